From an optimization exercise on the open Yosys and OpenROAD flow, aimed at small area; shortcuts taken in it are not production practice.
The RTL was checked by simulation tests, not by an equivalence proof against the original design.
The runs stand in the order in which they began. Some may have run side by side, so a run need not build on the results above it, and the first need not be the original design.
Some runs may be left out. An edit can pass the tests and still lose a function that they never use.

`flow/design.v`:
```
`timescale 1ns / 1ps
module barrelShifter(    
    input [31:0] Shift_Data,  
    input [7:0] Shift_Num,  
    input [2:0] SHIFT_OP,  
    input Carry_flag,
    output reg [31:0] Shift_Out,
    output reg Shift_Carry_Out
);
    always@(*) begin
    case(SHIFT_OP[2:1])
        2'b00: begin
            if (Shift_Num == 0) begin
                Shift_Out = Shift_Data;
                Shift_Carry_Out = Carry_flag;
            end
            else if (Shift_Num >= 1 && Shift_Num <= 32) begin
                Shift_Out = (Shift_Data << Shift_Num);
                Shift_Carry_Out = Shift_Data[32-Shift_Num];
            end
            else begin
                Shift_Out = 0;
                Shift_Carry_Out = 0;
            end
        end
        2'b01: begin
            if (Shift_Num == 0 && SHIFT_OP[0] == 1) begin
                    Shift_Out = Shift_Data;
                    Shift_Carry_Out = Carry_flag;
            end
            else if (Shift_Num == 0 && SHIFT_OP[0] == 0) begin
                Shift_Out = 0;
                Shift_Carry_Out = Shift_Data[31];
            end
            else if (Shift_Num >= 1 && Shift_Num <= 32) begin
                Shift_Out = (Shift_Data >> Shift_Num);
                Shift_Carry_Out = Shift_Data[Shift_Num-1];
            end
            else begin
                Shift_Out = 0;
                Shift_Carry_Out = 0;
            end
        end
        2'b10: begin
            if (Shift_Num == 0 && SHIFT_OP[0] == 1) begin
                Shift_Out = Shift_Data;
                Shift_Carry_Out = Carry_flag;
            end
            if (Shift_Num == 0 && SHIFT_OP[0] == 0) begin
                Shift_Out ={32{Shift_Data[31]}};
                Shift_Carry_Out = Shift_Data[31];
            end
            else if (Shift_Num >= 1 && Shift_Num <= 31) begin
                Shift_Out = ({{32{Shift_Data[31]}},Shift_Data}>>Shift_Num);
                Shift_Carry_Out = Shift_Data[Shift_Num-1];
            end
            else begin
                Shift_Out = {32{Shift_Data[31]}};
                Shift_Carry_Out = Shift_Data[31];
            end
        end
        2'b11: begin
            if (Shift_Num == 0 && SHIFT_OP[0] == 1) begin
                    Shift_Out = Shift_Data;
                    Shift_Carry_Out = Carry_flag;
            end
            else if (Shift_Num == 0 && SHIFT_OP[0] == 0) begin
                    Shift_Out = {Carry_flag, Shift_Data[31:1]};
                    Shift_Carry_Out = Shift_Data[0];
            end
            else if (Shift_Num >= 1 && Shift_Num <= 32) begin
                Shift_Out = ({Shift_Data,Shift_Data}>>Shift_Num);
                Shift_Carry_Out = Shift_Data[Shift_Num-1];
            end
            else begin
                Shift_Out = ({{32{Shift_Data}},Shift_Data}>>Shift_Num[4:0]);
                Shift_Carry_Out = (Shift_Num[4:0] == 5'd0) ? Shift_Data[31] : Shift_Data[Shift_Num[4:0]-1];
            end
        end
    endcase
    end
endmodule
`timescale 1ns / 1ps
module ALU(ALU_OP, A, B, Shift_Carry_Out, CF, VF, NZCV, F);
    input [31:0] A;
    input [3:0] ALU_OP;
    input CF;  
    input VF;  
    input  [31:0] B;
    input  Shift_Carry_Out;
    output reg [31:0] F;  
    output reg [3:0] NZCV;  
    reg C32;
    always@(*) begin
    C32 = 1'b0;
    F = A;
    NZCV = {2'b00, Shift_Carry_Out, VF};
    case(ALU_OP)
         4'b0000:begin
            F = A & B;
            NZCV[1] = Shift_Carry_Out;
            NZCV[0] = VF;end
         4'b0001:begin
            F = A ^ B;
            NZCV[1] = Shift_Carry_Out;
            NZCV[0] = VF;end
         4'b0010:begin 
            {C32, F} = A - B;
            NZCV[1] = ~C32;
            NZCV[0] = C32 ^ F[31];end
         4'b0011:begin 
            {C32, F} = B - A;
            NZCV[1] = ~C32;
            NZCV[0] = C32 ^ F[31];end
         4'b0100:begin 
            {C32, F} = A + B;
            NZCV[1] = C32;
            NZCV[0] = C32 ^ F[31];end
         4'b0101:begin 
            {C32, F} = A + B + CF;
            NZCV[1] = C32;
            NZCV[0] = C32 ^ F[31];end
         4'b0110:begin
            {C32, F} = A - B + CF - 1;
            NZCV[1] = ~C32;
            NZCV[0] = C32 ^ F[31];end
         4'b0111:begin 
            {C32, F} = B - A + CF - 1;
            NZCV[1] = ~C32;
            NZCV[0] = C32 ^ F[31];end
         4'b1000:begin
            F = A;
            NZCV[1] = Shift_Carry_Out;
            NZCV[0] = VF;end
         4'b1010:begin 
            {C32, F} = A - B + 4;
            NZCV[1] = ~C32;
            NZCV[0] = C32 ^ F[31];end
         4'b1100:begin 
            F = A|B;
            NZCV[1] = Shift_Carry_Out;
            NZCV[0] = VF;end
         4'b1101:begin
            F = B;
            NZCV[1] = Shift_Carry_Out;
            NZCV[0] = VF;end
         4'b1110:begin 
            F = A & (~B);
            NZCV[1] = Shift_Carry_Out;
            NZCV[0] = VF;end
         4'b1111:begin 
            F = ~B;
            NZCV[1] = Shift_Carry_Out;
            NZCV[0] = VF;end
         default:begin
            F = A;
            NZCV[1] = Shift_Carry_Out;
            NZCV[0] = VF;end
     endcase
     NZCV[3] = F[31];
     NZCV[2] = (F == 0) ? 1 : 0;
     end
endmodule
`timescale 1ns / 1ps
module ALU_barrelShifter(
    input clk,Rst,LF,S,ALU_A_s,
    input [1:0] ALU_B_s,
    input [31:0] Shift_Data,
    input [7:0] Shift_Num,
    input [2:0] SHIFT_OP,
    input [3:0] ALU_OP,
    input [31:0] A_New,PC,
    input CF,VF,
    input [23:0] imm24,
    input [11:0] imm12,
    output reg [3:0] NZCV,
    output reg [31:0] F,
    output [31:0] Shift_Out
);
    wire Shift_Carry_Out;
    wire [3:0] NZCV_New;
    wire [31:0] F_New,A,B;
    barrelShifter barrelShifter_Instance(.SHIFT_OP(SHIFT_OP),.Shift_Data(Shift_Data),.Shift_Num(Shift_Num),.Carry_flag(CF),.Shift_Out(Shift_Out),.Shift_Carry_Out(Shift_Carry_Out));
    ALU ALU_Instance(.ALU_OP(ALU_OP),.A(A),.B(B),.Shift_Carry_Out(Shift_Carry_Out),.CF(CF),.VF(VF),.NZCV(NZCV_New),.F(F_New));
    assign A = ALU_A_s ? PC:A_New;
    assign B = ALU_B_s[1]?{{20{1'b0}},imm12}:(ALU_B_s[0]?{{6{imm24[23]}},imm24,2'b00}:Shift_Out);
    always@(negedge clk or posedge Rst)
        if (Rst)
            NZCV <= 0;
        else if (S)
            NZCV <= NZCV_New;
    always@(negedge clk or posedge Rst)
        if (Rst)
            F <= 0;
        else if (LF)
            F <= F_New;
endmodule
`timescale 1ns / 1ps
module RegFile(
    input clk,
    input Rst,
    input Write_Reg,
    input LA,LB,LC,
    input [3:0] R_Addr_A, R_Addr_B, R_Addr_C,
    input [3:0] W_Addr,
    input [31:0] W_Data,
    output reg [31:0] R_Data_A, R_Data_B, R_Data_C
);
    reg [31:0] REG_Files[0:15];
    integer i;
    always@(negedge clk or posedge Rst)
        if (Rst)
            for(i = 0; i<16; i=i+1) REG_Files[i] <= 0;
        else if (Write_Reg)
            REG_Files[W_Addr] <= W_Data;
    always@(negedge clk or posedge Rst)
        if (Rst)
            R_Data_A <= 0;
        else if (LA)
            R_Data_A <= REG_Files[R_Addr_A];
    always@(negedge clk or posedge Rst)
        if (Rst)
            R_Data_B <= 0;
        else if (LB)
            R_Data_B <= REG_Files[R_Addr_B];
    always@(negedge clk or posedge Rst)
        if (Rst)
            R_Data_C <= 0;
        else if (LC)
            R_Data_C <= REG_Files[R_Addr_C];
endmodule
`timescale 1ns / 1ps
module PC(
    input clk,
    input Rst,
    input Write_PC,
    input [1:0] PC_s,
    input [31:0] B, F,
    output reg [31:0] PC
);
    wire [31:0] PC_New;
    assign PC_New = PC + 4;
    always@(negedge clk or posedge Rst) begin 
        if(Rst) begin
            PC <= 0;
        end
        else if(Write_PC) begin
            case(PC_s)
                2'b00:PC <= PC_New;
                2'b01:PC <= B;
                2'b10:PC <= F;
            endcase
        end
    end
endmodule
`timescale 1ns / 1ps
module Inst_Reg(
    input clk,
    input Rst,
    input [3:0] NZCV,  
    input [31:0] Inst,  
    input Write_IR,
    output reg flag,
    output reg [31:0] IR_complete
    );
    always@(*)
    begin
        case(Inst[31:28])
            4'b0000: begin flag = NZCV[2];   end
            4'b0001: begin flag = !NZCV[2];  end
            4'b0010: begin flag = NZCV[1];   end
            4'b0011: begin flag = !NZCV[1];  end
            4'b0100: begin flag = NZCV[3];   end
            4'b0101: begin flag = !NZCV[3];  end
            4'b0110: begin flag = NZCV[0];   end
            4'b0111: begin flag = !NZCV[0];  end
            4'b1000: begin flag = NZCV[1] & !NZCV[2]; end
            4'b1001: begin flag = !NZCV[1] | NZCV[2]; end
            4'b1010: begin flag = NZCV[3] ^~ NZCV[0]; end
            4'b1011: begin flag = NZCV[3] ^ NZCV[0];  end
            4'b1100: begin flag = !NZCV[2] & (NZCV[3] ^~ NZCV[0]);  end
            4'b1101: begin flag = NZCV[2] | (NZCV[3] ^ NZCV[0]);    end
            4'b1110: begin flag = 1; end
            4'b1111: begin flag = 0; end
        endcase
    end
    always@(negedge clk)
        if (flag & Write_IR)
            IR_complete <= Inst;
endmodule
`timescale 1ns / 1ps
module Inst_Mod(
    input clk,
    input Rst,
    input Write_PC,
    input Write_IR,
    input [3:0] NZCV,  
    input [31:0] B, F,
    input [1:0] PC_s,
    input [31:0] Inst,  
    output flag,
    output [7:2] Inst_Addr,
    output  [31:28] cond, 
    output [27:0] IR,
    output [31:0] PC
);
wire [31:0] IR_complete;
assign Inst_Addr = PC[7:2];
assign cond = IR_complete[31:28];  
assign IR = IR_complete[27:0]; 
PC PC_Instance(
    .clk(clk),
    .Rst(Rst),
    .Write_PC(Write_PC),
    .PC_s(PC_s),
    .B(B), 
    .F(F),
    .PC(PC)
);
Inst_Reg Inst_Reg_Instance(
    .clk(clk),
    .Rst(Rst),
    .NZCV(NZCV),
    .Write_IR(Write_IR),
    .Inst(Inst),
    .flag(flag),
    .IR_complete(IR_complete)
);
endmodule
`timescale 1ns / 1ps
module top_CPU(
    input clk, Rst,
    output [5:0] Inst_Addr,
    input [31:0] Inst_Data,
    output [6:0] Mem_Addr,
    output [31:0] M_W_Data,
    output reg Mem_Write,
    input [31:0] M_R_Data
);
    wire [31:0] Inst;
    wire [31:0] A, B, C, F, Shift_Out;
    wire [3:0] NZCV;
    wire [31:0] PC;
    reg Write_PC, Write_IR, Write_Reg, S;
    reg rm_imm_s;
    reg [1:0] rs_imm_s, PC_s;
    reg [3:0] ALU_OP;
    reg [2:0] SHIFT_OP;
    reg LA, LB, LC, LF, ALU_A_s, W_Rdata_s, Mem_W_s, Reg_C_s;
    reg [1:0] rd_s, ALU_B_s;
    reg [3:0] DP;
    wire [31:0] W_Data;
    wire flag; 
    wire[31:28] cond; 
    wire [27:0] IR;
    Inst_Mod Inst_Mod_Instance(
    .clk(clk),
    .Rst(Rst),
    .Write_IR(Write_IR),
    .Write_PC(Write_PC),
    .NZCV(NZCV),
    .flag(flag),
    .PC(PC),
    .cond(cond),
    .IR(IR),
    .B(B),
    .F(W_Data),
    .PC_s(PC_s),
    .Inst(Inst_Data));
    assign Inst_Addr = PC[7:2];
    assign Inst = {cond,IR};
    parameter DP0  = 4'd1;
    parameter DP1  = 4'd2;
    parameter DP2  = 4'd3;
    parameter B1   = 4'd4;
    parameter BL   = 4'd5;
    parameter BX   = 4'd6;
    parameter SWP  = 4'd7;
    parameter LDR0 = 4'd8; 
    parameter LDR1 = 4'd9; 
    parameter STR0 = 4'd10; 
    parameter STR1 = 4'd11; 
    parameter Und  = 4'd0; 
    wire [3:0] OP,rn,rd,rs,rm;
    wire [4:0] imm5;
    wire [1:0] sh_type;
    wire [11:0] imm12;
    wire [23:0] imm24;
    wire P,U,W;
    assign OP    = IR[24:21];
    assign rn    = IR[19:16];
    assign rd    = IR[15:12];
    assign imm5  = IR[11:7];
    assign rs    = IR[11:8];
    assign sh_type  = IR[6:5];
    assign rm    = IR[3:0];
    assign imm12 = IR[11:0];
    assign imm24 = IR[23:0];
    assign P     = IR[24];
    assign U     = IR[23];
    assign W     = IR[21];
    wire swp_flag;
    assign swp_flag = (~&rd & ~&rn & ~&rm) && rn != rd && rn != rm;
    always@(*)
    begin
        case(IR[27:25])
            3'b000:
            begin
                if (IR[24:4] == 21'b1_0010_1111_1111_1111_0001)
                    DP = BX;
                else if (IR[24:20] == 5'b1_0000 && IR[11:4] == 8'b0000_1001)
                    DP = SWP;
                else if (!IR[4])
                    DP = DP0;
                else if (!IR[7])
                    DP = DP1;
                else
                    DP = Und;
            end
            3'b001:
            begin
                DP = DP2;
            end
            3'b010:
            begin
                if (IR[22])
                    DP = Und;
                else if (IR[20])
                    DP = LDR0;
                else
                    DP = STR0;
            end
            3'b011:
            begin
                if (IR[22])
                    DP = Und;
                else if (IR[20])
                    DP = LDR1;
                else
                    DP = STR1;
            end
            3'b101:
            begin
                DP = IR[24]?BL:B1;
            end
            default: DP = Und;
        endcase
    end
    wire str_flag;
    assign str_flag = &rm || (W && (&rn || rn == rd));
    reg Und_Ins;
    always@(*)
    begin
        if (DP == Und)
            Und_Ins = 1;
        else if (DP == SWP && !swp_flag)
            Und_Ins = 1;
        else if (DP == LDR0 && W && rn == rd)
            Und_Ins = 1;
        else if (DP >= LDR1 && str_flag)
            Und_Ins = 1;
        else
            Und_Ins = 0;
    end
    wire [3:0] W_Addr,R_Addr_C;
    assign W_Addr = rd_s[1] ? rn : (rd_s[0]?4'b1110:rd);
    assign W_Data = W_Rdata_s ? M_R_Data : F;
    assign R_Addr_C = Reg_C_s ? rd : rs;
    RegFile RegFile_Instance(
    .clk(clk),
    .Rst(Rst),
    .Write_Reg(Write_Reg),
    .LA(LA),
    .LB(LB),
    .LC(LC),
    .R_Addr_A(rn),
    .R_Addr_B(rm),
    .R_Addr_C(R_Addr_C),
    .W_Addr(W_Addr),
    .W_Data(W_Data),
    .R_Data_A(A),
    .R_Data_B(B),
    .R_Data_C(C));
    wire [7:0] Shift_Num;
    wire [31:0] Shift_Data;
    assign Shift_Data = rm_imm_s?{{24{1'b0}},imm12[7:0]}:B;
    assign Shift_Num  = rs_imm_s[1]?{{3{1'b0}},imm12[11:8],1'b0}:(rs_imm_s[0]?C[7:0]:{{3{1'b0}},imm5});
    ALU_barrelShifter ALU_barrelShifter_Instance(
    .clk(clk),
    .Rst(Rst),
    .SHIFT_OP(SHIFT_OP),
    .Shift_Data(Shift_Data),
    .Shift_Num(Shift_Num),
    .ALU_OP(ALU_OP),
    .A_New(A),
    .CF(NZCV[1]),
    .VF(NZCV[0]),
    .NZCV(NZCV),
    .F(F),
    .S(S),
    .LF(LF)
    ,.Shift_Out(Shift_Out),
    .ALU_A_s(ALU_A_s),
    .ALU_B_s(ALU_B_s),
    .PC(PC),
    .imm24(imm24),
    .imm12(imm12));
    assign Mem_Addr = F[6:0];
    assign M_W_Data = Mem_W_s?C:B;
    localparam Idle = 5'd0;
    localparam S0   = 5'd1;
    localparam S1   = 5'd2;
    localparam S2   = 5'd3;
    localparam S3   = 5'd4;
    localparam S7   = 5'd8;
    localparam S8   = 5'd9;
    localparam S9   = 5'd10;
    localparam S10  = 5'd11;
    localparam S11  = 5'd12;
    localparam S12  = 5'd13;
    localparam S13  = 5'd14;
    localparam S14  = 5'd15;
    localparam S15  = 5'd16;
    localparam S16  = 5'd17;
    localparam S17  = 5'd18;
    localparam S18  = 5'd19;
    reg [4:0] ST,Next_ST;
    always@(posedge clk or posedge Rst) 
    begin
        if (Rst)
            ST <= Idle;
        else
            ST <= Next_ST;
    end
    always@(*) 
    begin
        Next_ST = Idle;
        case(ST)
            Idle:    Next_ST = S0;
            S0:
            begin
                if (flag & !Und_Ins)
                    case(DP)
                        B1:Next_ST      = S8;
                        BL:Next_ST      = S10;
                        default:Next_ST = S1;
                    endcase
                else
                    Next_ST = S0;
            end
            S1:
            begin
                if (DP == BX)
                    Next_ST = S7;
                else if (DP[3])
                    Next_ST = S12;
                else if (DP == SWP)
                    Next_ST = S16;
                else
                    Next_ST = S2;
            end
            S2:      Next_ST = S3;
            S8:      Next_ST = S9;
            S10:     Next_ST = S11;
            S11:     Next_ST = S9;
            S12:     Next_ST = DP[1]?S15:S13;
            S13:     Next_ST = S14;
            S15:     Next_ST = S14;
            S16:     Next_ST = S17;
            S17:     Next_ST = S18;
            default: Next_ST = S0;
        endcase
    end
    always@(posedge clk or posedge Rst) 
    begin
        if (Rst)
        begin
            Write_PC  <= 1'b0;
            Write_IR  <= 1'b0;
            Write_Reg <= 1'b0;
            LA        <= 1'b0;
            LB        <= 1'b0;
            LC        <= 1'b0;
            LF        <= 1'b0;
            S         <= 1'b0;
            rm_imm_s  <= 1'b0;
            rs_imm_s  <= 2'b00;
            PC_s      <= 2'b00;
            rd_s      <= 2'b00;
            ALU_A_s   <= 1'b0;
            ALU_B_s   <= 2'b00;
            W_Rdata_s <= 0;
            Reg_C_s   <= 1'b0;
            Mem_Write <= 1'b0;
            Mem_W_s   <= 1'b0;
        end
        else
        begin
            case(Next_ST)
                S0:begin
                    Write_PC    <= 1'b1;
                    Write_IR    <= 1'b1;
                    Write_Reg   <= 1'b0;
                    LA          <= 1'b0;
                    LB          <= 1'b0;
                    LC          <= 1'b0;
                    LF          <= 1'b0;
                    S           <= 1'b0;
                    rm_imm_s    <= 1'b0;
                    rs_imm_s    <= 2'b00;
                    PC_s        <= 2'b00;
                    rd_s        <= 2'b00;
                    ALU_A_s     <= 1'b0;
                    ALU_B_s     <= 2'b00;
                    W_Rdata_s   <= 0;
                    Reg_C_s     <= 1'b0;
                    Mem_Write   <= 1'b0;
                    Mem_W_s     <= 1'b0;
                end
                S1:begin
                    Write_PC    <= 1'b0;
                    Write_IR    <= 1'b0;
                    Write_Reg   <= 1'b0;
                    LA          <= 1'b1;
                    LB          <= 1'b1;
                    LC          <= 1'b1;
                    LF          <= 1'b0;
                    S           <= 1'b0;
                    PC_s        <= 2'b00;
                     rd_s       <= 2'b00;
                    ALU_A_s     <= 1'b0;
                    ALU_B_s     <= 2'b00;
                end
                S2:begin
                    Write_PC    <= 1'b0;
                    Write_IR    <= 1'b0;
                    Write_Reg   <= 1'b0;
                    LA          <= 1'b0;
                    LB          <= 1'b0;
                    LC          <= 1'b0;
                    LF          <= 1'b1;
                    rm_imm_s    <= DP == DP2;
                    rs_imm_s    <= DP[1:0]-2'b01;
                    S           <= IR[20];
                    PC_s        <= 2'b00;
                    rd_s        <= 2'b00;
                    ALU_A_s     <= 1'b0;
                    ALU_B_s     <= 2'b00;
                    if (OP[3] & !OP[2])
                        ALU_OP <= 4'b1000>>(4-OP[1:0]);
                    else
                        ALU_OP <= OP;
                    if (DP == DP2)
                        SHIFT_OP <= 3'b111;
                    else
                        SHIFT_OP <= {sh_type,!DP[0]};
                end
                S3:begin
                    Write_PC    <= 1'b0;
                    Write_IR    <= 1'b0;
                    Write_Reg   <= !OP[3] | OP[2]; 
                    LA          <= 1'b0;
                    LB          <= 1'b0;
                    LC          <= 1'b0;
                    LF          <= 1'b0;
                    S           <= 1'b0;
                    PC_s        <= 2'b00;
                    rd_s        <= 2'b00;
                    ALU_A_s     <= 1'b0;
                    ALU_B_s     <= 2'b00;
                end
                S7:begin
                    Write_PC    <= 1'b1;
                    Write_IR    <= 1'b0;
                    Write_Reg   <= 1'b0;
                    LA          <= 1'b0;
                    LB          <= 1'b0;
                    LC          <= 1'b0;
                    LF          <= 1'b0;
                    S           <= 1'b0;
                    PC_s        <= 2'b01;
                    rd_s        <= 2'b00;
                    ALU_A_s     <= 1'b0;
                    ALU_B_s     <= 2'b00;
                end
                S8:begin
                    Write_PC    <= 1'b0;
                    Write_IR    <= 1'b0;
                    Write_Reg   <= 1'b0;
                    LA          <= 1'b0;
                    LB          <= 1'b0;
                    LC          <= 1'b0;
                    LF          <= 1'b1;
                    S           <= 1'b0;
                    PC_s        <= 2'b00;
                    rd_s        <= 2'b00;
                    ALU_A_s     <= 1'b1;
                    ALU_B_s     <= 2'b01;
                    ALU_OP      <= 4'b0100;
                end
                S9:begin
                    Write_PC    <= 1'b1;
                    Write_IR    <= 1'b0;
                    Write_Reg   <= 1'b0;
                    LA          <= 1'b0;
                    LB          <= 1'b0;
                    LC          <= 1'b0;
                    LF          <= 1'b0;
                    S           <= 1'b0;
                    PC_s        <= 2'b10;
                    rd_s        <= 2'b00;
                    ALU_A_s     <= 1'b0;
                    ALU_B_s     <= 2'b00;
                end
                S10:begin
                    Write_PC    <= 1'b0;
                    Write_IR    <= 1'b0;
                    Write_Reg   <= 1'b0;
                    LA          <= 1'b0;
                    LB          <= 1'b0;
                    LC          <= 1'b0;
                    LF          <= 1'b1;
                    S           <= 1'b0;
                    PC_s        <= 2'b00;
                    rd_s        <= 2'b00;
                    ALU_A_s     <= 1'b1;
                    ALU_B_s     <= 2'b00;
                    ALU_OP      <= 4'b1000;
                end
                S11:begin
                    Write_PC    <= 1'b0;
                    Write_IR    <= 1'b0;
                    Write_Reg   <= 1'b1;
                    LA          <= 1'b0;
                    LB          <= 1'b0;
                    LC          <= 1'b0;
                    LF          <= 1'b1;
                    S           <= 1'b0;
                    PC_s        <= 2'b10;
                    rd_s        <= 2'b01;
                    ALU_A_s     <= 1'b1;
                    ALU_B_s     <= 2'b01;
                    ALU_OP      <= 4'b0100;
                end
                S12:begin
                    Write_PC    <= 1'b0;
                    Write_IR    <= 1'b0;
                    Write_Reg   <= 1'b0;
                    LA          <= 1'b0;
                    LB          <= 1'b0;
                    LC          <= 1'b0;
                    LF          <= 1'b1;
                    S           <= 1'b0;
                    PC_s        <= 2'b00;
                    rd_s        <= 2'b00;
                    ALU_A_s     <= 1'b0;
                    ALU_B_s     <= {!DP[0],1'b0};
                    ALU_OP      <= P?(U?4'b0100:4'b0010):4'b1000;
                    SHIFT_OP    <= {sh_type,1'b0};
                    rm_imm_s    <= 1'b0;
                    rs_imm_s    <= 2'b00;
                end
                S13:begin
                    Write_PC    <= 1'b0;
                    Write_IR    <= 1'b0;
                    Write_Reg   <= 1'b1;
                    LA          <= 1'b0;
                    LB          <= 1'b0;
                    LC          <= 1'b0;
                    LF          <= !P;
                    S           <= 1'b0;
                    PC_s        <= 2'b00;
                    rd_s        <= 2'b00;
                    ALU_A_s     <= 1'b0;
                    ALU_B_s     <= {!DP[0],1'b0};
                    ALU_OP      <= U?4'b0100:4'b0010;
                    SHIFT_OP    <= {sh_type,1'b0};
                    W_Rdata_s   <= 1'b1;
                end
                S14:begin
                    Write_PC    <= 1'b0;
                    Write_IR    <= 1'b0;
                    Write_Reg   <= W | !P;
                    LA          <= 1'b0;
                    LB          <= 1'b0;
                    LC          <= 1'b0;
                    LF          <= 0;
                    S           <= 1'b0;
                    PC_s        <= 2'b00;
                    rd_s        <= 2'b10;
                    ALU_A_s     <= 1'b0;
                    ALU_B_s     <= {!DP[0],1'b0};
                    ALU_OP      <= U?4'b0100:4'b0010;
                    SHIFT_OP    <= {sh_type,1'b0};
                    W_Rdata_s   <= 1'b0;
                    Reg_C_s     <= 1'b0;
                    Mem_Write   <= 1'b0;
                    Mem_W_s     <= 1'b0;
                end
                S15:begin
                    Write_PC    <= 1'b0;
                    Write_IR    <= 1'b0;
                    Write_Reg   <= 1'b0;
                    LA          <= 1'b0;
                    LB          <= 1'b0;
                    LC          <= 1'b1;
                    LF          <= !P;
                    S           <= 1'b0;
                    PC_s        <= 2'b00;
                    rd_s        <= 2'b00;
                    ALU_A_s     <= 1'b0;
                    ALU_B_s     <= {!DP[0],1'b0};
                    ALU_OP      <= U?4'b0100:4'b0010;
                    SHIFT_OP    <= {sh_type,1'b0};
                    W_Rdata_s   <= 1'b1;
                    Reg_C_s     <= 1'b1;
                    Mem_Write   <= 1'b1;
                    Mem_W_s     <= 1'b1;
                end
                S16:begin
                    Write_PC    <= 1'b0;
                    Write_IR    <= 1'b0;
                    Write_Reg   <= 1'b0;
                    LA          <= 1'b0;
                    LB          <= 1'b0;
                    LC          <= 1'b0;
                    LF          <= 1'b1;
                    S           <= 1'b0;
                    PC_s        <= 2'b00;
                    rd_s        <= 2'b00;
                    ALU_A_s     <= 1'b0;
                    ALU_B_s     <= 2'b00;
                    ALU_OP      <= 4'b1000;
                end
                S17:begin
                    Write_PC    <= 1'b0;
                    Write_IR    <= 1'b0;
                    Write_Reg   <= 1'b1;
                    LA          <= 1'b0;
                    LB          <= 1'b0;
                    LC          <= 1'b0;
                    LF          <= 1'b0;
                    S           <= 1'b0;
                    PC_s        <= 2'b00;
                    rd_s        <= 2'b00;
                    ALU_A_s     <= 1'b0;
                    ALU_B_s     <= 2'b00;
                    ALU_OP      <= 4'b1000;
                    W_Rdata_s   <= 1'b1;
                end
                S18:begin
                    Write_PC    <= 1'b0;
                    Write_IR    <= 1'b0;
                    Write_Reg   <= 1'b0;
                    LA          <= 1'b0;
                    LB          <= 1'b0;
                    LC          <= 1'b0;
                    LF          <= 1'b0;
                    S           <= 1'b0;
                    PC_s        <= 2'b00;
                    rd_s        <= 2'b00;
                    ALU_A_s     <= 1'b0;
                    ALU_B_s     <= 2'b00;
                    ALU_OP      <= 4'b1000;
                    W_Rdata_s   <= 1'b1;
                    Mem_Write   <= 1'b1;
                    Mem_W_s     <= 1'b0;
                end
            endcase
        end
    end
endmodule
```
`flow/run.sh`:
```
#!/bin/bash
# synth_recipe.tcl (not shown) runs the flow's synth.tcl, then flattens the netlist and writes it again
# the make line also repeats each setting of config.mk as NAME=value (left out here)
make -C /OpenROAD-flow-scripts/flow DESIGN_CONFIG=/design/flow/config.mk WORK_HOME=/design/flow/orfs CLKGATE_MAP_FILE= SYNTH_SCRIPT=/design/flow/synth_recipe.tcl finish
```
`flow/config.mk`:
```
export PLATFORM = sky130hd
export DESIGN_NAME = top_CPU
export DESIGN_NICKNAME = top_CPU
export VERILOG_FILES = /design/flow/design.v
export SDC_FILE = /design/flow/constraint.sdc
export NUM_CORES = 4
export LEC_CHECK = 0
export CAP_MARGIN = 20
export CORE_MARGIN = 2
export CORE_UTILIZATION = 30
export PLACE_DENSITY = 0.5
export SETUP_SLACK_MARGIN = 1.0
export SLEW_MARGIN = 20
```
`flow/constraint.sdc`:
```
create_clock -name core_clock -period 22.0 [get_ports {clk}]
set_input_delay 4.4000 -clock core_clock [delete_from_list [all_inputs] [get_ports {clk}]]
set_output_delay 4.4000 -clock core_clock [all_outputs]
set_load 0.01 [all_outputs]
```
==> impl_metrics.csv, run 1 <==
group,metric,value,unit
status,status,"finished clean",
setup_path,cp_max_fo,51,
timing,rsz0062_at_grt,"true",
setup_path,required,11.57,ns
yosys,synth_fp_nets,8333,
timing,finalMaxSlewViolations,0,
final_layout,area_delta_synth_final,19.9,%
routing,dr_total_vias,79500,
min_path,hp-start,"Inst_Mod_Instance.PC_Instance.PC[1]",
timing,hold_viol,0,
routing,drtPass1Iterations,8,
setup_path,slowest_delay,0.87,ns
routing,wl,487000,um
yosys,synth_top_area_cell,"dfrtn_1",
floorplan,ios,112,
clock_network,clock_path_buffers,3,
setup_path,crit_family,"compound AO/OA/AOI/OAI gates",
yosys,synthCells,8111,
placed_design,dp_slack,1.02,ns
global_route,grt_pass1_vias,73700,
timing,setup_tns,0,ns
yosys,synthAdderAreaFrac,0.0314,
floorplan,die_x,463,um
timing,tightest_slew,1.30,ns
yosys,synth_common_cells,"nor2_1, a21oi_1, dfrtn_1, a22oi_1, clkbuf_1",
timing,slew_headroom,0.127,
yosys,synth_xor_xnor_area_share,0.0255,
placed_design,io_buffers,111,
global_route,antenna_found_initial,63,
global_route,grt_usage,0.435,
placed_design,gp_congestion,1.15,
job,cap_viol_max_count,0,
final_layout,utilization,0.362,
setup_path,crit_arrival,10.44,ns
yosys,synth-simple-area-share,0.186,
yosys,async_reset_ff_frac,0.953,
floorplan,rows,168,
final_layout,drive_gt1_frac,0.161,
min_path,hold_class,"flip-flop to flip-flop",
yosys,synthMuxAreaShare,0.0486,
final_layout,nets,8675,
yosys,netlist_area,63200,um2
timing,skew,0.118,ns
timing,finalHoldWorstSlack,0.461,ns
setup_path,worst-setup-path-type,"flip-flop to flip-flop",
setup_path,critPathLaunchType,"flip-flop",
setup_path,crit_buf_inv,6,
clock_network,cts_tree,"done",
timing,setup_viol,0,
yosys,yosysSeqAreaShare,0.294,
yosys,synth_ff_type,"dfrtn_1",
setup_path,critPathCaptureType,"flip-flop",
routing,first_iter_violations,14400,
global_route,grt_overflow_total,0,
global_route,grt_max_degree,164,
yosys,synth-compound-area-share,0.351,
setup_path,reg2reg_from,"rs_imm_s[1]",
yosys,synth_top_family_by_area,"compound AO/OA/AOI/OAI gates",
placed_design,dp_hpwl,349000,um
setup_path,cp-startpoint,"rs_imm_s[1]",
clock_network,cts_buffers,89,
floorplan,start_util,0.302,
yosys,synth_cell_types,123,
global_route,grt_pass1_wl,651000,um
floorplan,die_area,214000,um2
routing,routedWlPerCell,42.9,um
routing,route.detailed.drc,0,
yosys,synth.avg_cell_area,7.80,um2
timing,finalWorstSetupSlack,1.13,ns
yosys,yosysTopAreaCellShare,0.268,
routing,drtAntennaViolNets,0,
clock_network,clk_latency,0.77,ns
clock_network,path_clk_slew,0.05,ns
clock_network,cts_root_buffer,"clkbuf_16",
yosys,yosys_warnings,8,
routing,viasPerCell,7.00,
floorplan,coreArea,210000,um2
floorplan,die_h,463,um
yosys,ys_top_cells_by_area,"dfrtn_1, a21oi_1, a22oi_1",
clock_network,cts_sinks,737,
clock_network,cts-hold-fix-buffers,0,
clock_network,htreeDepth,3,
setup_path,critical_path.most_common_cell,"buf_4",
yosys,synth_most_common_cell,"nor2_1",
setup_path,slowest_stage,"mux2i_1",
yosys,ys_seq_elements,737,
yosys,synth-edff-count,35,
==> layer usage <==
metal	wire length [um]	GRT usage	part of all wire
met2	189000	0.596	0.39
met1	186000	0.551	0.38
met3	67400	0.168	0.14
met4	44000	0.312	0.090
met5	309	0.00290	0.00063
==> what timing repair did <==
action	CTS	global route
setup endpoints to repair	3	20
resized for setup	1	28
pin swaps	1	3
buffers inserted	7	1
==> through the flow <==
stage / std cells / instance area (um2)
2_1_floorplan: 8111 / 63200
3_3_place_gp: 11100 / 72100
3_5_place_dp: 11100 / 72100
4_1_cts: 11300 / 75500
5_1_grt: 11300 / 75800
6_report: 11400 / 75800
==> placed cells by master (no fill, tap or decap), types with 35 or more instances in the layout <==
cell,n
nor2_1,962
o221ai_1,159
edfxtp_1,35
and3_1,45
a21oi_1,999
mux2_2,50
o21ai_0,457
nor2b_1,46
nand2b_1,81
clkdlybuf4s50_1,111
a31oi_1,56
nor4_1,47
o211ai_1,75
a22o_1,79
nor2_4,54
a221oi_1,109
mux2i_1,136
xor2_1,49
dfrtn_1,676
nand4_1,187
a22oi_1,587
o21a_1,55
a211oi_1,143
clkbuf_16,89
buf_4,820
ha_1,148
nor3_1,137
a21o_1,62
xnor2_1,132
nand3_1,215
nand2_1,460
inv_1,260
o22ai_1,92
==> sequential cells by signal (all words and copies together) (netlist names), 5 cells and up <==
signal	cells
RegFile_Instance.REG_Files	512
ALU_barrelShifter_Instance.F	32
Inst_Mod_Instance.PC_Instance.PC	32
RegFile_Instance.R_Data_A	32
RegFile_Instance.R_Data_B	32
RegFile_Instance.R_Data_C	32
Inst_Mod_Instance.Inst_Reg_Instance.IR_complete	28
ST	5
==> logic make-up after synthesis <==
kind of cell	count (synthesis)
compound gates	3309
simple gates	2495
buf+inv	971
mux	259
flops	737
xor+xnor	183
fa+ha+maj	157
==> area by class of cell <==
type,count,area (um2)
Fill cell,22000,134000
Multi-Input combinational cell,6403,41800
Sequential cell,737,18600
Timing Repair Buffer,948,7560
Tap cell,2805,3510
Clock buffer,116,2480
Inverter,246,928
Clock inverter,76,860
Antenna cell,20,50.0
==> worst reg2reg max path: cells and delay by family, from the launching register on <==
kind,cells,cell delay (ns)
AND/OR/NAND/NOR,7,2.12
multiplexers,2,1.18
adder cells (fa/ha/maj),1,0.59
buffers and inverters,6,1.63
AO/OA/AOI/OAI,12,3.43
flip-flops,1,0.57
XOR/XNOR,1,0.16
==> worst paths after layout <==
path | end | slack [ns] | cells past startpoint
setup / recovery | ALU_barrelShifter_Instance.F[26] | 1.13 | 29
setup reg to reg | ALU_barrelShifter_Instance.F[26] | 1.13 | 29
max in group asynchronous | RegFile_Instance.REG_Files[13][24] | 5.00 | 4
hold reg to reg | Inst_Mod_Instance.PC_Instance.PC[1] | 0.46 | 1
hold / removal | Inst_Mod_Instance.PC_Instance.PC[1] | 0.46 | 1
min in group asynchronous | PC_s[0] | 4.87 | 3
Power of run 1 is not shown: the default activity estimate is doubtful for this run.
==> run 2: changes to the inputs <==
==> flow/design.v (replaced) <==
`timescale 1ns / 1ps
module barrelShifter(
    input [31:0] d,
    input [7:0] n,
    input [1:0] t,
    input r,
    input z,
    input cf,
    output [31:0] q,
    output reg co
);
    wire nz  = (n == 8'd0);
    wire big = |n[7:5];
    wire lsl = (t == 2'b00);
    wire lsr = (t == 2'b01);
    wire asr = (t == 2'b10);
    wire ror = (t == 2'b11);
    wire rrx = ror & nz & ~r;
    wire n32 = (n == 8'd32);
    wire [4:0] k = lsl ? (5'd0 - n[4:0]) : {n[4:1], n[0] | rrx};
    wire [31:0] r0 = k[0] ? {d[0], d[31:1]} : d;
    wire [31:0] r1 = k[1] ? {r0[1:0], r0[31:2]} : r0;
    wire [31:0] r2 = k[2] ? {r1[3:0], r1[31:4]} : r1;
    wire [31:0] r3 = k[3] ? {r2[7:0], r2[31:8]} : r2;
    wire [31:0] rot = k[4] ? {r3[15:0], r3[31:16]} : r3;
    wire fill = asr & d[31];
    genvar i;
    generate
        for (i = 0; i < 32; i = i + 1) begin : m
            wire keep_l = ~big & ~z & (i >= n[4:0]);
            wire keep_r = ~big & ~nz & ((i + n[4:0]) <= 31);
            wire keep = lsl ? keep_l :
                        ror ? 1'b1 :
                        (keep_r | (nz & r & lsr));
            if (i == 31) begin : top
                assign q[i] = rrx ? cf : (keep ? rot[i] : fill);
            end else begin : low
                assign q[i] = keep ? rot[i] : fill;
            end
        end
    endgenerate
    always @(*) begin
        case (t)
            2'b00:   co = nz ? cf : ((big & ~n32) ? 1'b0 : rot[0]);
            2'b01:   co = (nz & r) ? cf : ((big & ~n32) ? 1'b0 : rot[31]);
            2'b10:   co = (nz | big) ? d[31] : rot[31];
            default: co = (nz & r) ? cf : rot[31];
        endcase
    end
endmodule
`timescale 1ns / 1ps
module ALU(
    input [31:0] x, y,
    input xinv, yinv, cin,
    input [3:0] rsel,
    input [31:0] mrd,
    output [31:0] f,
    output [31:0] sum,
    output cout
);
    wire [31:0] xp = x ^ {32{xinv}};
    wire [31:0] yp = y ^ {32{yinv}};
    wire [31:0] p = xp ^ yp;
    wire [31:0] g = xp & yp;
    wire [32:0] c;
    assign c[0] = cin;
    genvar i;
    generate
        for (i = 0; i < 32; i = i + 1) begin : bit_
            assign c[i+1] = g[i] | (p[i] & c[i]);
        end
    endgenerate
    assign sum = p ^ c[31:0];
    assign cout = c[32];
    assign f = (sum & {32{rsel[0]}}) | (p & {32{rsel[1]}}) |
               (g & {32{rsel[2]}}) | (mrd & {32{rsel[3]}});
endmodule
`timescale 1ns / 1ps
`timescale 1ns / 1ps
module RegFile(
    input clk,
    input Rst,
    input we,
    input [3:0] wa,
    input [31:0] wd,
    input [3:0] ra,
    input re,                   
    output [31:0] rq
);
    reg [15:0] valid;
    wire [31:0] q [0:15];
    wire [31:0] part [0:16];
    assign part[0] = 32'd0;
    genvar i;
    generate
        for (i = 0; i < 16; i = i + 1) begin : r
            reg [31:0] data;
            always @(posedge clk)
                if (we && wa == i) data <= wd;
            always @(posedge clk or posedge Rst)
                if (Rst) valid[i] <= 1'b0;
                else if (we && wa == i) valid[i] <= 1'b1;
            wire sel = re && valid[i] && ra == i;
            assign part[i+1] = part[i] | (data & {32{sel}});
        end
    endgenerate
    assign rq = part[16];
endmodule
`timescale 1ns / 1ps
`timescale 1ns / 1ps
`timescale 1ns / 1ps
`timescale 1ns / 1ps
module top_CPU(
    input clk, Rst,
    output [5:0] Inst_Addr,
    input [31:0] Inst_Data,
    output [6:0] Mem_Addr,
    output [31:0] M_W_Data,
    output Mem_Write,
    input [31:0] M_R_Data
);
    localparam [4:0] IDLE = 5'd0,
                     FE   = 5'd1,    
                     D1   = 5'd2,    
                     D2   = 5'd3,
                     D3   = 5'd4,
                     X1   = 5'd5,    
                     X7   = 5'd6,
                     B8   = 5'd7,    
                     J9   = 5'd8,    
                     L10  = 5'd9,    
                     L11  = 5'd10,
                     M1   = 5'd11,   
                     M12  = 5'd12,
                     L13  = 5'd13,   
                     L14  = 5'd14,
                     T15  = 5'd15,   
                     T14  = 5'd16,
                     W1   = 5'd17,   
                     W16  = 5'd18,
                     W17  = 5'd19,
                     W18  = 5'd20;
    reg [4:0] ST;
    reg [4:0] Next_ST;
    reg [27:0] IR;
    reg [3:0]  NZCV;
    reg [31:0] PC;
    reg        pcv;           
    reg [31:0] B;
    reg [7:0]  C8;
    reg [6:0]  F7;
    wire [3:0] rn = IR[19:16];
    wire [3:0] rd = IR[15:12];
    wire [3:0] rs = IR[11:8];
    wire [3:0] rm = IR[3:0];
    wire [3:0] OP = IR[24:21];
    wire P = IR[24];
    wire U = IR[23];
    wire W = IR[21];
    wire Ibit = IR[25];
    wire wb = W | ~P;
    wire sFE  = (ST == FE);
    wire sD1  = (ST == D1);
    wire sD2  = (ST == D2);
    wire sD3  = (ST == D3);
    wire sX1  = (ST == X1);
    wire sX7  = (ST == X7);
    wire sB8  = (ST == B8);
    wire sJ9  = (ST == J9);
    wire sL10 = (ST == L10);
    wire sL11 = (ST == L11);
    wire sM1  = (ST == M1);
    wire sM12 = (ST == M12);
    wire sL13 = (ST == L13);
    wire sL14 = (ST == L14);
    wire sT15 = (ST == T15);
    wire sT14 = (ST == T14);
    wire sW16 = (ST == W16);
    wire sW18 = (ST == W18);
    wire [31:0] I = Inst_Data;
    reg flag;
    always @(*) begin
        case (I[31:28])
            4'b0000: flag = NZCV[2];
            4'b0001: flag = !NZCV[2];
            4'b0010: flag = NZCV[1];
            4'b0011: flag = !NZCV[1];
            4'b0100: flag = NZCV[3];
            4'b0101: flag = !NZCV[3];
            4'b0110: flag = NZCV[0];
            4'b0111: flag = !NZCV[0];
            4'b1000: flag = NZCV[1] & !NZCV[2];
            4'b1001: flag = !NZCV[1] | NZCV[2];
            4'b1010: flag = NZCV[3] ^~ NZCV[0];
            4'b1011: flag = NZCV[3] ^ NZCV[0];
            4'b1100: flag = !NZCV[2] & (NZCV[3] ^~ NZCV[0]);
            4'b1101: flag = NZCV[2] | (NZCV[3] ^ NZCV[0]);
            4'b1110: flag = 1'b1;
            default: flag = 1'b0;
        endcase
    end
    wire [3:0] i_rn = I[19:16];
    wire [3:0] i_rd = I[15:12];
    wire [3:0] i_rm = I[3:0];
    wire i_W = I[21];
    wire i_isBX  = (I[27:25] == 3'b000) && (I[24:4] == 21'b1_0010_1111_1111_1111_0001);
    wire i_isSWP = (I[27:25] == 3'b000) && !i_isBX && (I[24:20] == 5'b1_0000) && (I[11:4] == 8'b0000_1001);
    wire i_isDP01 = (I[27:25] == 3'b000) && !i_isBX && !i_isSWP && (!I[4] || !I[7]);
    wire i_isDP2 = (I[27:25] == 3'b001);
    wire i_isMEM = (I[27:26] == 2'b01) && !I[22];
    wire i_isB   = (I[27:25] == 3'b101);
    wire swp_ok  = (~&i_rd & ~&i_rn & ~&i_rm) && i_rn != i_rd && i_rn != i_rm;
    wire str_bad = &i_rm || (i_W && (&i_rn || i_rn == i_rd));
    wire i_mem_bad = (I[25] | !I[20]) ? str_bad : (i_W && i_rn == i_rd);
    wire go = flag & (i_isDP01 | i_isDP2 | i_isB | (i_isBX) |
                      (i_isSWP & swp_ok) | (i_isMEM & !i_mem_bad));
    always @(*) begin
        Next_ST = FE;
        case (ST)
            IDLE: Next_ST = FE;
            FE: begin
                if (!go)            Next_ST = FE;
                else if (i_isB)     Next_ST = I[24] ? L10 : B8;
                else if (i_isBX)    Next_ST = X1;
                else if (i_isSWP)   Next_ST = W1;
                else if (i_isMEM)   Next_ST = M1;
                else                Next_ST = D1;
            end
            D1:  Next_ST = D2;
            D2:  Next_ST = D3;
            X1:  Next_ST = X7;
            B8:  Next_ST = J9;
            L10: Next_ST = L11;
            L11: Next_ST = J9;
            M1:  Next_ST = M12;
            M12: Next_ST = IR[20] ? L13 : T15;
            L13: Next_ST = L14;
            T15: Next_ST = T14;
            W1:  Next_ST = W16;
            W16: Next_ST = W17;
            W17: Next_ST = W18;
            default: Next_ST = FE;
        endcase
    end
    always @(posedge clk or posedge Rst)
        if (Rst) ST <= IDLE;
        else     ST <= Next_ST;
    always @(posedge clk)
        if (sFE) IR <= Inst_Data[27:0];
    reg [3:0] ra;
    always @(*) begin
        if (sD2)                                     ra = rs;
        else if (sT15)                               ra = rd;
        else if (sD3 | sM12 | sL13 | sT14 | sW16)    ra = rn;
        else                                         ra = rm;
    end
    wire dp_mov = (OP == 4'b1101) | (OP == 4'b1111);
    wire sel_pc  = sFE | sJ9 | sL11;
    wire sel_i24 = sB8 | sL10;
    wire sel_i8  = sD1 & Ibit;
    wire sel_i12 = sM1 & ~Ibit;
    wire sel_rf  = (sD1 & ~Ibit) | sX1 | (sM1 & Ibit) | sW18 | sD2 |
                   (sD3 & ~dp_mov) | sM12 | sL13 | sT14 | sW16 | sT15;
    wire [31:0] rf_q;
    wire        we;
    reg  [3:0]  wa;
    wire [31:0] wdata;
    RegFile RegFile_Instance(
        .clk(clk), .Rst(Rst),
        .we(we), .wa(wa), .wd(wdata),
        .ra(ra), .re(sel_rf), .rq(rf_q));
    wire [31:0] imm = { {8{IR[23] & sel_i24}},
                        IR[23:12] & {12{sel_i24}},
                        IR[11:8] & {4{sel_i24 | sel_i12}},
                        IR[7:0] & {8{sel_i24 | sel_i12 | sel_i8}} };
    wire [31:0] PC_eff = PC & {32{pcv}};
    wire [31:0] bus = rf_q | imm | (PC_eff & {32{sel_pc}});
    assign M_W_Data = bus;
    always @(posedge clk)
        if (sD1 | sX1 | sM1 | sB8 | sL10) B <= bus;
    always @(posedge clk)
        C8 <= bus[7:0];
    reg [1:0] sh_t;
    reg       sh_r;
    reg [7:0] sh_n;
    reg       sh_z;    
    always @(*) begin
        sh_t = 2'b00; sh_r = 1'b1; sh_n = 8'd0; sh_z = 1'b0;
        if (sD3) begin
            if (Ibit) begin
                sh_t = 2'b11; sh_r = 1'b1; sh_n = {3'b000, IR[11:8], 1'b0};
            end else if (IR[4]) begin
                sh_t = IR[6:5]; sh_r = 1'b1; sh_n = C8;
            end else begin
                sh_t = IR[6:5]; sh_r = 1'b0; sh_n = {3'b000, IR[11:7]};
            end
        end else if (sFE | sL11 | sW16 | (sM12 & IR[20] & ~P)) begin
            sh_z = 1'b1;
        end else if ((sM12 | sL13 | sT14) & Ibit) begin
            sh_t = IR[6:5]; sh_r = 1'b0; sh_n = {3'b000, IR[11:7]};
        end else if (sJ9) begin
            sh_n = 8'd2;
        end
    end
    wire [31:0] sh_out;
    wire        sh_c;
    barrelShifter barrelShifter_Instance(
        .d(B), .n(sh_n), .t(sh_t), .r(sh_r), .z(sh_z), .cf(NZCV[1]),
        .q(sh_out), .co(sh_c));
    reg xinv, yinv;
    reg [1:0] cs;         
    reg [3:0] rsel;       
    reg arith;
    always @(*) begin
        xinv = 1'b0; yinv = 1'b0; cs = 2'd0; rsel = 4'b0001; arith = 1'b1;
        if (sD3) begin
            case (OP)
                4'b0000, 4'b1000: begin rsel = 4'b0100; arith = 1'b0; end             
                4'b0001, 4'b1001: begin rsel = 4'b0010; arith = 1'b0; end             
                4'b0010, 4'b1010: begin yinv = 1'b1; cs = 2'd1; end                   
                4'b0011:          begin xinv = 1'b1; cs = 2'd1; end                   
                4'b0100, 4'b1011: begin end                                           
                4'b0101:          begin cs = 2'd2; end                                
                4'b0110:          begin yinv = 1'b1; cs = 2'd2; end                   
                4'b0111:          begin xinv = 1'b1; cs = 2'd2; end                   
                4'b1100:          begin rsel = 4'b0110; arith = 1'b0; end             
                4'b1101:          begin rsel = 4'b0010; arith = 1'b0; end             
                4'b1110:          begin yinv = 1'b1; rsel = 4'b0100; arith = 1'b0; end  
                default:          begin yinv = 1'b1; rsel = 4'b0010; arith = 1'b0; end  
            endcase
        end else if ((sM12 & ~(IR[20] & ~P)) | sL13 | sT14) begin
            if (!U) begin yinv = 1'b1; cs = 2'd1; end
        end else if (sL14 | sW18) begin
            rsel = 4'b1000;
        end
    end
    wire [31:0] alu_f;
    wire [31:0] alu_sum;
    wire        alu_c, alu_v;
    ALU ALU_Instance(
        .x(bus), .y({sh_out[31:3], sh_out[2] | sFE, sh_out[1:0]}),
        .xinv(xinv), .yinv(yinv),
        .cin(cs[1] ? NZCV[1] : cs[0]),
        .rsel(rsel), .mrd(M_R_Data),
        .f(alu_f), .sum(alu_sum), .cout(alu_c));
    assign alu_v = (alu_c ^ (xinv | yinv)) ^ alu_f[31];
    always @(posedge clk or posedge Rst)
        if (Rst) NZCV <= 4'b0000;
        else if (sD3 & IR[20])
            NZCV <= {alu_f[31], alu_f == 32'd0,
                     arith ? alu_c : sh_c,
                     arith ? alu_v : NZCV[0]};
    assign wdata = alu_f;
    assign we = (sD3 & (~OP[3] | OP[2])) | sL11 | (sL13 & wb) |
                (sL14 & ~(wb & (rd == rn))) | (sT14 & wb) | sW18;
    always @(*) begin
        if (sL11)              wa = 4'd14;
        else if (sL13 | sT14)  wa = rn;
        else                   wa = rd;
    end
    always @(posedge clk)
        if (sM12 | sW16) F7 <= alu_f[6:0];
    assign Mem_Addr = F7;
    assign Mem_Write = sT15 | sW18;
    wire pc_we = sFE | sX7 | sJ9;
    always @(posedge clk)
        if (pc_we) PC <= alu_sum;
    always @(posedge clk or posedge Rst)
        if (Rst) pcv <= 1'b0;
        else     pcv <= (ST != IDLE);
    assign Inst_Addr = pc_we ? alu_sum[7:2] : PC_eff[7:2];
endmodule
==> run 2 against run 1 <==
Net effect: flip-flop and latch count fell by 87; clock skew fell by 0.081 ns; still clean; core utilization fell by 0.46 points; sequential share of layout area rose by 28 points; first-iteration DRC count fell by 79%; design area fell by 51%; wire length fell by 75%; critical endpoint is now NZCV[2]; largest cell class is now sequential cells; global-route usage fell by 21 points; setup slack improved by 2.5 ns; register-to-register slack improved by 2.5 ns; hold slack improved by 0.013 ns.
==> impl_metrics.csv, run 2 <==
group,metric,value,unit
timing,finalMaxSlewViolations,0,
clock_network,clock_path_buffers,3,
yosys,synth_ff_type,"edfxtp_1",
final_layout,multi_input_area,11400,um2
global_route,grt_pass1_vias,22000,
floorplan,die_area,107000,um2
final_layout,num_antenna_cells,0,
setup_path,critical_path.most_common_cell,"fa_1",
global_route,grt.met2_usage,0.380,
yosys,ys_seq_elements,650,
global_route,busiest_layer,"met2",
floorplan,start_util,0.302,
timing,rsz0062_at_grt,"false",
yosys,synth_common_cells,"edfxtp_1, mux2i_1, a22oi_1, nand2_1",
min_path,hp-start,"RegFile_Instance.valid[9]",
floorplan,ios,112,
timing,hold_viol,0,
clock_network,cts-hold-fix-buffers,0,
timing,fin_crit_sh,0.836,
setup_path,reg2reg_slack,3.61,ns
yosys,synth-edff-count,609,
setup_path,slowest_stage,"dfrtp_1",
timing,setup_tns,0,ns
min_path,whs_path_depth,1,
setup_path,reg2reg_to,"NZCV[2]",
timing,slew_headroom,0.202,
final_layout,largest_reg_flops,512,
final_layout,nets,2600,
yosys,async_reset_ff_frac,0.0400,
routing,wl,123000,um
routing,drtPass1Iterations,10,
yosys,yosys_warnings,3,
placed_design,io_buffers,111,
status,status,"finished clean",
final_layout,final_cell_mix,"edfxtp_1, mux2i_1, a22oi_1, clkdlybuf4s50_1, buf_4",
global_route,use_met1,0.301,
routing,drtAntennaViolNets,0,
clock_network,cts-resized-gates,0,
final_layout,regArea,19200,um2
yosys,synth-compound-area-share,0.137,
min_path,hold_class,"flip-flop to flip-flop",
placed_design,gp_congestion,0.902,
setup_path,reg2reg_from,"ST[1]",
floorplan,coreArea,103000,um2
routing,first_iter_violations,3037,
final_layout,largest_register,"RegFile_Instance.r.data",
yosys,netlist_area,31200,um2
setup_path,worst-setup-path-type,"flip-flop to flip-flop",
yosys,synth.avg_cell_area,13.5,um2
routing,dr_total_vias,22500,
global_route,grt_util_met3,0.0301,
yosys,synth_most_common_cell,"edfxtp_1",
yosys,synth_cell_types,91,
yosys,synth_xor_xnor_area_share,0.0344,
job,cap_viol_max_count,0,
global_route,grt_max_degree,49,
yosys,synth_fp_nets,2454,
timing,max_freq,54.4,MHz
final_layout,nFillCells,10000,
global_route,grt_usage,0.226,
global_route,antenna_found_initial,2,
yosys,synthCells,2313,
clock_network,cts_buffers,71,
final_layout,reg.largest.list,"RegFile_Instance.r.data (512), B (32), PC (32)",
global_route,grt_pass1_wl,172000,um
routing,route.detailed.drc,0,
placed_design,dp_hpwl,81800,um
timing,fin_crit,18.39,ns
floorplan,die_x,327,um
final_layout,area_delta_synth_final,18.2,%
final_layout,drive_gt1_frac,0.126,
timing,tightest_slew,1.19,ns
global_route,grt_overflow_total,0,
yosys,synthMuxAreaShare,0.0641,
clock_network,path_clk_slew,0.06,ns
setup_path,crit_arrival,18.94,ns
yosys,yosysTopAreaCellShare,0.585,
clock_network,cts_root_buffer,"clkbuf_16",
routing,viasPerCell,5.78,
yosys,yosysSeqAreaShare,0.616,
clock_network,htreeDepth,3,
clock_network,clk_latency,0.65,ns
setup_path,slowest_delay,0.86,ns
floorplan,die_h,327,um
setup_path,cp_max_fo,32,
setup_path,required,22.55,ns
yosys,synth_top_area_cell,"edfxtp_1",
setup_path,r2r_cells,58,
min_path,hold-path-endpoint,"RegFile_Instance.valid[9]",
yosys,synth_top_family_by_area,"compound AO/OA/AOI/OAI gates",
setup_path,critPathLaunchType,"flip-flop",
timing,setup_viol,0,
setup_path,critPathCaptureType,"flip-flop",
yosys,synthAdderAreaFrac,0.0377,
timing,skew,0.0370,ns
floorplan,rows,118,
final_layout,final_common_cell,"edfxtp_1",
clock_network,post-cts-setup-buffers,0,
yosys,synth-simple-area-share,0.0808,
yosys,ys_top_cells_by_area,"edfxtp_1, mux2i_1, a22oi_1",
routing,routedWlPerCell,31.6,um
clock_network,cts_tree,"done",
clock_network,cts_sinks,650,
run 2: worst max-delay path by stage:
stage                from      end  cells past startpoint
floorplan           ST[2]  NZCV[2]                     59
finish              ST[1]  NZCV[2]                     58
detailed placement  ST[1]  NZCV[2]                     58
CTS                 ST[1]  NZCV[2]                     58
global placement    ST[1]  NZCV[2]                     58
global route        ST[4]  NZCV[2]                     58
run 2: metrics by stage:
step / cell area [um2] / hold WS (ns) / setup WS, ns / utilization / cells
finish: 36900 / 0.474 / 3.61 / 0.357 / 3896
global route: 36900 / 0.491 / 2.77 / 0.357 / 3896
CTS: 36900 / 0.474 / 3.73 / 0.357 / 3896
detailed placement: 34500 / 0.459 / 3.74 / 0.334 / 3766
global placement: 34500 / 0.452 / 4.11 / 0.334 / 3766
floorplan: 31200 / 0.430 / 5.96 / - / 2313
run 2: kinds of logic after synthesis:
| kind of cell | Yosys count |
|---|---|
| flops | 650 |
| compound gates | 581 |
| simple gates | 472 |
| buf+inv | 222 |
| mux | 191 |
| xor+xnor | 122 |
| fa+ha+maj | 75 |
run 2: final cells by class:
| class | instances | area share |
|---|---|---|
| clock buffer | 94 | 0.0511 |
| clock inverter | 36 | 0.0133 |
| inverter | 78 | 0.00793 |
| multi-input combinational | 1441 | 0.308 |
| sequential | 650 | 0.521 |
| tap | 1380 | 0.0468 |
| timing repair buffer | 217 | 0.0517 |
run 2: layer usage:
metal / up-vias / routed length (um)
met3: 176 / 8840
met4: 0 / 4040
met1: 11800 / 50300
li1: 9485 / -
met5: - / 0
met2: 1123 / 59800
run 2: critical path: cells and delay by family, from the launching register on:
| family | cells | cell delay, ns |
|---|---|---|
| fa+ha+maj | 33 | 11.59 |
| compound gates | 8 | 2.01 |
| simple gates | 8 | 1.83 |
| buf+inv | 5 | 0.96 |
| mux | 3 | 0.88 |
| flops | 1 | 0.86 |
| xor+xnor | 1 | 0.11 |
Power of run 2 is not shown: default switching activity piles up to over one toggle a cycle in this logic, so the estimate is an artifact.
==> run 3: changes to the inputs <==
--- a/flow/design.v
+++ b/flow/design.v
@@ -7,61 +7,49 @@
     input z,
     input cf,
     output [31:0] q,
-    output reg co
+    output co
 );
+    wire [4:0] s = n[4:0];
     wire nz  = (n == 8'd0);
     wire big = |n[7:5];
+    wire n32 = big & (n[7:6] == 2'b00) & (s == 5'd0);
     wire lsl = (t == 2'b00);
     wire lsr = (t == 2'b01);
     wire asr = (t == 2'b10);
     wire ror = (t == 2'b11);
     wire rrx = ror & nz & ~r;
-    wire n32 = (n == 8'd32);
-    wire [4:0] k = lsl ? (5'd0 - n[4:0]) : {n[4:1], n[0] | rrx};
-    wire [31:0] r0 = k[0] ? {d[0], d[31:1]} : d;
-    wire [31:0] r1 = k[1] ? {r0[1:0], r0[31:2]} : r0;
-    wire [31:0] r2 = k[2] ? {r1[3:0], r1[31:4]} : r1;
-    wire [31:0] r3 = k[3] ? {r2[7:0], r2[31:8]} : r2;
-    wire [31:0] rot = k[4] ? {r3[15:0], r3[31:16]} : r3;
-    wire fill = asr & d[31];
-    genvar i;
-    generate
-        for (i = 0; i < 32; i = i + 1) begin : m
-            wire keep_l = ~big & ~z & (i >= n[4:0]);
-            wire keep_r = ~big & ~nz & ((i + n[4:0]) <= 31);
-            wire keep = lsl ? keep_l :
-                        ror ? 1'b1 :
-                        (keep_r | (nz & r & lsr));
-            if (i == 31) begin : top
-                assign q[i] = rrx ? cf : (keep ? rot[i] : fill);
-            end else begin : low
-                assign q[i] = keep ? rot[i] : fill;
-            end
-        end
-    endgenerate
-    always @(*) begin
-        case (t)
-            2'b00:   co = nz ? cf : ((big & ~n32) ? 1'b0 : rot[0]);
-            2'b01:   co = (nz & r) ? cf : ((big & ~n32) ? 1'b0 : rot[31]);
-            2'b10:   co = (nz | big) ? d[31] : rot[31];
-            default: co = (nz & r) ? cf : rot[31];
-        endcase
-    end
+    wire sign = d[31];
+    wire zero_all = z | (lsr & ((nz & ~r) | big)) | (lsl & big & ~n32);
+    wire sign_all = asr & (nz | big);
+    wire [31:0] hi_d = (lsl | ror) ? d : {32{asr & sign}};
+    wire [31:0] hi = zero_all ? 32'd0 : sign_all ? {32{sign}} :
+                     {hi_d[31:1], rrx ? cf : hi_d[0]};
+    wire [31:0] lo = zero_all ? 32'd0 : sign_all ? {32{sign}} :
+                     (lsl & ~nz) ? 32'd0 : d;
+    wire dn = sign & ~(lsr & big & ~n32);
+    wire [4:0] k = lsl ? (5'd0 - s) : {s[4:1], s[0] | rrx};
+    wire [64:0] v = {hi, lo, dn};
+    wire [48:0] v4 = k[4] ? v[64:16] : v[48:0];
+    wire [40:0] v3 = k[3] ? v4[48:8] : v4[40:0];
+    wire [36:0] v2 = k[2] ? v3[40:4] : v3[36:0];
+    wire [34:0] v1 = k[1] ? v2[36:2] : v2[34:0];
+    wire [33:0] w  = k[0] ? v1[34:1] : v1[33:0];
+    assign q = w[32:1];
+    assign co = (nz & (lsl | (r & ~asr))) ? cf : (lsl ? w[33] : w[0]);
 endmodule
 `timescale 1ns / 1ps
 module ALU(
     input [31:0] x, y,
-    input xinv, yinv, cin,
-    input [3:0] rsel,
+    input yinv, cin,
+    input [4:0] rs,
     input [31:0] mrd,
     output [31:0] f,
     output [31:0] sum,
     output cout
 );
-    wire [31:0] xp = x ^ {32{xinv}};
     wire [31:0] yp = y ^ {32{yinv}};
-    wire [31:0] p = xp ^ yp;
-    wire [31:0] g = xp & yp;
+    wire [31:0] p = x ^ yp;
+    wire [31:0] g = x & yp;
     wire [32:0] c;
     assign c[0] = cin;
     genvar i;
@@ -72,8 +60,8 @@
     endgenerate
     assign sum = p ^ c[31:0];
     assign cout = c[32];
-    assign f = (sum & {32{rsel[0]}}) | (p & {32{rsel[1]}}) |
-               (g & {32{rsel[2]}}) | (mrd & {32{rsel[3]}});
+    assign f = (sum & {32{rs[0]}}) | (~sum & {32{rs[1]}}) | (p & {32{rs[2]}}) |
+               (g & {32{rs[3]}}) | (mrd & {32{rs[4]}});
 endmodule
 `timescale 1ns / 1ps
 `timescale 1ns / 1ps
@@ -147,8 +135,7 @@
     reg [31:0] PC;
     reg        pcv;           
     reg [31:0] B;
-    reg [7:0]  C8;
-    reg [6:0]  F7;
+    reg [7:0]  C8;            
     wire [3:0] rn = IR[19:16];
     wire [3:0] rd = IR[15:12];
     wire [3:0] rs = IR[11:8];
@@ -278,8 +265,6 @@
     assign M_W_Data = bus;
     always @(posedge clk)
         if (sD1 | sX1 | sM1 | sB8 | sL10) B <= bus;
-    always @(posedge clk)
-        C8 <= bus[7:0];
     reg [1:0] sh_t;
     reg       sh_r;
     reg [7:0] sh_n;
@@ -294,7 +279,7 @@
             end else begin
                 sh_t = IR[6:5]; sh_r = 1'b0; sh_n = {3'b000, IR[11:7]};
             end
-        end else if (sFE | sL11 | sW16 | (sM12 & IR[20] & ~P)) begin
+        end else if (sFE | sD2 | sL11 | sW16 | (sM12 & IR[20] & ~P)) begin
             sh_z = 1'b1;
         end else if ((sM12 | sL13 | sT14) & Ibit) begin
             sh_t = IR[6:5]; sh_r = 1'b0; sh_n = {3'b000, IR[11:7]};
@@ -307,48 +292,38 @@
     barrelShifter barrelShifter_Instance(
         .d(B), .n(sh_n), .t(sh_t), .r(sh_r), .z(sh_z), .cf(NZCV[1]),
         .q(sh_out), .co(sh_c));
-    reg xinv, yinv;
-    reg [1:0] cs;         
-    reg [3:0] rsel;       
-    reg arith;
-    always @(*) begin
-        xinv = 1'b0; yinv = 1'b0; cs = 2'd0; rsel = 4'b0001; arith = 1'b1;
-        if (sD3) begin
-            case (OP)
-                4'b0000, 4'b1000: begin rsel = 4'b0100; arith = 1'b0; end             
-                4'b0001, 4'b1001: begin rsel = 4'b0010; arith = 1'b0; end             
-                4'b0010, 4'b1010: begin yinv = 1'b1; cs = 2'd1; end                   
-                4'b0011:          begin xinv = 1'b1; cs = 2'd1; end                   
-                4'b0100, 4'b1011: begin end                                           
-                4'b0101:          begin cs = 2'd2; end                                
-                4'b0110:          begin yinv = 1'b1; cs = 2'd2; end                   
-                4'b0111:          begin xinv = 1'b1; cs = 2'd2; end                   
-                4'b1100:          begin rsel = 4'b0110; arith = 1'b0; end             
-                4'b1101:          begin rsel = 4'b0010; arith = 1'b0; end             
-                4'b1110:          begin yinv = 1'b1; rsel = 4'b0100; arith = 1'b0; end  
-                default:          begin yinv = 1'b1; rsel = 4'b0010; arith = 1'b0; end  
-            endcase
-        end else if ((sM12 & ~(IR[20] & ~P)) | sL13 | sT14) begin
-            if (!U) begin yinv = 1'b1; cs = 2'd1; end
-        end else if (sL14 | sW18) begin
-            rsel = 4'b1000;
-        end
-    end
+    wire [15:0] opd = 16'd1 << OP;
+    wire d_and   = opd[0] | opd[8] | opd[14];               
+    wire d_xor   = opd[1] | opd[9] | opd[13] | opd[15];     
+    wire d_orr   = opd[12];
+    wire d_nsum  = opd[3] | opd[7];                         
+    wire d_arith = ~(d_and | d_xor | d_orr);
+    wire d_yinv  = opd[2] | opd[10] | opd[3] | opd[6] | opd[7] | opd[14] | opd[15];
+    wire d_cin   = opd[2] | opd[10] | ((opd[5] | opd[6] | opd[7]) & (NZCV[1] ^ opd[7]));
+    wire mem_u   = (sM12 & ~(IR[20] & ~P)) | sL13 | sT14;   
+    wire use_mrd = sL14 | sW18;
+    wire yinv = sD3 ? d_yinv : (mem_u & ~U);
+    wire cin  = sD3 ? d_cin  : (mem_u & ~U);
+    wire [4:0] rsl = sD3 ? {1'b0, d_and | d_orr, d_xor | d_orr, d_nsum, d_arith & ~d_nsum}
+                         : {use_mrd, 3'b000, ~use_mrd};
+    wire arith = d_arith;
     wire [31:0] alu_f;
     wire [31:0] alu_sum;
     wire        alu_c, alu_v;
     ALU ALU_Instance(
         .x(bus), .y({sh_out[31:3], sh_out[2] | sFE, sh_out[1:0]}),
-        .xinv(xinv), .yinv(yinv),
-        .cin(cs[1] ? NZCV[1] : cs[0]),
-        .rsel(rsel), .mrd(M_R_Data),
+        .yinv(yinv),
+        .cin(cin),
+        .rs(rsl), .mrd(M_R_Data),
         .f(alu_f), .sum(alu_sum), .cout(alu_c));
-    assign alu_v = (alu_c ^ (xinv | yinv)) ^ alu_f[31];
+    wire c32 = alu_c ^ (yinv & ~rsl[1]);
+    assign alu_v = c32 ^ alu_f[31];
+    wire alu_cflag = alu_c ^ rsl[1];
     always @(posedge clk or posedge Rst)
         if (Rst) NZCV <= 4'b0000;
         else if (sD3 & IR[20])
             NZCV <= {alu_f[31], alu_f == 32'd0,
-                     arith ? alu_c : sh_c,
+                     arith ? alu_cflag : sh_c,
                      arith ? alu_v : NZCV[0]};
     assign wdata = alu_f;
     assign we = (sD3 & (~OP[3] | OP[2])) | sL11 | (sL13 & wb) |
@@ -359,8 +334,8 @@
         else                   wa = rd;
     end
     always @(posedge clk)
-        if (sM12 | sW16) F7 <= alu_f[6:0];
-    assign Mem_Addr = F7;
+        if (sD2 | sM12 | sW16) C8 <= alu_f[7:0];
+    assign Mem_Addr = C8[6:0];
     assign Mem_Write = sT15 | sW18;
     wire pc_we = sFE | sX7 | sJ9;
     always @(posedge clk)
==> flow/flow/run.sh (new file) <==
#!/bin/bash
# The standard layout (standard.sh), with two changes:
#  - the input and output ports are buffered with the smallest buffer (buf_1);
#  - clock tree synthesis clusters up to 25 sinks within 100 um per leaf
#    buffer and inserts no dummy loads.
# Each tool's full output is in orfs/logs/ (one log per step); make's own
# output is in standard.log.
set -euo pipefail
export BUFFER_PORTS_ARGS="-buffer_cell sky130_fd_sc_hd__buf_1"
export CTS_ARGS="-sink_clustering_enable -repair_clock_nets -sink_clustering_size 25 -sink_clustering_max_diameter 100 -dont_use_dummy_load"
bash standard.sh > standard.log 2>&1
==> flow/standard.sh (new file) <==
#!/bin/bash
# synth_recipe.tcl (not shown) runs the flow's synth.tcl, then flattens the netlist and writes it again
# the make line also repeats each setting of config.mk as NAME=value (left out here)
make -C /OpenROAD-flow-scripts/flow DESIGN_CONFIG=/design/flow/config.mk WORK_HOME=/design/flow/orfs CLKGATE_MAP_FILE= SYNTH_SCRIPT=/design/flow/synth_recipe.tcl "${@:-finish}"
--- a/flow/config.mk
+++ b/flow/config.mk
@@ -7,7 +7,8 @@
 export LEC_CHECK = 0
 export CAP_MARGIN = 20
 export CORE_MARGIN = 2
-export CORE_UTILIZATION = 30
-export PLACE_DENSITY = 0.5
+export CORE_UTILIZATION = 45
+export PLACE_DENSITY = 0.7
 export SETUP_SLACK_MARGIN = 1.0
 export SLEW_MARGIN = 20
+export SYNTH_HIERARCHICAL = 1
removed: flow/run.sh
==> run 3 against run 2 <==
Net effect: still clean on timing, DRC and antenna; cell count decreased by 21%; via count decreased by 6.1%; critical path depth decreased by 2; highest routed layer is now met5.
==> impl_metrics.csv, run 3 <==
group,metric,value,unit
routing,dr_total_vias,21200,
timing,max_freq,49.9,MHz
yosys,yosys_warnings,8,
floorplan,die_h,264,um
job,cap_viol_max_count,0,
yosys,synth_common_cells,"edfxtp_1, a22o_1, nand2_1, mux2i_1, a221oi_1",
yosys,ys_seq_elements,636,
min_path,hold_class,"flip-flop to flip-flop",
floorplan,start_util,0.454,
yosys,netlist_area,30400,um2
status,status,"finished clean",
yosys,synth_most_common_cell,"edfxtp_1",
placed_design,gp_congestion,1.00,
clock_network,path_clk_slew,0.10,ns
clock_network,cts_root_buffer,"clkbuf_16",
yosys,yosysSeqAreaShare,0.623,
clock_network,clk_latency,0.66,ns
timing,setup_tns,0,ns
timing,fin_crit_sh,0.911,
clock_network,cts_tree,"done",
yosys,ys_top_cells_by_area,"edfxtp_1, a22o_1, mux2i_1",
floorplan,ios,112,
timing,hold_viol,0,
placed_design,io_buffers,111,
setup_path,critPathCaptureType,"flip-flop",
final_layout,reg.largest.list,"RegFile_Instance.r.data (512), B (32), PC (32)",
setup_path,required,22.53,ns
routing,wl,99400,um
global_route,grt_max_degree,36,
timing,slew_headroom,0.263,
clock_network,htreeDepth,1,
global_route,grt_usage,0.282,
yosys,synth_ff_type,"edfxtp_1",
clock_network,cts-hold-fix-buffers,0,
yosys,synth_cell_types,102,
final_layout,nets,2325,
yosys,synth-edff-count,610,
yosys,synth_fp_nets,2283,
final_layout,final_cell_mix,"edfxtp_1, a22o_1, buf_1, nand2_1, mux2i_1",
yosys,synthCells,2147,
routing,drtAntennaViolNets,0,
clock_network,cts_buffers,31,
floorplan,die_area,69700,um2
global_route,grt_pass1_wl,144000,um
floorplan,rows,95,
global_route,grt_overflow_total,0,
setup_path,critPathLaunchType,"flip-flop",
timing,rsz0062_at_grt,"false",
clock_network,cts_sinks,636,
setup_path,slowest_delay,0.93,ns
final_layout,largest_reg_flops,512,
yosys,async_reset_ff_frac,0.0409,
global_route,antenna_found_initial,1,
global_route,grt_pass1_vias,20700,
floorplan,die_x,264,um
yosys,synth_top_area_cell,"edfxtp_1",
routing,viasPerCell,6.91,
routing,routedWlPerCell,32.5,um
setup_path,critical_path.most_common_cell,"fa_1",
final_layout,area_delta_synth_final,6.88,%
clock_network,clock_path_buffers,3,
routing,first_iter_violations,2790,
floorplan,coreArea,67000,um2
setup_path,crit_arrival,20.57,ns
routing,route.detailed.drc,0,
yosys,synth.avg_cell_area,14.2,um2
final_layout,largest_register,"RegFile_Instance.r.data",
timing,finalMaxSlewViolations,0,
final_layout,final_common_cell,"edfxtp_1",
final_layout,drive_gt1_frac,0.0974,
setup_path,reg2reg_slack,1.96,ns
setup_path,cp_max_fo,33,
timing,skew,0.0898,ns
timing,fin_crit,20.04,ns
timing,tightest_slew,1.08,ns
setup_path,slowest_stage,"dfrtp_1",
yosys,yosysTopAreaCellShare,0.602,
placed_design,dp_hpwl,63600,um
routing,drtPass1Iterations,8,
setup_path,worst-setup-path-type,"flip-flop to flip-flop",
timing,setup_viol,0,
-- run 3: cell types whose count changed in the layout (fill, tap and decap cells not counted), sizes merged, moves of 63 or more --
cell and change:
clkdlybuf4s50 -111, a22oi -109, a22o +96, a221oi +78, mux2i -77, buf +63
clkbuf -63
-- run 3: final timing paths --
kind | endpoint | cells after the start | startpoint
max | NZCV[0] | 56 | ST[3]
min | RegFile_Instance.valid[11] | 1 | RegFile_Instance.valid[11]
max reg2reg | NZCV[0] | 56 | ST[3]
min reg2reg | RegFile_Instance.valid[11] | 1 | RegFile_Instance.valid[11]
max in group asynchronous | pcv | 2 | Rst
min in group asynchronous | NZCV[2] | 2 | Rst
-- run 3: logic make-up (layout without fill, tap and decap cells) --
group,count (synthesis),after routing,synth area share
simple gates,447,447,0.0816
other cells,0,2,0
mux,110,110,0.0371
flops,636,636,0.623
buf+inv,184,224,0.0309
fa+ha+maj,70,70,0.0367
compound gates,645,645,0.175
xor+xnor,55,55,0.0158
-- run 3: cell type report --
type	count	area, um2
antenna	2	5.00
clock buffer	31	776
fill	5702	34500
inverter	24	90.1
multi-input combinational	1327	10700
sequential	636	19000
tap	873	1090
timing repair buffer	169	872
-- run 3: per-stage QoR --
step / worst slack [ns] / area, um2 / util / hold slack, ns / std cells
floorplan: 4.53 / 30400 / - / 0.430 / 2147
global placement: 2.28 / 31700 / 0.473 / 0.444 / 3028
detailed placement: 2.04 / 31700 / 0.473 / 0.445 / 3028
CTS: 2.06 / 32500 / 0.485 / 0.468 / 3059
global route: 1.02 / 32500 / 0.485 / 0.488 / 3060
finish: 1.96 / 32500 / 0.485 / 0.468 / 3062
-- run 3: per-layer routing --
layer	vias up	share of wire	track usage	routed length, um
met5	-	0.00011	0	11
met4	2	0.046	0.116	4620
met3	254	0.11	0.0561	11300
met2	1382	0.47	0.454	46300
met1	10700	0.37	0.375	37200
li1	8838	-	-	-
-- run 3: per-module statistics from Yosys, one instance, submodules excluded --
module	copies in the design	flops+latches	cells	cell area [um2]
ALU	1	0	216	2210
barrelShifter	1	0	493	3330
RegFile	1	528	958	19200
top_CPU	1	108	480	5670
-- run 3: timing repair --
item,in CTS,in global routing
setup endpoints to repair,0,2
resized for setup,0,2
buffers inserted,0,0
-- run 3: worst max-delay path, delay by kind of cell, from the launching register on --
family                   cells  cell delay (ns)
multiplexers                 5             1.30
flip-flops                   1             0.93
buffers and inverters        4             0.67
AND/OR/NAND/NOR              4             1.08
XOR/XNOR                     3             0.70
AO/OA/AOI/OAI                7             1.93
adder cells (fa/ha/maj)     33            13.30
Power of run 3 is left out for the same reason.
==> run 4: changes to the inputs <==
==> flow/run.sh (new file) <==
#!/bin/bash
# synth_recipe.tcl (not shown) runs the flow's synth.tcl, then flattens the netlist and writes it again
# the make line also repeats each setting of config.mk as NAME=value (left out here)
make -C /OpenROAD-flow-scripts/flow DESIGN_CONFIG=/design/flow/config.mk WORK_HOME=/design/flow/orfs CLKGATE_MAP_FILE= SYNTH_SCRIPT=/design/flow/synth_recipe.tcl finish
--- a/flow/config.mk
+++ b/flow/config.mk
@@ -8,7 +8,8 @@
 export CAP_MARGIN = 20
 export CORE_MARGIN = 2
 export CORE_UTILIZATION = 45
+export CTS_CLUSTER_DIAMETER = 100
+export CTS_CLUSTER_SIZE = 25
 export PLACE_DENSITY = 0.7
 export SETUP_SLACK_MARGIN = 1.0
 export SLEW_MARGIN = 20
-export SYNTH_HIERARCHICAL = 1
removed: flow/flow/run.sh
removed: flow/standard.sh
==> run 4 against run 3 <==
Net effect: synthesized cell count grew 9.5%; cell count up 8.6%; hold slack got worse by 0.0013 ns; clock skew down 0.059 ns; register-to-register slack got worse by 0.09 ns; still clean; design area up 5.9%; critical path type unchanged; setup slack worse by 0.095 ns; via count is 6.8% higher; maximum frequency down 0.47%; global-route usage increased by 1.9 points; sequential share of layout area fell by 3.2 points.
==> impl_metrics.csv, run 4 <==
group,metric,value,unit
status,status,"finished clean",
placed_design,io_buffers,111,
setup_path,reg2reg_slack,1.87,ns
clock_network,cts_buffers,35,
global_route,grt_util_met3,0.0579,
yosys,synth_most_common_cell,"edfxtp_1",
setup_path,cp_max_fo,23,
timing,max_freq,49.7,MHz
yosys,async_reset_ff_frac,0.0409,
setup_path,crit_buf_inv,5,
setup_path,critical_path.most_common_cell,"fa_1",
yosys,synth_top_area_cell,"edfxtp_1",
clock_network,cts_sinks,636,
floorplan,start_util,0.452,
yosys,yosysSeqAreaShare,0.615,
routing,wl,108000,um
yosys,synth.avg_cell_area,13.1,um2
timing,hold_viol,0,
yosys,synth_ff_type,"edfxtp_1",
yosys,synthAdderAreaFrac,0.0362,
final_layout,drive_gt1_frac,0.115,
clock_network,path_clk_slew,0.09,ns
yosys,synth-simple-area-share,0.100,
timing,tightest_slew,1.13,ns
timing,skew,0.0311,ns
timing,fin_crit,20.13,ns
setup_path,slowest_delay,0.57,ns
floorplan,die_x,266,um
final_layout,nets,2561,
timing,setup_tns,0,ns
global_route,grt_max_degree,53,
floorplan,ios,112,
timing,rsz0062_at_grt,"false",
yosys,yosys_warnings,2,
routing,first_iter_violations,3736,
yosys,synth-compound-area-share,0.164,
placed_design,dp_hpwl,71900,um
global_route,grt.met2_usage,0.469,
yosys,synth_top_family_by_area,"compound AO/OA/AOI/OAI gates",
routing,route.detailed.drc,0,
final_layout,final_common_cell,"edfxtp_1",
setup_path,slowest_stage,"or4b_4",
floorplan,coreArea,68200,um2
global_route,busiest_layer,"met2",
final_layout,largest_register,"RegFile_Instance.r.data",
yosys,synth_common_cells,"edfxtp_1, nand2_1, a22oi_1, clkbuf_1, nor2_1",
yosys,synth-edff-count,610,
yosys,synthCells,2350,
global_route,grt_usage,0.300,
clock_network,htreeDepth,2,
timing,fin_crit_sh,0.915,
setup_path,worst-setup-path-type,"flip-flop to flip-flop",
yosys,netlist_area,30900,um2
clock_network,cts_root_buffer,"clkbuf_16",
global_route,grt_pass1_vias,21500,
routing,routedWlPerCell,32.4,um
final_layout,area_delta_synth_final,11.6,%
yosys,ys_seq_elements,636,
yosys,synthMuxAreaShare,0.0293,
routing,dr_total_vias,22600,
yosys,yosysTopAreaCellShare,0.593,
yosys,synth_xor_xnor_area_share,0.0255,
global_route,use_met1,0.406,
routing,viasPerCell,6.80,
placed_design,gp_congestion,0.967,
clock_network,clock_path_buffers,3,
routing,drtPass1Iterations,9,
final_layout,final_cell_mix,"edfxtp_1, nand2_1, a22oi_1, clkdlybuf4s50_1, buf_4",
floorplan,die_area,70700,um2
setup_path,critPathLaunchType,"flip-flop",
final_layout,reg.largest.list,"RegFile_Instance.r.data (512), B (32), PC (32)",
final_layout,nFillCells,5761,
yosys,ys_top_cells_by_area,"edfxtp_1, a22oi_1, a222oi_1",
setup_path,critPathCaptureType,"flip-flop",
yosys,synth_cell_types,106,
setup_path,crit_arrival,20.64,ns
final_layout,largest_reg_flops,512,
global_route,antenna_found_initial,0,
global_route,grt_pass1_wl,153000,um
global_route,grt_overflow_total,0,
timing,setup_viol,0,
timing,finalMaxSlewViolations,0,
min_path,hold_class,"flip-flop to flip-flop",
clock_network,clk_latency,0.60,ns
setup_path,required,22.51,ns
floorplan,die_h,266,um
yosys,synth_fp_nets,2486,
setup_path,crit_family,"adder cells",
timing,slew_headroom,0.240,
routing,drtAntennaViolNets,0,
floorplan,rows,96,
clock_network,cts_tree,"done",
job,cap_viol_max_count,0,
clock_network,post-cts-setup-buffers,0,
-- run 4: changes by cell type after synthesis, moves of 34 or more --
cell | before | now
a222oi_1 | 32 | 81
mux2i_1 | 97 | 54
a22oi_1 | 30 | 143
clkbuf_1 | 66 | 114
nand2_1 | 100 | 180
nor2_1 | 56 | 97
nand4_1 | 45 | 9
a22o_1 | 129 | 19
a221oi_1 | 88 | 54
and3_1 | 29 | 75
-- run 4: layer usage --
layer | wire length [um] | up-vias
li1 | - | 9509
met1 | 40800 | 11300
met2 | 48800 | 1535
met3 | 12000 | 266
met4 | 6000 | 0
met5 | 0 | -
-- run 4: logic make-up (layout without fill, tap and decap cells) --
kind of cell               after synthesis  in the layout
other                                    0              1
adders and majority gates               70             70
and+or+nand+nor                        600            601
xor gates and xnor gates                87             87
buffers and inverters                  219            309
muxes                                   82             82
AOI/OAI and AO/OA                      656            656
DFF                                    636            636
-- run 4: path summary, 6_finish.rpt --
path | from | endpoint | depth (start not counted)
worst max-delay path | ST[3] | NZCV[2] | 59
worst min-delay path | RegFile_Instance.valid[1] | RegFile_Instance.valid[1] | 1
worst max register to register | ST[3] | NZCV[2] | 59
worst min register to register | RegFile_Instance.valid[1] | RegFile_Instance.valid[1] | 1
max in group asynchronous | Rst | ST[4] | 3
min in group asynchronous | Rst | NZCV[3] | 3
-- run 4: area by class of cell --
type	count	area, um2	area share
repair buffers	209	1850	0.0536
clock inverters	11	166	0.00483
flip-flops and latches	636	19000	0.551
diodes	1	2.50	0.0000726
well taps	882	1100	0.0320
clock buffers	42	923	0.0268
inverters	47	176	0.00512
multi-input cells	1496	11300	0.327
-- run 4: timing repair --
| action | 4_1_cts | 5_1_grt |
|---|---|---|
| hold endpoints to repair | 0 | 0 |
| gates resized for setup | 0 | 17 |
| setup endpoints to repair | 0 | 20 |
| hold buffers | 0 | 0 |
-- run 4: through the flow --
stage	hold slack [ns]	instances	util	cell area [um2]	setup slack, ns
after floorplan	0.430	2350	-	30900	3.35
after global placement	0.443	3255	0.486	33200	1.29
after detailed placement	0.447	3258	0.486	33200	1.20
after CTS	0.469	3311	0.502	34300	1.13
after global routing	0.488	3323	0.505	34400	1.02
final	0.466	3324	0.505	34400	1.87
Power of run 4 is left out for the same reason.
==> run 5: changes to the inputs <==
--- a/flow/design.v
+++ b/flow/design.v
@@ -107,27 +107,27 @@
     output Mem_Write,
     input [31:0] M_R_Data
 );
-    localparam [4:0] IDLE = 5'd0,
-                     FE   = 5'd1,    
-                     D1   = 5'd2,    
-                     D2   = 5'd3,
-                     D3   = 5'd4,
-                     X1   = 5'd5,    
-                     X7   = 5'd6,
-                     B8   = 5'd7,    
-                     J9   = 5'd8,    
-                     L10  = 5'd9,    
-                     L11  = 5'd10,
-                     M1   = 5'd11,   
-                     M12  = 5'd12,
-                     L13  = 5'd13,   
-                     L14  = 5'd14,
-                     T15  = 5'd15,   
-                     T14  = 5'd16,
-                     W1   = 5'd17,   
-                     W16  = 5'd18,
-                     W17  = 5'd19,
-                     W18  = 5'd20;
+    localparam [4:0] IDLE = 5'b10011,
+                     FE   = 5'b01000,    
+                     D1   = 5'b10000,    
+                     D2   = 5'b11001,
+                     D3   = 5'b11000,
+                     X1   = 5'b10001,    
+                     X7   = 5'b01010,
+                     B8   = 5'b10110,    
+                     J9   = 5'b01001,    
+                     L10  = 5'b10111,    
+                     L11  = 5'b01011,
+                     M1   = 5'b10010,   
+                     M12  = 5'b11100,
+                     L13  = 5'b11101,   
+                     L14  = 5'b01100,
+                     T15  = 5'b11010,   
+                     T14  = 5'b11110,
+                     W1   = 5'b10100,   
+                     W16  = 5'b11111,
+                     W17  = 5'b10101,
+                     W18  = 5'b11011;
     reg [4:0] ST;
     reg [4:0] Next_ST;
     reg [27:0] IR;
@@ -146,24 +146,30 @@
     wire W = IR[21];
     wire Ibit = IR[25];
     wire wb = W | ~P;
-    wire sFE  = (ST == FE);
-    wire sD1  = (ST == D1);
-    wire sD2  = (ST == D2);
-    wire sD3  = (ST == D3);
-    wire sX1  = (ST == X1);
-    wire sX7  = (ST == X7);
-    wire sB8  = (ST == B8);
-    wire sJ9  = (ST == J9);
-    wire sL10 = (ST == L10);
-    wire sL11 = (ST == L11);
-    wire sM1  = (ST == M1);
-    wire sM12 = (ST == M12);
-    wire sL13 = (ST == L13);
-    wire sL14 = (ST == L14);
-    wire sT15 = (ST == T15);
-    wire sT14 = (ST == T14);
-    wire sW16 = (ST == W16);
-    wire sW18 = (ST == W18);
+    wire q01 = ~ST[4];                  
+    wire q10 = ST[4] & ~ST[3];          
+    wire q11 = ST[4] & ST[3];           
+    wire [3:0] lo = 4'b0001 << ST[1:0];
+    wire sFE  = q01 & ~ST[2] & lo[0];
+    wire sJ9  = q01 & ~ST[2] & lo[1];
+    wire sX7  = q01 & ~ST[2] & lo[2];
+    wire sL11 = q01 & ~ST[2] & lo[3];
+    wire sL14 = q01 & ST[2];
+    wire sD1  = q10 & ~ST[2] & lo[0];
+    wire sX1  = q10 & ~ST[2] & lo[1];
+    wire sM1  = q10 & ~ST[2] & lo[2];
+    wire sW17 = q10 & ST[2] & lo[1];
+    wire sB8  = q10 & ST[2] & lo[2];
+    wire sL10 = q10 & ST[2] & lo[3];
+    wire sD3  = q11 & ~ST[2] & lo[0];
+    wire sD2  = q11 & ~ST[2] & lo[1];
+    wire sT15 = q11 & ~ST[2] & lo[2];
+    wire sW18 = q11 & ~ST[2] & lo[3];
+    wire sM12 = q11 & ST[2] & lo[0];
+    wire sL13 = q11 & ST[2] & lo[1];
+    wire sT14 = q11 & ST[2] & lo[2];
+    wire sW16 = q11 & ST[2] & lo[3];
+    wire sWA  = sW16 | sW17;            
     wire [31:0] I = Inst_Data;
     reg flag;
     always @(*) begin
@@ -238,16 +244,16 @@
     always @(*) begin
         if (sD2)                                     ra = rs;
         else if (sT15)                               ra = rd;
-        else if (sD3 | sM12 | sL13 | sT14 | sW16)    ra = rn;
+        else if (sD3 | sM12 | sL13 | sT14 | sWA)     ra = rn;
         else                                         ra = rm;
     end
     wire dp_mov = (OP == 4'b1101) | (OP == 4'b1111);
-    wire sel_pc  = sFE | sJ9 | sL11;
+    wire sel_pc  = q01 & ~ST[2] & (~ST[1] | ST[0]);   
     wire sel_i24 = sB8 | sL10;
     wire sel_i8  = sD1 & Ibit;
     wire sel_i12 = sM1 & ~Ibit;
     wire sel_rf  = (sD1 & ~Ibit) | sX1 | (sM1 & Ibit) | sW18 | sD2 |
-                   (sD3 & ~dp_mov) | sM12 | sL13 | sT14 | sW16 | sT15;
+                   (sD3 & ~dp_mov) | sM12 | sL13 | sT14 | sWA | sT15;
     wire [31:0] rf_q;
     wire        we;
     reg  [3:0]  wa;
@@ -264,7 +270,7 @@
     wire [31:0] bus = rf_q | imm | (PC_eff & {32{sel_pc}});
     assign M_W_Data = bus;
     always @(posedge clk)
-        if (sD1 | sX1 | sM1 | sB8 | sL10) B <= bus;
+        if (q10) B <= bus;    
     reg [1:0] sh_t;
     reg       sh_r;
     reg [7:0] sh_n;
@@ -279,7 +285,7 @@
             end else begin
                 sh_t = IR[6:5]; sh_r = 1'b0; sh_n = {3'b000, IR[11:7]};
             end
-        end else if (sFE | sD2 | sL11 | sW16 | (sM12 & IR[20] & ~P)) begin
+        end else if (sFE | sD2 | sL11 | sWA | (sM12 & IR[20] & ~P)) begin
             sh_z = 1'b1;
         end else if ((sM12 | sL13 | sT14) & Ibit) begin
             sh_t = IR[6:5]; sh_r = 1'b0; sh_n = {3'b000, IR[11:7]};
@@ -334,10 +340,10 @@
         else                   wa = rd;
     end
     always @(posedge clk)
-        if (sD2 | sM12 | sW16) C8 <= alu_f[7:0];
+        C8 <= alu_f[7:0];
     assign Mem_Addr = C8[6:0];
-    assign Mem_Write = sT15 | sW18;
-    wire pc_we = sFE | sX7 | sJ9;
+    assign Mem_Write = q11 & ~ST[2] & ST[1];          
+    wire pc_we = q01 & ~ST[2] & ~(ST[1] & ST[0]);    
     always @(posedge clk)
         if (pc_we) PC <= alu_sum;
     always @(posedge clk or posedge Rst)
==> flow/flow/run.sh (new file) <==
#!/bin/bash
# The standard layout (standard.sh), with two changes:
#  - the input and output ports are buffered with the smallest buffer (buf_1);
#  - clock tree synthesis clusters up to 25 sinks within 100 um per leaf
#    buffer and inserts no dummy loads.
# Each tool's full output is in orfs/logs/ (one log per step); make's own
# output is in standard.log.
set -euo pipefail
export BUFFER_PORTS_ARGS="-buffer_cell sky130_fd_sc_hd__buf_1"
export CTS_ARGS="-sink_clustering_enable -repair_clock_nets -sink_clustering_size 25 -sink_clustering_max_diameter 100 -dont_use_dummy_load"
bash standard.sh > standard.log 2>&1
==> flow/standard.sh (new file) <==
#!/bin/bash
# synth_recipe.tcl (not shown) runs the flow's synth.tcl, then flattens the netlist and writes it again
# the make line also repeats each setting of config.mk as NAME=value (left out here)
make -C /OpenROAD-flow-scripts/flow DESIGN_CONFIG=/design/flow/config.mk WORK_HOME=/design/flow/orfs CLKGATE_MAP_FILE= SYNTH_SCRIPT=/design/flow/synth_recipe.tcl "${@:-finish}"
--- a/flow/config.mk
+++ b/flow/config.mk
@@ -8,8 +8,7 @@
 export CAP_MARGIN = 20
 export CORE_MARGIN = 2
 export CORE_UTILIZATION = 45
-export CTS_CLUSTER_DIAMETER = 100
-export CTS_CLUSTER_SIZE = 25
 export PLACE_DENSITY = 0.7
 export SETUP_SLACK_MARGIN = 1.0
 export SLEW_MARGIN = 20
+export SYNTH_HIERARCHICAL = 1
removed: flow/run.sh
==> run 5 against run 4 <==
Net effect: still clean; cell count fell by 7.3%; non-clock buffer count decreased by 35; clock-buffer cell count fell by 8; hold slack better by 0.00082 ns; synthesized area decreased by 2.0%.
==> impl_metrics.csv, run 5 <==
group,metric,value,unit
global_route,grt_max_degree,45,
floorplan,die_h,263,um
final_layout,area_delta_synth_final,7.18,%
global_route,grt_overflow_total,0,
clock_network,htreeDepth,2,
yosys,ys_top_cells_by_area,"edfxtp_1, a22o_1, mux2i_1",
routing,first_iter_violations,2577,
clock_network,path_clk_slew,0.10,ns
clock_network,cts-hold-fix-buffers,0,
setup_path,slowest_delay,0.65,ns
clock_network,clock_path_buffers,3,
timing,finalHoldWorstSlack,0.467,ns
timing,setup_tns,0,ns
clock_network,cts_sinks,636,
floorplan,die_x,263,um
placed_design,io_buffers,111,
timing,tightest_slew,1.15,ns
timing,rsz0062_at_grt,"false",
yosys,synth_common_cells,"edfxtp_1, nand2_1, a22o_1, mux2i_1, a221oi_1",
final_layout,num_antenna_cells,0,
routing,routedWlPerCell,32.3,um
routing,drtAntennaViolNets,0,
timing,max_freq,50.0,MHz
final_layout,final_cell_mix,"edfxtp_1, nand2_1, a22o_1, buf_1, mux2i_1",
setup_path,critPathCaptureType,"flip-flop",
final_layout,nFillCells,5695,
setup_path,cp_max_fo,30,
placed_design,dp_slack,2.13,ns
final_layout,largest_register,"RegFile_Instance.r.data",
global_route,grt_pass1_wl,143000,um
timing,skew,0.107,ns
clock_network,cts-resized-gates,0,
floorplan,coreArea,66900,um2
timing,slew_headroom,0.214,
clock_network,clk_latency,0.60,ns
final_layout,nets,2348,
yosys,synth.avg_cell_area,14.0,um2
timing,fin_crit_sh,0.908,
floorplan,rows,95,
global_route,grt_usage,0.282,
final_layout,drive_gt1_frac,0.101,
placed_design,gp_congestion,0.972,
clock_network,cts_root_buffer,"clkbuf_16",
setup_path,worst-setup-path-type,"flip-flop to flip-flop",
routing,wl,99500,um
setup_path,critical_path.most_common_cell,"fa_1",
routing,route.detailed.drc,0,
timing,finalMaxSlewViolations,0,
yosys,netlist_area,30300,um2
global_route,antenna_found_initial,1,
yosys,synthCells,2162,
status,status,"finished clean",
timing,setup_viol,0,
setup_path,required,22.48,ns
yosys,yosys_warnings,8,
clock_network,post-cts-setup-buffers,0,
timing,finalWorstSetupSlack,2.02,ns
final_layout,final_common_cell,"edfxtp_1",
job,cap_viol_max_count,0,
routing,dr_total_vias,20900,
yosys,synth-edff-count,602,
final_layout,reg.largest.list,"RegFile_Instance.r.data (512), B (32), PC (32)",
placed_design,dp_hpwl,62700,um
final_layout,utilization,0.485,
final_layout,largest_reg_flops,512,
yosys,synth_top_area_cell,"edfxtp_1",
yosys,synth_fp_nets,2298,
yosys,synth_most_common_cell,"edfxtp_1",
routing,drtPass1Iterations,7,
floorplan,ios,112,
yosys,async_reset_ff_frac,0.0409,
routing,viasPerCell,6.77,
timing,fin_crit,19.98,ns
yosys,synth_ff_type,"edfxtp_1",
floorplan,die_area,69300,um2
clock_network,cts_buffers,34,
yosys,ys_seq_elements,636,
setup_path,slowest_stage,"o2bb2ai_1",
min_path,hold_class,"flip-flop to flip-flop",
clock_network,cts_tree,"done",
floorplan,start_util,0.452,
yosys,yosysSeqAreaShare,0.624,
timing,hold_viol,0,
setup_path,critPathLaunchType,"flip-flop",
yosys,synth_cell_types,102,
yosys,yosysTopAreaCellShare,0.597,
global_route,grt_pass1_vias,20200,
setup_path,crit_arrival,20.46,ns
==> run 5: cell type report <==
class / count / area, um2 / share of cell area
sequential: 636 / 18900 / 0.582
tap: 873 / 1090 / 0.0337
clock buffer: 34 / 851 / 0.0262
inverter: 29 / 109 / 0.00336
multi-input combinational: 1337 / 10600 / 0.327
timing repair buffer: 174 / 890 / 0.0274
==> run 5: cell families after synthesis <==
family,synth area share
simple gates,0.0835
compound gates,0.171
fa+ha+maj,0.0372
xor+xnor,0.0159
flops,0.624
buf+inv,0.0322
mux,0.0354
==> run 5: layer usage <==
layer,global-route usage,vias up,wire (um)
li1,-,8855,-
met4,0.126,2,4680
met1,0.367,10600,37800
met5,0,-,13
met2,0.473,1170,48000
met3,0.0399,217,9040
==> run 5: critical path, delay by kind of cell (launching register included) <==
kind / cells / cell delay (ns)
muxes: 6 / 1.65
xor gates and xnor gates: 1 / 0.18
AOI/OAI and AO/OA: 8 / 1.96
and+or+nand+nor: 5 / 1.61
adders and majority gates: 34 / 13.30
DFF: 1 / 0.54
buffers and inverters: 4 / 0.61
==> run 5: worst paths after layout <==
| path | startpoint | endpoint | slack [ns] | cells past startpoint |
|---|---|---|---|---|
| worst max register to register | ST[0] | NZCV[2] | 2.02 | 58 |
| worst max-delay path | ST[0] | NZCV[2] | 2.02 | 58 |
| min in group asynchronous | Rst | ST[3] | 3.88 | 2 |
| worst min-delay path | RegFile_Instance.valid[1] | RegFile_Instance.valid[1] | 0.47 | 1 |
| max in group asynchronous | Rst | RegFile_Instance.valid[7] | 17.63 | 2 |
| worst min register to register | RegFile_Instance.valid[1] | RegFile_Instance.valid[1] | 0.47 | 1 |
==> run 5: through the flow <==
| stage | area, um2 | cells |
|---|---|---|
| after floorplan | 30300 | 2162 |
| after global placement | 31600 | 3049 |
| after detailed placement | 31600 | 3049 |
| after CTS | 32400 | 3083 |
| after global routing | 32400 | 3083 |
| final | 32400 | 3083 |
==> run 5: per-module statistics from Yosys (local to each module, per instance) <==
module	times used	cell area, um2
top_CPU	1	5500
barrelShifter	1	3330
RegFile	1	19200
ALU	1	2220
Power of run 5 is left out for the same reason.
==> run 6: changes to the inputs <==
--- a/flow/design.v
+++ b/flow/design.v
@@ -67,16 +67,11 @@
 `timescale 1ns / 1ps
 module RegFile(
     input clk,
-    input Rst,
-    input we,
-    input [3:0] wa,
+    input [15:0] wsel,          
     input [31:0] wd,
-    input [3:0] ra,
-    input re,                   
+    input [15:0] rsel,          
     output [31:0] rq
 );
-    reg [15:0] valid;
-    wire [31:0] q [0:15];
     wire [31:0] part [0:16];
     assign part[0] = 32'd0;
     genvar i;
@@ -84,12 +79,8 @@
         for (i = 0; i < 16; i = i + 1) begin : r
             reg [31:0] data;
             always @(posedge clk)
-                if (we && wa == i) data <= wd;
-            always @(posedge clk or posedge Rst)
-                if (Rst) valid[i] <= 1'b0;
-                else if (we && wa == i) valid[i] <= 1'b1;
-            wire sel = re && valid[i] && ra == i;
-            assign part[i+1] = part[i] | (data & {32{sel}});
+                if (wsel[i]) data <= wd;
+            assign part[i+1] = part[i] | (data & {32{rsel[i]}});
         end
     endgenerate
     assign rq = part[16];
@@ -133,7 +124,6 @@
     reg [27:0] IR;
     reg [3:0]  NZCV;
     reg [31:0] PC;
-    reg        pcv;           
     reg [31:0] B;
     reg [7:0]  C8;            
     wire [3:0] rn = IR[19:16];
@@ -156,6 +146,7 @@
     wire sL11 = q01 & ~ST[2] & lo[3];
     wire sL14 = q01 & ST[2];
     wire sD1  = q10 & ~ST[2] & lo[0];
+    wire sIDLE = q10 & ~ST[2] & lo[3];
     wire sX1  = q10 & ~ST[2] & lo[1];
     wire sM1  = q10 & ~ST[2] & lo[2];
     wire sW17 = q10 & ST[2] & lo[1];
@@ -258,16 +249,17 @@
     wire        we;
     reg  [3:0]  wa;
     wire [31:0] wdata;
+    wire [15:0] rf_wsel = ({15'd0, we} << wa) | {16{sIDLE}};
+    wire [15:0] rf_rsel = {15'd0, sel_rf} << ra;
     RegFile RegFile_Instance(
-        .clk(clk), .Rst(Rst),
-        .we(we), .wa(wa), .wd(wdata),
-        .ra(ra), .re(sel_rf), .rq(rf_q));
+        .clk(clk),
+        .wsel(rf_wsel), .wd(wdata),
+        .rsel(rf_rsel), .rq(rf_q));
     wire [31:0] imm = { {8{IR[23] & sel_i24}},
                         IR[23:12] & {12{sel_i24}},
                         IR[11:8] & {4{sel_i24 | sel_i12}},
                         IR[7:0] & {8{sel_i24 | sel_i12 | sel_i8}} };
-    wire [31:0] PC_eff = PC & {32{pcv}};
-    wire [31:0] bus = rf_q | imm | (PC_eff & {32{sel_pc}});
+    wire [31:0] bus = rf_q | imm | (PC & {32{sel_pc}});
     assign M_W_Data = bus;
     always @(posedge clk)
         if (q10) B <= bus;    
@@ -285,7 +277,7 @@
             end else begin
                 sh_t = IR[6:5]; sh_r = 1'b0; sh_n = {3'b000, IR[11:7]};
             end
-        end else if (sFE | sD2 | sL11 | sWA | (sM12 & IR[20] & ~P)) begin
+        end else if (sFE | sIDLE | sD2 | sL11 | sWA | (sM12 & IR[20] & ~P)) begin
             sh_z = 1'b1;
         end else if ((sM12 | sL13 | sT14) & Ibit) begin
             sh_t = IR[6:5]; sh_r = 1'b0; sh_n = {3'b000, IR[11:7]};
@@ -343,11 +335,8 @@
         C8 <= alu_f[7:0];
     assign Mem_Addr = C8[6:0];
     assign Mem_Write = q11 & ~ST[2] & ST[1];          
-    wire pc_we = q01 & ~ST[2] & ~(ST[1] & ST[0]);    
+    wire pc_we = (q01 & ~ST[2] & ~(ST[1] & ST[0])) | sIDLE;
     always @(posedge clk)
         if (pc_we) PC <= alu_sum;
-    always @(posedge clk or posedge Rst)
-        if (Rst) pcv <= 1'b0;
-        else     pcv <= (ST != IDLE);
-    assign Inst_Addr = pc_we ? alu_sum[7:2] : PC_eff[7:2];
+    assign Inst_Addr = pc_we ? alu_sum[7:2] : PC[7:2];
 endmodule
==> run 6 against run 5 <==
Net effect: still clean on timing, DRC and antenna; via count down 2.2%; hold slack improved by 0.20 ns; synthesized cell count fell by 4.9%; cell count down 3.6%; sequential share of layout area down 0.40 points; wire length shrank 5.2%; register-to-register slack got worse by 0.08 ns; clock skew shrank 0.052 ns; non-clock buffer count grew 4; first-iteration DRC count increased by 14%; design area is 1.5% lower; largest cell class unchanged.
==> impl_metrics.csv, run 6 <==
group,metric,value,unit
floorplan,start_util,0.457,
routing,drtAntennaViolNets,0,
clock_network,path_clk_slew,0.10,ns
routing,wl,94400,um
floorplan,die_h,260,um
yosys,async_reset_ff_frac,0.0145,
final_layout,num_antenna_cells,0,
yosys,synth_cell_types,106,
routing,first_iter_violations,2934,
setup_path,crit_buf_inv,3,
timing,setup_viol,0,
setup_path,critPathCaptureType,"flip-flop",
global_route,antenna_found_initial,0,
global_route,grt_pass1_wl,135000,um
placed_design,io_buffers,111,
routing,drtPass1Iterations,11,
yosys,netlist_area,29600,um2
routing,route.detailed.drc,0,
min_path,whs_path_depth,2,
timing,slew_headroom,0.290,
yosys,synth_most_common_cell,"edfxtp_1",
yosys,yosysTopAreaCellShare,0.612,
final_layout,regArea,18500,um2
clock_network,cts_tree,"done",
yosys,synth_common_cells,"edfxtp_1, a22o_1, a221oi_1, nand2_1, mux2i_1",
setup_path,reg2reg_to,"NZCV[2]",
timing,max_freq,49.8,MHz
placed_design,dp_hpwl,60500,um
min_path,hp-start,"NZCV[1]",
placed_design,dpl.cell_count,2938,
routing,wl_met2,44600,um
setup_path,crit_arrival,20.59,ns
final_layout,largest_reg_flops,512,
min_path,hold-path-endpoint,"NZCV[1]",
clock_network,clock_path_buffers,3,
global_route,grt_usage,0.272,
job,cap_viol_max_count,0,
yosys,synth-edff-count,602,
setup_path,slowest_stage,"dfstp_4",
final_layout,nFillCells,5495,
setup_path,r2r_cells,56,
routing,routed.top_layer,"met4",
clock_network,cts_root_buffer,"clkbuf_16",
floorplan,coreArea,64700,um2
final_layout,final_cell_mix,"edfxtp_1, a22o_1, a221oi_1, buf_1, nand2_1",
floorplan,die_x,260,um
floorplan,die_area,67800,um2
routing,viasPerCell,6.87,
routing,routedWlPerCell,31.7,um
final_layout,drive_gt1_frac,0.106,
timing,skew,0.0554,ns
timing,fin_crit,20.07,ns
timing,rsz0062_at_grt,"false",
global_route,grt_pass1_vias,19800,
timing,setup_tns,0,ns
global_route,grt_overflow_total,0,
clock_network,clk_latency,0.64,ns
yosys,synth_top_area_cell,"edfxtp_1",
final_layout,reg.largest.list,"RegFile_Instance.r.data (512), B (32), PC (32)",
routing,wl_met3,9280,um
yosys,yosys_warnings,8,
clock_network,cts_sinks,619,
setup_path,required,22.52,ns
timing,fin_crit_sh,0.912,
placed_design,gp_congestion,0.988,
final_layout,fin_cells,2972,
yosys,synth.avg_cell_area,14.4,um2
placed_design,dp_slack,0.870,ns
yosys,synthCells,2056,
setup_path,critPathLaunchType,"flip-flop",
floorplan,rows,93,
clock_network,cts_buffers,31,
timing,finalMaxSlewViolations,0,
setup_path,cp_max_fo,35,
setup_path,crit_family,"adder cells",
setup_path,slowest_delay,0.83,ns
timing,hold_viol,0,
final_layout,nets,2255,
min_path,hold_class,"flip-flop to flip-flop",
timing,tightest_slew,1.06,ns
status,status,"finished clean",
global_route,grt_max_degree,39,
routing,dr_total_vias,20400,
yosys,ys_top_cells_by_area,"edfxtp_1, a22o_1, a221oi_1",
setup_path,reg2reg_from,"ST[0]",
final_layout,area_delta_synth_final,8.07,%
routing,routedLengthMet1,35400,um
timing,finalWorstSetupSlack,1.93,ns
setup_path,critical_path.most_common_cell,"fa_1",
setup_path,worst-setup-path-type,"flip-flop to flip-flop",
floorplan,ios,112,
clock_network,htreeDepth,1,
final_layout,largest_register,"RegFile_Instance.r.data",
setup_path,reg2reg_slack,1.93,ns
yosys,synth_ff_type,"edfxtp_1",
yosys,yosysSeqAreaShare,0.625,
yosys,ys_seq_elements,619,
yosys,synth_fp_nets,2192,
final_layout,final_common_cell,"edfxtp_1",
final_layout,utilization,0.494,
final_layout,multi_input_area,10600,um2
==> run 6: cell types whose count changed after synthesis, sizes merged, moves of 17 or more <==
cell / previous run / this run
nand2: 141 / 97
a22oi: 32 / 8
o31ai: 6 / 29
nor2: 56 / 78
a211oi: 31 / 11
a221oi: 115 / 134
and3: 29 / 10
a21oi: 72 / 54
dfrtp: 23 / 6
==> run 6: how the worst max path moves through the flow <==
stage               start  endpoint  depth (start not counted)
detailed placement  ST[4]   NZCV[2]                         57
CTS                 ST[4]   NZCV[2]                         57
floorplan           ST[1]   NZCV[2]                         57
global placement    ST[4]   NZCV[2]                         57
finish              ST[0]   NZCV[2]                         56
global route        ST[4]   NZCV[2]                         56
==> run 6: layout make-up <==
type	instances	share of cell area
tap	855	0.0335
sequential	619	0.578
timing repair buffer	178	0.0290
clock buffer	31	0.0243
inverter	26	0.00306
multi-input combinational	1263	0.332
==> run 6: through the flow <==
stage / hold WS, ns / area, um2
CTS: 0.679 / 31900
finish: 0.671 / 31900
global placement: 0.667 / 31100
detailed placement: 0.667 / 31100
floorplan: 0.528 / 29600
global route: 0.722 / 31900
==> run 6: kinds of logic (layout without fill, tap and decap cells) <==
family,after synthesis,count (layout),share of synthesized area
multiplexers,122,122,0.0455
adder cells (fa/ha/maj),71,71,0.0381
AO/OA/AOI/OAI,630,630,0.173
XOR/XNOR,56,56,0.0168
buffers and inverters,174,235,0.0331
flip-flops,619,619,0.625
AND/OR/NAND/NOR,384,384,0.0682
==> run 6: timing repair <==
action                     CTS  global route
setup buffers                0             2
pin swaps                    0             1
hold buffers                 0             0
setup endpoints to repair    1            20
hold endpoints to repair     0             0
gates resized for setup      2            15
==> run 6: worst min-delay path: stages, from the launching register on <==
cell     delay (ns)
dfrtp_1        0.49
nand2_1        0.09
o21ai_1        0.06
==> run 6: routing by layer <==
metal | up-vias | global-route usage
met1 | 10400 | 0.355
met4 | 0 | 0.127
met3 | 232 | 0.0495
li1 | 8605 | -
met2 | 1209 | 0.444
met5 | - | 0
==> run 6: Yosys stat by module (local to each module, per instance) <==
module         times used  area [um2]  cells  flops+latches
ALU                     1        2210    216              0
RegFile                 1       18200    848            512
barrelShifter           1        3360    489              0
top_CPU                 1        5800    503            107
Power of run 6 is left out for the same reason.
==> run 7: changes to the inputs <==
--- a/flow/design.v
+++ b/flow/design.v
@@ -98,7 +98,7 @@
     output Mem_Write,
     input [31:0] M_R_Data
 );
-    localparam [4:0] IDLE = 5'b10011,
+    localparam [4:0] IDLE = 5'b00000,
                      FE   = 5'b01000,    
                      D1   = 5'b10000,    
                      D2   = 5'b11001,
@@ -136,7 +136,8 @@
     wire W = IR[21];
     wire Ibit = IR[25];
     wire wb = W | ~P;
-    wire q01 = ~ST[4];                  
+    wire sIDLE = ~ST[4] & ~ST[3];
+    wire q01 = ~ST[4] & ST[3];          
     wire q10 = ST[4] & ~ST[3];          
     wire q11 = ST[4] & ST[3];           
     wire [3:0] lo = 4'b0001 << ST[1:0];
@@ -146,7 +147,6 @@
     wire sL11 = q01 & ~ST[2] & lo[3];
     wire sL14 = q01 & ST[2];
     wire sD1  = q10 & ~ST[2] & lo[0];
-    wire sIDLE = q10 & ~ST[2] & lo[3];
     wire sX1  = q10 & ~ST[2] & lo[1];
     wire sM1  = q10 & ~ST[2] & lo[2];
     wire sW17 = q10 & ST[2] & lo[1];
==> run 7 against run 6 <==
Net effect: still clean on timing, DRC and antenna; sequential share of layout area about the same; via count grew 0.56%; non-clock buffer count is 18 higher; synthesized cell count increased by 1.0%; critical path type unchanged; critical endpoint unchanged; largest cell class unchanged; highest routed layer unchanged.
==> impl_metrics.csv, run 7 <==
group,metric,value,unit
status,status,"finished clean",
clock_network,clk_latency,0.65,ns
min_path,hp-start,"ST[4]",
placed_design,gp_congestion,1.05,
routing,drtPass1Iterations,6,
clock_network,cts-hold-fix-buffers,0,
setup_path,crit_family,"adder cells",
final_layout,area_delta_synth_final,8.55,%
global_route,grt_usage,0.282,
placed_design,dp_hpwl,64300,um
setup_path,slowest_delay,0.54,ns
yosys,yosysTopAreaCellShare,0.614,
yosys,synth_top_area_cell,"edfxtp_1",
yosys,synth_most_common_cell,"edfxtp_1",
setup_path,slowest_stage,"fa_1",
yosys,yosysSeqAreaShare,0.627,
routing,wl,96900,um
setup_path,crit_arrival,20.92,ns
final_layout,reg.largest.list,"RegFile_Instance.r.data (512), B (32), PC (32)",
yosys,synth_common_cells,"edfxtp_1, a22o_1, a221oi_1, nand2_1, mux2i_1",
routing,routedWlPerCell,32.2,um
final_layout,final_common_cell,"edfxtp_1",
timing,rsz0062_at_grt,"false",
setup_path,worst-setup-path-type,"flip-flop to flip-flop",
yosys,ys_seq_elements,619,
setup_path,cp-startpoint,"ST[4]",
final_layout,nets,2296,
timing,max_freq,49.1,MHz
final_layout,largest_reg_flops,512,
floorplan,die_x,260,um
clock_network,cts_tree,"done",
timing,tightest_slew,1.08,ns
routing,first_iter_violations,2919,
clock_network,htreeDepth,1,
clock_network,cts_root_buffer,"clkbuf_16",
clock_network,clock_path_buffers,3,
timing,fin_crit_sh,0.927,
setup_path,reg2reg_from,"ST[4]",
setup_path,crit_buf_inv,5,
global_route,grt_overflow_total,0,
final_layout,largest_register,"RegFile_Instance.r.data",
routing,viasPerCell,6.81,
yosys,synth_ff_type,"edfxtp_1",
global_route,grt_pass1_wl,138000,um
timing,skew,0.0651,ns
yosys,synth.avg_cell_area,14.2,um2
clock_network,cts_sinks,619,
floorplan,rows,93,
floorplan,ios,112,
placed_design,dpl.cell_count,2976,
placed_design,io_buffers,111,
timing,setup_viol,0,
timing,finalWorstSetupSlack,1.62,ns
yosys,async_reset_ff_frac,0.0145,
placed_design,dp_slack,0.971,ns
final_layout,nFillCells,5459,
setup_path,cp_max_fo,21,
setup_path,required,22.53,ns
timing,finalMaxSlewViolations,0,
yosys,yosys_warnings,8,
global_route,grt_max_degree,39,
timing,setup_tns,0,ns
timing,fin_crit,20.38,ns
floorplan,start_util,0.456,
setup_path,critical_path.most_common_cell,"fa_1",
clock_network,path_clk_slew,0.10,ns
yosys,ys_top_cells_by_area,"edfxtp_1, a22o_1, a221oi_1",
routing,drtAntennaViolNets,0,
global_route,antenna_found_initial,3,
routing,dr_total_vias,20500,
final_layout,fin_cells,3013,
yosys,netlist_area,29400,um2
min_path,hold_class,"flip-flop to flip-flop",
floorplan,die_area,67500,um2
job,cap_viol_max_count,0,
yosys,synthCells,2077,
final_layout,final_cell_mix,"edfxtp_1, a22o_1, a221oi_1, nand2_1, buf_1",
floorplan,coreArea,64600,um2
final_layout,utilization,0.495,
routing,route.detailed.drc,0,
yosys,synth_cell_types,97,
floorplan,die_h,260,um
final_layout,num_antenna_cells,0,
timing,hold_viol,0,
setup_path,critPathLaunchType,"flip-flop",
global_route,grt_pass1_vias,20000,
final_layout,drive_gt1_frac,0.106,
clock_network,cts_buffers,31,
yosys,synth-edff-count,602,
setup_path,critPathCaptureType,"flip-flop",
yosys,synth_fp_nets,2213,
timing,slew_headroom,0.275,
-- run 7: cell type report --
cell class | count | area (um2) | share of cell area
Sequential cell | 619 | 18500 | 0.578
Multi-Input combinational cell | 1283 | 10500 | 0.328
Tap cell | 855 | 1070 | 0.0335
Timing Repair Buffer | 196 | 1060 | 0.0331
Clock buffer | 31 | 776 | 0.0243
Inverter | 29 | 109 | 0.00341
-- run 7: logic make-up after synthesis --
family | synth area share
mux | 0.0469
fa+ha+maj | 0.0379
buf+inv | 0.0335
flops | 0.627
xor+xnor | 0.0164
compound gates | 0.169
simple gates | 0.0689
-- run 7: metal layers --
metal	part of all wire	routed length, um	global-route usage
met5	0	0	0
met4	0.067	6480	0.161
met3	0.093	9000	0.0407
met2	0.47	45300	0.458
met1	0.37	36100	0.364
-- run 7: worst paths after layout --
kind	slack (ns)	to	cells past startpoint
min in group asynchronous	3.75	ST[1]	2
min	0.68	ST[1]	2
min reg2reg	0.68	ST[1]	2
max	1.62	NZCV[2]	59
max in group asynchronous	17.90	ST[3]	2
max reg2reg	1.62	NZCV[2]	59
-- run 7: timing repair --
action,4_1_cts,5_1_grt
buffers inserted,0,5
setup endpoints to repair,1,19
hold endpoints to repair,0,0
gates resized for setup,2,17
pin swaps,0,1
gates cloned,0,1
-- run 7: per-module statistics from Yosys, one instance, submodules excluded --
| module | copies in the design | flip-flops and latches | cells |
|---|---|---|---|
| ALU | 1 | 0 | 216 |
| barrelShifter | 1 | 0 | 489 |
| RegFile | 1 | 512 | 848 |
| top_CPU | 1 | 107 | 524 |
-- run 7: tightest hold or removal path: stages, from the launching register on --
cell and delay [ns]:
dfrtp_2 0.51, nand2_1 0.09, o21ai_1 0.05
-- run 7: stage by stage --
stage	hold WS [ns]	cell area [um2]
finish	0.683	31900
global route	0.676	31900
CTS	0.669	31800
global placement	0.643	31100
detailed placement	0.657	31100
floorplan	0.486	29400
Power of run 7 is left out for the same reason.

what the ideal ports hide:
How much do the figures lean on ideal ports? The routed layouts below were timed once more, with nothing changed but the port constraints. Step 1: set_driving_cell puts a clkbuf_16 on clk and a buf_2 on each other input, an assumption about the parent block. Step 2, shift: input delay + t, output delay - t, t = (earliest + latest rising clock arrival at the registers) / 2. This alone moves slack from input paths to output paths. Slacks: ideal ports / drivers / drivers and shift; pairs: ideal ports / drivers.
run	t (ns)	slack for setup (ns)	clock arrival spread, ns	worst register clock-pin slew, ns
run 2	0.695	3.607 / 3.607 / 3.607	0.037 / 0.037	0.07 / 0.07
run 3	0.675	1.960 / 1.960 / 1.960	0.090 / 0.090	0.10 / 0.10
run 4	0.653	1.866 / 1.866 / 1.866	0.031 / 0.031	0.10 / 0.10
run 5	0.616	2.018 / 2.018 / 2.018	0.108 / 0.107	0.10 / 0.10
run 6	0.665	1.933 / 1.933 / 1.933	0.055 / 0.055	0.10 / 0.10
run 7	0.682	1.616 / 1.616 / 1.616	0.065 / 0.065	0.10 / 0.10
After both steps every run listed still meets setup and hold.
